What follows belongs to an exercise in optimizing a design on an open flow for small area and a short achievable clock period; a production flow would make more cautious choices.
The RTL was checked by simulation tests, not by an equivalence proof against the original design.
Order is by start time. A run may have started before the one above it ended, and the first run may already hold edits.
Some runs may be left out. An edit can pass the tests and still lose a function that they never use.
Power is estimated from default activity; no workload was simulated.

==> design/flow/design.v <==
module DffNegRst #(
    parameter DATA_WIDTH = 1,
    parameter RST_VALUE = 1'b0
) (
    input clk,
    input rst_n,
    input  [DATA_WIDTH - 1 : 0] d,
    output [DATA_WIDTH - 1 : 0] q
);
  reg [DATA_WIDTH - 1 : 0] q_reg;
  always @(posedge clk or negedge rst_n) begin
    if (~rst_n) q_reg <= {DATA_WIDTH{RST_VALUE}};
    else q_reg <= d;
  end
  assign q = q_reg;
endmodule
module DffNegRstEn #(
    parameter DATA_WIDTH = 1,
    parameter RST_VALUE = 1'b0
) (
    input clk,
    input rst_n,
    input en,
    input  [DATA_WIDTH - 1 : 0] d,
    output [DATA_WIDTH - 1 : 0] q
);
  reg [DATA_WIDTH - 1 : 0] q_reg;
  always @(posedge clk or negedge rst_n) begin
    if (~rst_n) q_reg <= {DATA_WIDTH{RST_VALUE}};
    else if (en) q_reg <= d;
  end
  assign q = q_reg;
endmodule
module DffNegRstEnClr #(
    parameter DATA_WIDTH = 1,
    parameter RST_VALUE = 1'b0
) ( 
    input clk,
    input rst_n,
    input en,
    input clr,
    input  [DATA_WIDTH - 1 : 0] d,
    output [DATA_WIDTH - 1 : 0] q
);
  reg [DATA_WIDTH - 1 : 0] q_reg;
  always @(posedge clk or negedge rst_n) begin
    if (~rst_n) q_reg <= {DATA_WIDTH{RST_VALUE}};
    else if (clr) q_reg <= {DATA_WIDTH{1'b0}};
    else if (en) q_reg <= d;
  end
  assign q = q_reg;
endmodule
module DffPosRst #(
    parameter DATA_WIDTH = 1,
    parameter RST_VALUE = 1'b0
) (
    input clk,
    input rst,
    input  [DATA_WIDTH - 1 : 0] d,
    output [DATA_WIDTH - 1 : 0] q
);
  reg [DATA_WIDTH - 1 : 0] q_reg;
  always @(posedge clk or posedge rst) begin
    if (rst) q_reg <= {DATA_WIDTH{RST_VALUE}};
    else q_reg <= d;
  end
  assign q = q_reg;
endmodule
module DffnoRst #(
    parameter DATA_WIDTH = 1
) (
    input clk,
    input  [DATA_WIDTH - 1 : 0] d,
    output [DATA_WIDTH - 1 : 0] q
);
  reg [DATA_WIDTH - 1 : 0] q_reg;
  always @(posedge clk) begin
    q_reg <= d;
  end
  assign q = q_reg;
endmodule
module Round#(
    parameter INPUT_DATA_WIDTH = 16,
    parameter OUTPUT_DATA_WIDTH = 8
)(
    input [INPUT_DATA_WIDTH - 1 : 0] data_in,
    output [OUTPUT_DATA_WIDTH - 1 : 0] data_out
);
assign data_out = (|data_in[INPUT_DATA_WIDTH - 1 : OUTPUT_DATA_WIDTH]) ? {OUTPUT_DATA_WIDTH{1'b1}} : data_in;
endmodule
module Mac#(
    parameter INPUT_DATA_WIDTH = 8,
    parameter OUTPUT_DATA_WIDTH = 8
)(
    input [INPUT_DATA_WIDTH-1:0] data_in,
    input [INPUT_DATA_WIDTH-1:0] weight_in,
    input [INPUT_DATA_WIDTH-1:0] bias_in,
    output [OUTPUT_DATA_WIDTH-1:0] res_out
);
    wire [INPUT_DATA_WIDTH * 2 + 1 - 1 : 0] mac_res;  
    assign mac_res = data_in * weight_in + bias_in;
    Round#(
        .INPUT_DATA_WIDTH(INPUT_DATA_WIDTH * 2 + 1),
        .OUTPUT_DATA_WIDTH(OUTPUT_DATA_WIDTH)
    ) RoundUnit(
        .data_in(mac_res),
        .data_out(res_out)
    );
endmodule
module PE#(
    parameter DATA_WIDTH = 8
)(
    input clk,
    input rst_n,
    input [2 : 0] mode_ctrl, 
    input weight_clr,
    input [DATA_WIDTH - 1 : 0] data_in,
    input [DATA_WIDTH - 1 : 0] weight_sum_in,
    output [DATA_WIDTH - 1 : 0] data_out,  
    output [DATA_WIDTH - 1 : 0] weight_sum_out  
);
    localparam integer OS_COMPUTE = 3'b110;
    localparam integer OS_OUTPUT = 3'b111;
    localparam integer WS_COMPUTE = 3'b101;
    localparam integer WS_LOAD = 3'b100;
    localparam integer IDLE = 3'b000;
    wire [DATA_WIDTH - 1 : 0] weight_sum_reg_in;
    wire [DATA_WIDTH - 1 : 0] weight_sum_reg_out;
    wire [DATA_WIDTH - 1 : 0] mac_data_in;
    wire [DATA_WIDTH - 1 : 0] mac_weight_in;
    wire [DATA_WIDTH - 1 : 0] mac_bias_in;
    wire [DATA_WIDTH - 1 : 0] mac_res_out;
    assign weight_sum_reg_in = (mode_ctrl == OS_COMPUTE) ? mac_res_out : weight_sum_in;
   DffNegRstEnClr #(
        .DATA_WIDTH(DATA_WIDTH),
        .RST_VALUE({DATA_WIDTH{1'b0}})
   ) weight_acc_reg (
        .clk(clk),
        .rst_n(rst_n),
        .en(mode_ctrl == WS_LOAD || mode_ctrl == OS_COMPUTE || mode_ctrl == OS_OUTPUT),
        .clr(weight_clr),
        .d(weight_sum_reg_in),
        .q(weight_sum_reg_out)
   );
    assign mac_data_in = data_in;
    assign mac_weight_in = (mode_ctrl == OS_COMPUTE) ? weight_sum_in : weight_sum_reg_out;
    assign mac_bias_in = (mode_ctrl == OS_COMPUTE) ? weight_sum_reg_out : weight_sum_in;
    Mac #(
        .INPUT_DATA_WIDTH(DATA_WIDTH),
        .OUTPUT_DATA_WIDTH(DATA_WIDTH)
    ) mac_unit(
        .data_in(mac_data_in),
        .weight_in(mac_weight_in),
        .bias_in(mac_bias_in),
        .res_out(mac_res_out)
    );
    DffNegRstEn #(
        .DATA_WIDTH(DATA_WIDTH),
        .RST_VALUE({DATA_WIDTH{1'b0}})
    ) horizontal_reg (
        .clk(clk),
        .rst_n(rst_n),
        .en(mode_ctrl == WS_COMPUTE || mode_ctrl == OS_COMPUTE),
        .d(data_in),
        .q(data_out)
    );
    wire [DATA_WIDTH - 1 : 0] vertical_reg_in;
    wire [DATA_WIDTH - 1 : 0] vertical_reg_out;
    assign vertical_reg_in = (mode_ctrl == OS_COMPUTE) ? weight_sum_in : mac_res_out;
    DffNegRstEn #(
        .DATA_WIDTH(DATA_WIDTH),
        .RST_VALUE({DATA_WIDTH{1'b0}})
    ) vertical_reg (
        .clk(clk),
        .rst_n(rst_n),
        .en(mode_ctrl == WS_COMPUTE || mode_ctrl == OS_COMPUTE),
        .d(vertical_reg_in),
        .q(vertical_reg_out)
    );
   assign weight_sum_out = (mode_ctrl == WS_LOAD || mode_ctrl == OS_COMPUTE) ? weight_sum_reg_out : vertical_reg_out;
endmodule
module PEarray#(
    parameter integer DATA_WIDTH = 8,
    parameter integer PE_CHANNEL = 8,
    parameter integer PE_DIM = 8
)(
    input clk,
    input rst_n,
    input [2 : 0] mode_ctrl,
    input weight_clr,
    input [DATA_WIDTH * PE_DIM - 1:0] data_in,
    input [DATA_WIDTH * PE_CHANNEL - 1:0] weight_in,
    output [DATA_WIDTH * PE_CHANNEL - 1:0] res_out
);
wire [DATA_WIDTH - 1 : 0] data_path[0 : PE_DIM - 1][0 : PE_CHANNEL];
wire [DATA_WIDTH - 1 : 0] weight_sum_path[0 : PE_DIM][0 : PE_CHANNEL - 1];
genvar i, j;
generate
    for (i = 0; i < PE_DIM; i = i + 1) begin : gen_PE_INPUT_horizonal
       assign data_path[i][0] = data_in[DATA_WIDTH * (i + 1) - 1 : DATA_WIDTH * i];
    end
    for (i = 0; i < PE_CHANNEL; i = i + 1) begin : gen_PE_INPUT_vertical
       assign weight_sum_path[0][i] = weight_in[DATA_WIDTH * (i + 1) - 1 : DATA_WIDTH * i];
    end
    for (i = 0; i < PE_CHANNEL; i = i + 1) begin : gen_PE_OUTPUT_vertical
       assign res_out[DATA_WIDTH * (i + 1) - 1 : DATA_WIDTH * i] = weight_sum_path[PE_DIM][i];
    end
endgenerate
generate
    for (i = 0; i < PE_DIM; i = i + 1) begin : gen_PE_DIM_horizonal
        for (j = 0; j < PE_CHANNEL; j = j + 1) begin : gen_PE_CHANNEL_vertical
            PE #(
                .DATA_WIDTH(DATA_WIDTH)
            ) pe (
                .clk(clk),
                .rst_n(rst_n),
                .mode_ctrl(mode_ctrl),
                .weight_clr(weight_clr),
                .data_in(data_path[i][j]),
                .weight_sum_in(weight_sum_path[i][j]),
                .data_out(data_path[i][j+1]),
                .weight_sum_out(weight_sum_path[i+1][j])
            );
        end
    end
endgenerate
endmodule
==> design/flow/run.sh <==
#!/bin/bash
# synth_recipe.tcl (not shown) runs the flow's synth.tcl, then flattens the netlist and writes it again
# the make line also repeats each setting of config.mk as NAME=value (left out here)
make -C /OpenROAD-flow-scripts/flow DESIGN_CONFIG=/design/flow/config.mk WORK_HOME=/design/flow/orfs CLKGATE_MAP_FILE= SYNTH_SCRIPT=/design/flow/synth_recipe.tcl finish
==> design/flow/config.mk <==
export PLATFORM = sky130hd
export DESIGN_NAME = PEarray
export DESIGN_NICKNAME = PEarray
export VERILOG_FILES = /design/flow/design.v
export SDC_FILE = /design/flow/constraint.sdc
export NUM_CORES = 4
export LEC_CHECK = 0
export CAP_MARGIN = 20
export CORE_MARGIN = 2
export CORE_UTILIZATION = 40
export SLEW_MARGIN = 20
==> design/flow/constraint.sdc <==
create_clock -name core_clock -period 8.0 [get_ports {clk}]
set_input_delay 1.6000 -clock core_clock [delete_from_list [all_inputs] [get_ports {clk}]]
set_output_delay 1.6000 -clock core_clock [all_outputs]
set_load 0.01 [all_outputs]
==> results of run 1 <==
## area by class of cell
class,instances,area (µm²)
Tap cell,7727,9668
Clock inverter,92,1299
Antenna cell,30,75.07
Clock buffer,243,5276
Timing Repair Buffer,3245,26400
Multi-Input combinational cell,22233,177000
Inverter,3304,12410
Sequential cell,1472,36840
Fill cell,56543,308400
## Yosys cell counts, types with 166 or more instances
library cell | number | share of area, %
clkbuf_1 | 1183 | 1.9
a21oi_1 | 1286 | 2.8
nor3_1 | 683 | 1.5
ha_1 | 2560 | 14
nand2_1 | 6511 | 11
a31oi_1 | 176 | 0.47
o22ai_1 | 314 | 0.85
inv_1 | 3304 | 5.3
dfrtp_1 | 1472 | 16
xnor2_1 | 166 | 0.63
a21o_1 | 298 | 0.96
and2_1 | 1657 | 4.5
o21ai_0 | 1523 | 3.3
a211oi_1 | 209 | 0.68
fa_1 | 2816 | 24
nor2_1 | 1035 | 1.7
a22oi_1 | 169 | 0.55
mux2i_1 | 468 | 2.0
## worst reg2reg max path: cells and delay by family, from the launching register on
family / cells / cell delay [ns]
simple gates: 4 / 1.07
fa+ha+maj: 5 / 2.17
flops: 1 / 0.64
compound gates: 8 / 1.90
buf+inv: 5 / 0.55
## power breakdown
group,leakage [nW],internal (mW),switching (mW)
Sequential,18.6,9.72,5.71
Combinational,117,21.6,26.2
Clock,3.18,5.48,3.92
Total,139,36.8,35.8
## routing by layer
layer  global-route usage [%]  vias to the layer above
met1                    35.02                   104072
met5                        0                        -
met2                    43.29                     7449
li1                         -                    97496
met4                    10.90                       20
met3                    4.428                     1388
## cells by family after synthesis
| kind of cell | Yosys count | share of synthesized area [%] |
|---|---|---|
| AND/OR/NAND/NOR | 10960 | 21.14 |
| adder cells (fa/ha/maj) | 5376 | 38.11 |
| AO/OA/AOI/OAI | 5106 | 13.67 |
| buffers and inverters | 4764 | 7.945 |
| flip-flops | 1472 | 15.88 |
| multiplexers | 486 | 2.107 |
| XOR/XNOR | 305 | 1.152 |
## worst max path at each step
stage                       startpoint   end  slack, ns
after floorplan           mode_ctrl[1]  flop      -0.02
after global placement    mode_ctrl[2]  flop      -0.67
after detailed placement  mode_ctrl[2]  flop      -0.79
after CTS                 mode_ctrl[2]  flop       0.18
after global routing      mode_ctrl[2]  flop      -0.04
final                     mode_ctrl[2]  flop       0.28
## timing repair
action | CTS | global route
setup buffers | 0 | 2
resized for setup | 0 | 56
hold buffers | 0 | 0
endpoints found under the hold margin | 0 | 0
endpoints found under the setup margin | 0 | 155
==> flow_metrics.env, run 1 <==
export IMPL_nNetsFinal=35955
export IMPL_grt_max_degree=174
export IMPL_initial_core_util_pct=40.18
export IMPL_worstSetupEndpointType="flop"
export IMPL_path_buf_inv=9
export IMPL_synth_edf_count=0
export IMPL_p_per_area_nw_per_um2=270.0
export IMPL_drt_iter0_drc=17668
export IMPL_num_vias=210425
export IMPL_setup_viol=0
export IMPL_synth_cells=28469
export IMPL_die_w_um=765.5
export IMPL_power_mw=72.63
export IMPL_drive_gt1_share_pct=11.59
export IMPL_grt_pass1_wl_um=1236000
export IMPL_clock_path_buffers=4
export IMPL_dp_cells=37977
export IMPL_yosys_warnings=3
export IMPL_max_stage_delay_ns=0.63
export IMPL_drt_pass1_iter_count=7
export IMPL_max_cap_violations=0
export IMPL_most_common_layout_cells="nand2_1, inv_1, buf_4"
export IMPL_cp_arrival_ns=8.47
export IMPL_grt_usage_pct=26.54
export IMPL_ff2ff_path_depth=22
export IMPL_wl_um=784900
export IMPL_syn_nets=33979
export IMPL_clock_sinks=1472
export IMPL_fin_skew_ns=0.1015
export IMPL_path_depth=27
export IMPL_report_final_slew_viol_count=0
export IMPL_relSlewSlack_pct=19.06
export IMPL_num_rows=279
export IMPL_antenna_found_initial=41
export IMPL_port_buffers=197
export IMPL_coreArea_um2=577400
export IMPL_worst_slack_ns=0.2778
export IMPL_wl_per_cell_um=20.47
export IMPL_synthFlopType="dfrtp_1"
export IMPL_vias_per_cell=5.488
export IMPL_cts_htree_levels=4
export IMPL_routed_top_layer="met5"
export IMPL_fin_setup_tns_ns=0
export IMPL_p_leak_nw=138.5
export IMPL_clk_pin_slew_ns=0.06
export IMPL_m1WireLength_um=329200
export IMPL_ir_drop_v=0.0002307
export IMPL_critPathSlowestCell="or4b_2"
export IMPL_cpLargestDelayFamily="adder cells"
export IMPL_dpl_instance_area_um2=262100
export IMPL_cts_inserted_buffers=189
export IMPL_period_needed_ns=7.722
export IMPL_worst_ep_required_time_ns=8.75
export IMPL_hp_class="reg2reg"
export IMPL_hold_slack_ns=0.4759
export IMPL_fin_crit_sh_pct=96.53
export IMPL_synth_async_reset_ratio_pct=100.0
export IMPL_cp_start_kind="primary input"
export IMPL_dpl_hpwl_um=626800
export IMPL_grt_ovfl_total=0
export IMPL_syn_avg_cell_area_um2=8.148
export IMPL_yosysUniqueCellTypes=94
export IMPL_status="finished clean"
export IMPL_cts_root_buffer="clkbuf_16"
export IMPL_yosys_register_bits=1472
export IMPL_gp_congestion=0.9374
export IMPL_drc=0
export IMPL_die_height_um=765.5
export IMPL_layout_commonest_cell="nand2_1"
export IMPL_fmax_ghz=0.1295
export IMPL_met2_length_um=357300
export IMPL_syn_to_final_growth_pct=15.95
export IMPL_grt_pass1_vias=214063
export IMPL_criticalPathCategory="in2reg"
export IMPL_final_util_pct=46.59
export IMPL_hold_path_cell_count=1
export IMPL_finalNonFillerCells=38346
export IMPL_r2r_slack_ns=1.56
export IMPL_ys_seq_area_share_pct=15.88
export IMPL_place_ws_ns=-0.7934
export IMPL_cp_max_fo=21
export IMPL_worst_pin_slew_ns=1.214
export IMPL_pin_count=198
export IMPL_ant_nets=0
export IMPL_finalInstanceArea_um2=269000
export IMPL_hold_violations=0
export IMPL_met3_length_um=60850
export IMPL_clock_latency_ns=0.98
export IMPL_mappedNetlistArea_um2=232000
export IMPL_die_area_um2=586100
export IMPL_cts_tree="yes"
==> run 2, diff against run 1 <==
==> design/flow/design.v (replaced) <==
module Mac (
    input  [7:0] a,
    input  [7:0] b,
    input  [7:0] c,
    output [7:0] res
);
  wire pp0_0 = a[0] & b[0];
  wire pp0_1 = a[0] & b[1];
  wire pp0_2 = a[0] & b[2];
  wire pp0_3 = a[0] & b[3];
  wire pp0_4 = a[0] & b[4];
  wire pp0_5 = a[0] & b[5];
  wire pp0_6 = a[0] & b[6];
  wire pp0_7 = a[0] & b[7];
  wire pp1_0 = a[1] & b[0];
  wire pp1_1 = a[1] & b[1];
  wire pp1_2 = a[1] & b[2];
  wire pp1_3 = a[1] & b[3];
  wire pp1_4 = a[1] & b[4];
  wire pp1_5 = a[1] & b[5];
  wire pp1_6 = a[1] & b[6];
  wire pp2_0 = a[2] & b[0];
  wire pp2_1 = a[2] & b[1];
  wire pp2_2 = a[2] & b[2];
  wire pp2_3 = a[2] & b[3];
  wire pp2_4 = a[2] & b[4];
  wire pp2_5 = a[2] & b[5];
  wire pp3_0 = a[3] & b[0];
  wire pp3_1 = a[3] & b[1];
  wire pp3_2 = a[3] & b[2];
  wire pp3_3 = a[3] & b[3];
  wire pp3_4 = a[3] & b[4];
  wire pp4_0 = a[4] & b[0];
  wire pp4_1 = a[4] & b[1];
  wire pp4_2 = a[4] & b[2];
  wire pp4_3 = a[4] & b[3];
  wire pp5_0 = a[5] & b[0];
  wire pp5_1 = a[5] & b[1];
  wire pp5_2 = a[5] & b[2];
  wire pp6_0 = a[6] & b[0];
  wire pp6_1 = a[6] & b[1];
  wire pp7_0 = a[7] & b[0];
  wire fs0, fc0;
  wire fs1, fc1;
  wire fs2, fc2;
  wire fs3, fc3;
  wire fs4, fc4;
  wire fs5, fc5;
  wire fs6, fc6;
  wire fs7, fc7;
  wire fs8, fc8;
  wire fs9, fc9;
  wire fs10, fc10;
  wire fs11, fc11;
  wire fs12, fc12;
  wire fs13, fc13;
  wire fs14, fc14;
  wire fs15, fc15;
  wire fs16, fc16;
  wire fs17, fc17;
  wire fs18, fc18;
  wire fs19, fc19;
  wire fs20, fc20;
  wire fs21, fc21;
  wire fs22, fc22;
  wire fs23, fc23;
  wire fs24, fc24;
  wire fs25, fc25;
  wire fs26, fc26;
  wire fs27, fc27;
  assign fs0 = c[1] ^ pp0_1 ^ pp1_0;
  assign fc0 = (c[1] & pp0_1) | (c[1] & pp1_0) | (pp0_1 & pp1_0);
  assign fs1 = c[2] ^ pp0_2 ^ pp1_1;
  assign fc1 = (c[2] & pp0_2) | (c[2] & pp1_1) | (pp0_2 & pp1_1);
  assign fs2 = pp2_0 ^ fc0 ^ fs1;
  assign fc2 = (pp2_0 & fc0) | (pp2_0 & fs1) | (fc0 & fs1);
  assign fs3 = c[3] ^ pp0_3 ^ pp1_2;
  assign fc3 = (c[3] & pp0_3) | (c[3] & pp1_2) | (pp0_3 & pp1_2);
  assign fs4 = pp2_1 ^ pp3_0 ^ fc1;
  assign fc4 = (pp2_1 & pp3_0) | (pp2_1 & fc1) | (pp3_0 & fc1);
  assign fs5 = fs3 ^ fc2 ^ fs4;
  assign fc5 = (fs3 & fc2) | (fs3 & fs4) | (fc2 & fs4);
  assign fs6 = c[4] ^ pp0_4 ^ pp1_3;
  assign fc6 = (c[4] & pp0_4) | (c[4] & pp1_3) | (pp0_4 & pp1_3);
  assign fs7 = pp2_2 ^ pp3_1 ^ pp4_0;
  assign fc7 = (pp2_2 & pp3_1) | (pp2_2 & pp4_0) | (pp3_1 & pp4_0);
  assign fs8 = fc3 ^ fs6 ^ fs7;
  assign fc8 = (fc3 & fs6) | (fc3 & fs7) | (fs6 & fs7);
  assign fs9 = fc4 ^ fs8 ^ fc5;
  assign fc9 = (fc4 & fs8) | (fc4 & fc5) | (fs8 & fc5);
  assign fs10 = c[5] ^ pp0_5 ^ pp1_4;
  assign fc10 = (c[5] & pp0_5) | (c[5] & pp1_4) | (pp0_5 & pp1_4);
  assign fs11 = pp2_3 ^ pp3_2 ^ pp4_1;
  assign fc11 = (pp2_3 & pp3_2) | (pp2_3 & pp4_1) | (pp3_2 & pp4_1);
  assign fs12 = pp5_0 ^ fc6 ^ fc7;
  assign fc12 = (pp5_0 & fc6) | (pp5_0 & fc7) | (fc6 & fc7);
  assign fs13 = fs10 ^ fs11 ^ fc8;
  assign fc13 = (fs10 & fs11) | (fs10 & fc8) | (fs11 & fc8);
  assign fs14 = fs12 ^ fs13 ^ fc9;
  assign fc14 = (fs12 & fs13) | (fs12 & fc9) | (fs13 & fc9);
  assign fs15 = c[6] ^ pp0_6 ^ pp1_5;
  assign fc15 = (c[6] & pp0_6) | (c[6] & pp1_5) | (pp0_6 & pp1_5);
  assign fs16 = pp2_4 ^ pp3_3 ^ pp4_2;
  assign fc16 = (pp2_4 & pp3_3) | (pp2_4 & pp4_2) | (pp3_3 & pp4_2);
  assign fs17 = pp5_1 ^ pp6_0 ^ fc10;
  assign fc17 = (pp5_1 & pp6_0) | (pp5_1 & fc10) | (pp6_0 & fc10);
  assign fs18 = fc11 ^ fs15 ^ fs16;
  assign fc18 = (fc11 & fs15) | (fc11 & fs16) | (fs15 & fs16);
  assign fs19 = fc12 ^ fs17 ^ fs18;
  assign fc19 = (fc12 & fs17) | (fc12 & fs18) | (fs17 & fs18);
  assign fs20 = fc13 ^ fs19 ^ fc14;
  assign fc20 = (fc13 & fs19) | (fc13 & fc14) | (fs19 & fc14);
  assign fs21 = c[7] ^ pp0_7 ^ pp1_6;
  assign fc21 = (c[7] & pp0_7) | (c[7] & pp1_6) | (pp0_7 & pp1_6);
  assign fs22 = pp2_5 ^ pp3_4 ^ pp4_3;
  assign fc22 = (pp2_5 & pp3_4) | (pp2_5 & pp4_3) | (pp3_4 & pp4_3);
  assign fs23 = pp5_2 ^ pp6_1 ^ pp7_0;
  assign fc23 = (pp5_2 & pp6_1) | (pp5_2 & pp7_0) | (pp6_1 & pp7_0);
  assign fs24 = fc15 ^ fc16 ^ fs21;
  assign fc24 = (fc15 & fc16) | (fc15 & fs21) | (fc16 & fs21);
  assign fs25 = fs22 ^ fs23 ^ fc17;
  assign fc25 = (fs22 & fs23) | (fs22 & fc17) | (fs23 & fc17);
  assign fs26 = fc18 ^ fs24 ^ fs25;
  assign fc26 = (fc18 & fs24) | (fc18 & fs25) | (fs24 & fs25);
  assign fs27 = fc19 ^ fs26 ^ fc20;
  assign fc27 = (fc19 & fs26) | (fc19 & fc20) | (fs26 & fc20);
  wire [7:0] r0 = {fs27, fs20, fs14, fs9, fs5, fs2, fs0, c[0]};
  wire [7:0] r1 = {1'b0, 1'b0, 1'b0, 1'b0, 1'b0, 1'b0, 1'b0, pp0_0};
  wire [8:0] s = r0 + r1;
  wire hi = (a[1] & (|b[7:7])) | (a[2] & (|b[7:6])) | (a[3] & (|b[7:5])) | (a[4] & (|b[7:4])) | (a[5] & (|b[7:3])) | (a[6] & (|b[7:2])) | (a[7] & (|b[7:1]));
  wire ovf = hi | fc21 | fc22 | fc23 | fc24 | fc25 | fc26 | fc27 | s[8];
  assign res = s[7:0] | {8{ovf}};
endmodule
module PE (
    input clk,
    input rst_n,
    input [2:0] mode_ctrl,
    input weight_clr,
    input [7:0] din,    
    input [7:0] wa,     
    input [7:0] va,     
    output reg [7:0] w_q,
    output reg [7:0] v_q,
    output reg [7:0] h_q
);
  wire m2 = mode_ctrl[2];
  wire m1 = mode_ctrl[1];
  wire m0 = mode_ctrl[0];
  wire [7:0] mac_b = m1 ? wa : w_q;
  wire [7:0] mac_c = m1 ? w_q : va;
  wire [7:0] mac;
  Mac mac_unit (
      .a(din),
      .b(mac_b),
      .c(mac_c),
      .res(mac)
  );
  wire hv_en = m1 ^ m0;                
  wire w_en = m2 & (m1 | ~m0);         
  wire [7:0] w_d = ~m1 ? wa : (m0 ? va : mac);
  wire [7:0] v_d = m1 ? wa : mac;
  always @(posedge clk or negedge rst_n) begin
    if (~rst_n) w_q <= 8'd0;
    else if (weight_clr) w_q <= 8'd0;
    else if (w_en) w_q <= w_d;
  end
  always @(posedge clk or negedge rst_n) begin
    if (~rst_n) begin
      v_q <= 8'd0;
      h_q <= 8'd0;
    end else if (hv_en) begin
      v_q <= v_d;
      h_q <= din;
    end
  end
endmodule
module PEarray #(
    parameter integer DATA_WIDTH = 8,
    parameter integer PE_CHANNEL = 8,
    parameter integer PE_DIM = 8
) (
    input clk,
    input rst_n,
    input [2 : 0] mode_ctrl,
    input weight_clr,
    input [DATA_WIDTH * PE_DIM - 1:0] data_in,
    input [DATA_WIDTH * PE_CHANNEL - 1:0] weight_in,
    output [DATA_WIDTH * PE_CHANNEL - 1:0] res_out
);
  wire [7:0] h[0:7][0:7];
  wire [7:0] w[0:7][0:7];
  wire [7:0] v[0:7][0:7];
  wire wso_w = mode_ctrl[2] & ~mode_ctrl[0];
  genvar i, j;
  generate
    for (i = 0; i < 8; i = i + 1) begin : gen_row
      for (j = 0; j < 8; j = j + 1) begin : gen_col
        wire [7:0] din = (j == 0) ? data_in[8*i+7:8*i] : h[i][(j==0)?0:j-1];
        wire [7:0] wa = (i == 0) ? weight_in[8*j+7:8*j] : w[(i==0)?0:i-1][j];
        wire [7:0] va = (i == 0) ? weight_in[8*j+7:8*j] : v[(i==0)?0:i-1][j];
        PE pe (
            .clk(clk),
            .rst_n(rst_n),
            .mode_ctrl(mode_ctrl),
            .weight_clr(weight_clr),
            .din(din),
            .wa(wa),
            .va(va),
            .w_q(w[i][j]),
            .v_q(v[i][j]),
            .h_q(h[i][j])
        );
      end
    end
    for (j = 0; j < 8; j = j + 1) begin : gen_out
      assign res_out[8*j+7:8*j] = wso_w ? w[7][j] : v[7][j];
    end
  endgenerate
endmodule
==> run 2 against run 1 <==
Net effect:
- via count shrank 43%
- critical path type unchanged
- routed wire length shrank 41%
- highest routed layer unchanged
- setup slack gained 0.93 ns
- die area shrank 35%
==> flow_metrics.env, run 2 <==
export IMPL_cts_root_buffer="clkbuf_16"
export IMPL_syn_to_final_growth_pct=9.368
export IMPL_hp_class="reg2reg"
export IMPL_layout_commonest_cell="fa_1"
export IMPL_relSlewSlack_pct=24.94
export IMPL_ant_nets=0
export IMPL_coreArea_um2=372500
export IMPL_fmax_ghz=0.1472
export IMPL_fillers=35895
export IMPL_cp_max_fo=38
export IMPL_post_cts_setup_buffers=0
export IMPL_nNetsFinal=17643
export IMPL_yosysMostFrequentCell="fa_1"
export IMPL_grt_pass1_vias=123005
export IMPL_hold_end="gen_row[7].gen_col[0].pe.v_q[4]$_DFFE_PN0P_"
export IMPL_hold_path_startpoint="gen_row[7].gen_col[0].pe.v_q[4]$_DFFE_PN0P_"
export IMPL_cts_htree_levels=4
export IMPL_grt_ovfl_total=0
export IMPL_grt_usage_pct=24.26
export IMPL_gp_congestion=0.8972
export IMPL_fin_setup_tns_ns=0
export IMPL_worst_ep_required_time_ns=8.71
export IMPL_num_rows=224
export IMPL_ir_drop_v=0.0002057
export IMPL_drc=0
export IMPL_hold_path_cell_count=2
export IMPL_ff2ff_path_depth=15
export IMPL_num_vias=119765
export IMPL_fin_crit_sh_pct=84.94
export IMPL_max_stage_delay_ns=0.57
export IMPL_cts_inserted_buffers=193
export IMPL_initial_core_util_pct=40.21
export IMPL_cts_tree="yes"
export IMPL_drt_pass1_iter_count=8
export IMPL_max_cap_violations=0
export IMPL_port_buffers=197
export IMPL_antenna_found_initial=21
export IMPL_yosysTopAreaCell="dfrtp_1"
export IMPL_ys_seq_area_share_pct=24.59
export IMPL_mappedNetlistArea_um2=149800
export IMPL_wl_um=459700
export IMPL_worstSetupEndpointType="flop"
export IMPL_post_cts_resize_count=0
export IMPL_holdBufCountCts=0
export IMPL_vias_per_cell=5.780
export IMPL_largestRegisters="gen_row.gen_col.pe.v_q x512, gen_row.gen_col.pe.w_q x512, gen_row.gen_col.pe.h_q x448"
export IMPL_status="finished clean"
export IMPL_clock_latency_ns=0.91
export IMPL_place_ws_ns=0.3931
export IMPL_critPathSlowestCell="mux2i_1"
export IMPL_report_final_slew_viol_count=0
export IMPL_dpl_hpwl_um=336900
export IMPL_path_cells="buf_16 > buf_12 > buf_12 > mux2i_1 > nor2b_1 > fa_1 > fa_1 > fa_1 > fa_1 > inv_1 > fa_1 > inv_1 > fa_1 > fa_1 > nor4_1 > nand3_1 > nor4_4 > a31oi_1"
export IMPL_die_w_um=615.9
export IMPL_period_needed_ns=6.795
export IMPL_yosysUniqueCellTypes=107
export IMPL_r2r_end="gen_row[0].gen_col[6].pe.v_q[5]$_DFFE_PN0P_"
export IMPL_path_buf_inv=5
export IMPL_fin_skew_ns=0.05879
export IMPL_cpLargestDelayFamily="adder cells"
export IMPL_worst_pin_slew_ns=1.126
export IMPL_syn_nets=17806
export IMPL_wl_per_cell_um=22.18
export IMPL_p_per_area_nw_per_um2=302.1
export IMPL_cp_start_kind="primary input"
export IMPL_p_leak_nw=66.57
export IMPL_clock_sinks=1472
export IMPL_criticalPathCategory="in2reg"
export IMPL_yosys_register_bits=1472
export IMPL_die_height_um=615.9
export IMPL_drt_iter0_drc=10168
export IMPL_rsz0062_at_grt="no"
export IMPL_setup_viol=0
export IMPL_synthFlopType="dfrtp_1"
export IMPL_syn_avg_cell_area_um2=9.509
export IMPL_clk_pin_slew_ns=0.06
export IMPL_grt_pass1_wl_um=741300
export IMPL_hold_violations=0
export IMPL_yosysTopAreaCellShare_pct=24.59
export IMPL_synth_cells=15751
export IMPL_r2r_start="gen_row[0].gen_col[6].pe.w_q[1]$_DFFE_PN0P_"
export IMPL_synth_async_reset_ratio_pct=100.0
export IMPL_pin_count=198
export IMPL_worst_slack_ns=1.205
export IMPL_cp_arrival_ns=7.51
export IMPL_synth_area_leaders="dfrtp_1, fa_1, mux2_2, and2_1, inv_1"
export IMPL_cpMostUsedCell="fa_1"
export IMPL_yosys_warnings=2
export IMPL_drive_gt1_share_pct=11.78
export IMPL_most_common_layout_cells="fa_1, inv_1, nand2_1"
export IMPL_clock_path_buffers=4
export IMPL_grt_max_degree=181
export IMPL_die_area_um2=379300
export IMPL_r2r_slack_ns=2.04
export IMPL_synthTopCellsByCount="fa_1, inv_1, nand2_1"
export IMPL_synth_edf_count=0
export IMPL_power_mw=49.49
[run 2: changes by cell type after synthesis, moves of 662 or more]
cell | previous run | this run
a21oi_1 | 1286 | 590
ha_1 | 2560 | 129
inv_1 | 3304 | 1504
mux2_2 | 18 | 1041
clkbuf_1 | 1183 | 521
nand2_1 | 6511 | 1486
fa_1 | 2816 | 1792
[run 2: cells by family (layout without fill, tap and decap cells)]
group | count (synthesis) | after routing | share of synthesized area [%]
mux | 1364 | 1364 | 9.996
compound gates | 3222 | 3222 | 13.60
xor+xnor | 367 | 367 | 2.146
other cells | 0 | 13 | 0
flops | 1472 | 1472 | 24.59
fa+ha+maj | 1921 | 1921 | 25.03
buf+inv | 2377 | 2361 | 6.374
simple gates | 5028 | 5028 | 18.26
[run 2: how the worst max path moves through the flow]
stage / from / endpoint / slack, ns / depth (start not counted)
after global placement: mode_ctrl[1] / gen_row[7].gen_col[5].pe.v_q[6]$_DFFE_PN0P_ / 0.47 / 20
final: mode_ctrl[1] / gen_row[6].gen_col[0].pe.v_q[7]$_DFFE_PN0P_ / 1.20 / 18
after floorplan: mode_ctrl[1] / gen_row[0].gen_col[6].pe.v_q[5]$_DFFE_PN0P_ / 0.03 / 23
after detailed placement: mode_ctrl[1] / gen_row[6].gen_col[0].pe.v_q[7]$_DFFE_PN0P_ / 0.39 / 18
after global routing: mode_ctrl[1] / gen_row[1].gen_col[0].pe.v_q[5]$_DFFE_PN0P_ / 0.84 / 19
after CTS: mode_ctrl[1] / gen_row[6].gen_col[0].pe.v_q[6]$_DFFE_PN0P_ / 1.33 / 18
[run 2: power breakdown]
part / internal [mW] / switching [mW] / total, mW
registers: 9.51 / 4.03 / 13.5
logic: 11.6 / 15.2 / 26.8
clock network: 5.51 / 3.67 / 9.17
total: 26.6 / 22.9 / 49.5
[run 2: final cells by class]
class / count / area, µm² / share of cell area, %
Antenna cell: 13 / 32.53 / 0.01986
Clock buffer: 266 / 5589 / 3.412
Sequential cell: 1472 / 36840 / 22.49
Clock inverter: 76 / 960.9 / 0.5866
Tap cell: 4972 / 6221 / 3.798
Inverter: 1506 / 5675 / 3.465
Timing Repair Buffer: 513 / 4982 / 3.042
Multi-Input combinational cell: 11902 / 103500 / 63.19
[run 2: worst min-delay path: cells and delay by family (launching register included)]
| kind | cells | cell delay [ns] |
|---|---|---|
| simple gates | 1 | 0.04 |
| compound gates | 1 | 0.06 |
| flops | 1 | 0.34 |
[run 2: stage by stage]
| stage | cell area, µm² | utilization, % | hold slack (ns) | std cells |
|---|---|---|---|---|
| after floorplan | 149800 | - | 0.4444 | 15751 |
| after global placement | 157200 | 42.21 | 0.4596 | 20364 |
| after detailed placement | 157200 | 42.21 | 0.4623 | 20365 |
| after CTS | 163800 | 43.97 | 0.4785 | 20707 |
| after global routing | 163800 | 43.98 | 0.4934 | 20717 |
| final | 163800 | 43.98 | 0.4772 | 20720 |
[run 2: per-layer routing]
metal / GRT usage (%) / routed length (µm) / vias to the layer above
met3: 3.226 / 29620 / 588
met2: 37.87 / 206000 / 4127
met1: 35.88 / 214600 / 61239
li1: - / - / 53801
met5: 0 / 68 / -
met4: 5.034 / 9325 / 10
==> run 3, diff against run 2 <==
--- a/design/flow/config.mk
+++ b/design/flow/config.mk
@@ -8,4 +8,5 @@
 export CAP_MARGIN = 20
 export CORE_MARGIN = 2
 export CORE_UTILIZATION = 40
+export SETUP_SLACK_MARGIN = 2
 export SLEW_MARGIN = 20
==> run 3 against run 2 <==
Net effect:
- fmax rose by 14%
- register-to-register slack improved by 0.55 ns
- critical path depth grew 1
- cell area is 4.3% higher
- hold slack improved by 0.0024 ns
- setup slack improved by 0.82 ns
- via count rose by 1.6%
- sequential cell count unchanged
- critical path type unchanged
- largest power group unchanged
- highest routed layer unchanged
==> flow_metrics.env, run 3 <==
export IMPL_clk_pin_slew_ns=0.06
export IMPL_nNetsFinal=17895
export IMPL_muxShareOfSynthArea_pct=9.996
export IMPL_synthTopCellsByCount="fa_1, inv_1, nand2_1"
export IMPL_vias_per_cell=5.804
export IMPL_cp_arrival_ns=6.68
export IMPL_cts_root_buffer="clkbuf_16"
export IMPL_routed_top_layer="met5"
export IMPL_yosys_area_share_simple_pct=18.26
export IMPL_synth_async_reset_ratio_pct=100.0
export IMPL_ys_seq_area_share_pct=24.59
export IMPL_syn_avg_cell_area_um2=9.509
export IMPL_dpl_instance_area_um2=157600
export IMPL_fmax_ghz=0.1674
export IMPL_yosys_warnings=2
export IMPL_port_buffers=197
export IMPL_cts_htree_levels=4
export IMPL_critPathSlowestCell="or4b_4"
export IMPL_syn_nets=17806
export IMPL_holdBufCountCts=0
export IMPL_most_common_layout_cells="fa_1, inv_1, dfrtp_1"
export IMPL_grt_max_degree=192
export IMPL_die_area_um2=379300
export IMPL_antenna_found_initial=26
export IMPL_mappedNetlistArea_um2=149800
export IMPL_wl_per_cell_um=22.93
export IMPL_hold_path_cell_count=2
export IMPL_cts_tree="yes"
export IMPL_initial_core_util_pct=40.21
export IMPL_final_util_pct=45.87
export IMPL_synth_adder_area_share_pct=25.03
export IMPL_yosysTopAreaCell="dfrtp_1"
export IMPL_ir_drop_v=0.0001945
export IMPL_fin_setup_tns_ns=0
export IMPL_p_leak_nw=69.34
export IMPL_synthFlopType="dfrtp_1"
export IMPL_seqCellArea_um2=36840
export IMPL_die_w_um=615.9
export IMPL_place_ws_ns=0.4490
export IMPL_rsz0062_at_grt="yes"
export IMPL_clock_sinks=1472
export IMPL_synth_top_family_by_area="adder cells"
export IMPL_gp_congestion=0.8918
export IMPL_criticalPathCategory="in2reg"
export IMPL_ff2ff_path_depth=16
export IMPL_worst_pin_slew_ns=1.220
export IMPL_synth_cells=15751
export IMPL_relSlewSlack_pct=18.69
export IMPL_cp_start_kind="primary input"
export IMPL_cts_inserted_buffers=190
export IMPL_num_vias=121668
export IMPL_finalInstanceArea_um2=170800
export IMPL_layout_commonest_cell="fa_1"
export IMPL_hp_class="reg2reg"
export IMPL_worst_slack_ns=2.025
export IMPL_drt_pass1_iter_count=9
export IMPL_max_stage_delay_ns=0.55
export IMPL_synth_edf_count=0
export IMPL_met3_length_um=32000
export IMPL_drc=0
export IMPL_grt_pass1_wl_um=752100
export IMPL_drive_gt1_share_pct=16.26
export IMPL_drt_iter0_drc=10423
export IMPL_fin_crit_sh_pct=74.68
export IMPL_hold_violations=0
export IMPL_cpMostUsedCell="fa_2"
export IMPL_fillers=35204
export IMPL_max_cap_violations=0
export IMPL_clock_path_buffers=4
export IMPL_met2_length_um=219400
export IMPL_coreArea_um2=372500
export IMPL_grt_usage_pct=24.75
export IMPL_report_final_slew_viol_count=0
export IMPL_m1WireLength_um=219200
export IMPL_synth_compound_area_share_pct=13.60
export IMPL_setup_viol=0
export IMPL_die_height_um=615.9
export IMPL_synth_area_leaders="dfrtp_1, fa_1, mux2_2, and2_1, inv_1"
export IMPL_grt_pass1_vias=122469
export IMPL_path_cells="buf_16 > buf_12 > mux2_4 > and2_4 > fa_1 > fa_2 > fa_2 > fa_2 > inv_2 > fa_2 > inv_2 > fa_2 > fa_2 > nand4b_1 > a2111o_1 > buf_4 > or4b_4 > nor4_1 > o31ai_1"
export IMPL_syn_to_final_growth_pct=14.07
export IMPL_clock_latency_ns=0.88
export IMPL_status="finished clean"
export IMPL_worst_ep_required_time_ns=8.71
export IMPL_yosys_register_bits=1472
export IMPL_dpl_hpwl_um=334000
export IMPL_wl_um=480700
export IMPL_pin_count=198
export IMPL_num_rows=224
export IMPL_grt_ovfl_total=0
export IMPL_yosysUniqueCellTypes=107
export IMPL_multi_input_area_um2=106500
export IMPL_p_per_area_nw_per_um2=304.1
export IMPL_largestRegisters="gen_row.gen_col.pe.v_q x512, gen_row.gen_col.pe.w_q x512, gen_row.gen_col.pe.h_q x448"
export IMPL_synthXorXnorAreaFrac_pct=2.146
export IMPL_ant_nets=0
export IMPL_worstSetupEndpointType="flop"
export IMPL_cp_max_fo=9
export IMPL_yosysTopAreaCellShare_pct=24.59
export IMPL_fin_skew_ns=0.03329
export IMPL_yosysMostFrequentCell="fa_1"
export IMPL_period_needed_ns=5.975
-- run 3: cell types whose count changed in the layout (fill, tap and decap cells not counted), sizes merged, moves of 8 or more --
cell	before	now
bufinv	20	28
clkbuf	266	282
bufbuf	0	16
clkdlybuf4s50	194	173
dlymetal6s2s	0	16
buf	319	527
-- run 3: cell families after synthesis --
logic type      count (synthesis)
compound gates               3222
xor+xnor                      367
fa+ha+maj                    1921
buf+inv                      2377
flops                        1472
mux                          1364
simple gates                 5028
-- run 3: worst paths after layout --
check	startpoint	endpoint	slack [ns]
worst min register to register	gen_row[7].gen_col[0].pe.v_q[0]$_DFFE_PN0P_	gen_row[7].gen_col[0].pe.v_q[0]$_DFFE_PN0P_	0.48
worst max-delay path	mode_ctrl[1]	gen_row[0].gen_col[7].pe.v_q[2]$_DFFE_PN0P_	2.03
worst max register to register	gen_row[4].gen_col[7].pe.w_q[1]$_DFFE_PN0P_	gen_row[4].gen_col[7].pe.v_q[6]$_DFFE_PN0P_	2.59
min in group asynchronous	rst_n	gen_row[7].gen_col[6].pe.h_q[2]$_DFFE_PN0P_	0.58
max in group asynchronous	rst_n	gen_row[7].gen_col[2].pe.h_q[0]$_DFFE_PN0P_	5.62
worst min-delay path	gen_row[7].gen_col[0].pe.v_q[0]$_DFFE_PN0P_	gen_row[7].gen_col[0].pe.v_q[0]$_DFFE_PN0P_	0.48
-- run 3: where the power goes --
| group | switching, mW | total, mW | internal (mW) |
|---|---|---|---|
| Clock | 3.67 | 9.29 | 5.62 |
| Sequential | 4.06 | 13.6 | 9.51 |
| Combinational | 16.2 | 29.1 | 12.9 |
-- run 3: timing repair --
item,CTS,global route
gates resized for setup,170,541
endpoints found under the setup margin,1019,998
gates cloned,33,38
setup buffers,98,163
pin swaps,63,214
-- run 3: layout make-up --
class                           instances  area share (%)
Clock inverter                         81          0.6745
Sequential cell                      1472           21.56
Clock buffer                          253           3.165
Inverter                             1506           3.325
Antenna cell                            7         0.01025
Multi-Input combinational cell      11905           62.34
Tap cell                             4972           3.641
Timing Repair Buffer                  765           5.285
-- run 3: through the flow --
step / power, mW / hold WS, ns / instances
floorplan: 32.73 / 0.4444 / 15751
global placement: 40.17 / 0.4583 / 20286
detailed placement: 40.57 / 0.4653 / 20287
CTS: 50.71 / 0.4800 / 20752
global route: 56.14 / 0.5022 / 20959
finish: 51.96 / 0.4796 / 20961
-- run 3: worst max-delay path: cells and delay by family --
kind	cells	cell delay (ns)
simple gates	4	1.16
fa+ha+maj	7	2.42
mux	1	0.35
buf+inv	5	0.60
compound gates	2	0.50
-- run 3: per-layer routing --
| layer | GRT usage [%] | vias to the layer above |
|---|---|---|
| li1 | - | 54301 |
| met1 | 36.29 | 62491 |
| met2 | 38.89 | 4265 |
| met3 | 3.226 | 591 |
| met4 | 5.572 | 20 |
| met5 | 0 | - |
==> run 4, diff against run 3 <==
--- a/design/flow/design.v
+++ b/design/flow/design.v
@@ -2,7 +2,11 @@
     input  [7:0] a,
     input  [7:0] b,
     input  [7:0] c,
-    output [7:0] res
+    input  fb,
+    input  fc,
+    output [7:0] s,
+    output fe,
+    output fl
 );
   wire pp0_0 = a[0] & b[0];
   wire pp0_1 = a[0] & b[1];
@@ -40,6 +44,7 @@
   wire pp6_0 = a[6] & b[0];
   wire pp6_1 = a[6] & b[1];
   wire pp7_0 = a[7] & b[0];
+  wire [7:0] cc = c;
   wire fs0, fc0;
   wire fs1, fc1;
   wire fs2, fc2;
@@ -68,28 +73,28 @@
   wire fs25, fc25;
   wire fs26, fc26;
   wire fs27, fc27;
-  assign fs0 = c[1] ^ pp0_1 ^ pp1_0;
-  assign fc0 = (c[1] & pp0_1) | (c[1] & pp1_0) | (pp0_1 & pp1_0);
-  assign fs1 = c[2] ^ pp0_2 ^ pp1_1;
-  assign fc1 = (c[2] & pp0_2) | (c[2] & pp1_1) | (pp0_2 & pp1_1);
+  assign fs0 = cc[1] ^ pp0_1 ^ pp1_0;
+  assign fc0 = (cc[1] & pp0_1) | (cc[1] & pp1_0) | (pp0_1 & pp1_0);
+  assign fs1 = cc[2] ^ pp0_2 ^ pp1_1;
+  assign fc1 = (cc[2] & pp0_2) | (cc[2] & pp1_1) | (pp0_2 & pp1_1);
   assign fs2 = pp2_0 ^ fc0 ^ fs1;
   assign fc2 = (pp2_0 & fc0) | (pp2_0 & fs1) | (fc0 & fs1);
-  assign fs3 = c[3] ^ pp0_3 ^ pp1_2;
-  assign fc3 = (c[3] & pp0_3) | (c[3] & pp1_2) | (pp0_3 & pp1_2);
+  assign fs3 = cc[3] ^ pp0_3 ^ pp1_2;
+  assign fc3 = (cc[3] & pp0_3) | (cc[3] & pp1_2) | (pp0_3 & pp1_2);
   assign fs4 = pp2_1 ^ pp3_0 ^ fc1;
   assign fc4 = (pp2_1 & pp3_0) | (pp2_1 & fc1) | (pp3_0 & fc1);
   assign fs5 = fs3 ^ fc2 ^ fs4;
   assign fc5 = (fs3 & fc2) | (fs3 & fs4) | (fc2 & fs4);
-  assign fs6 = c[4] ^ pp0_4 ^ pp1_3;
-  assign fc6 = (c[4] & pp0_4) | (c[4] & pp1_3) | (pp0_4 & pp1_3);
+  assign fs6 = cc[4] ^ pp0_4 ^ pp1_3;
+  assign fc6 = (cc[4] & pp0_4) | (cc[4] & pp1_3) | (pp0_4 & pp1_3);
   assign fs7 = pp2_2 ^ pp3_1 ^ pp4_0;
   assign fc7 = (pp2_2 & pp3_1) | (pp2_2 & pp4_0) | (pp3_1 & pp4_0);
   assign fs8 = fc3 ^ fs6 ^ fs7;
   assign fc8 = (fc3 & fs6) | (fc3 & fs7) | (fs6 & fs7);
   assign fs9 = fc4 ^ fs8 ^ fc5;
   assign fc9 = (fc4 & fs8) | (fc4 & fc5) | (fs8 & fc5);
-  assign fs10 = c[5] ^ pp0_5 ^ pp1_4;
-  assign fc10 = (c[5] & pp0_5) | (c[5] & pp1_4) | (pp0_5 & pp1_4);
+  assign fs10 = cc[5] ^ pp0_5 ^ pp1_4;
+  assign fc10 = (cc[5] & pp0_5) | (cc[5] & pp1_4) | (pp0_5 & pp1_4);
   assign fs11 = pp2_3 ^ pp3_2 ^ pp4_1;
   assign fc11 = (pp2_3 & pp3_2) | (pp2_3 & pp4_1) | (pp3_2 & pp4_1);
   assign fs12 = pp5_0 ^ fc6 ^ fc7;
@@ -98,8 +103,8 @@
   assign fc13 = (fs10 & fs11) | (fs10 & fc8) | (fs11 & fc8);
   assign fs14 = fs12 ^ fs13 ^ fc9;
   assign fc14 = (fs12 & fs13) | (fs12 & fc9) | (fs13 & fc9);
-  assign fs15 = c[6] ^ pp0_6 ^ pp1_5;
-  assign fc15 = (c[6] & pp0_6) | (c[6] & pp1_5) | (pp0_6 & pp1_5);
+  assign fs15 = cc[6] ^ pp0_6 ^ pp1_5;
+  assign fc15 = (cc[6] & pp0_6) | (cc[6] & pp1_5) | (pp0_6 & pp1_5);
   assign fs16 = pp2_4 ^ pp3_3 ^ pp4_2;
   assign fc16 = (pp2_4 & pp3_3) | (pp2_4 & pp4_2) | (pp3_3 & pp4_2);
   assign fs17 = pp5_1 ^ pp6_0 ^ fc10;
@@ -110,8 +115,8 @@
   assign fc19 = (fc12 & fs17) | (fc12 & fs18) | (fs17 & fs18);
   assign fs20 = fc13 ^ fs19 ^ fc14;
   assign fc20 = (fc13 & fs19) | (fc13 & fc14) | (fs19 & fc14);
-  assign fs21 = c[7] ^ pp0_7 ^ pp1_6;
-  assign fc21 = (c[7] & pp0_7) | (c[7] & pp1_6) | (pp0_7 & pp1_6);
+  assign fs21 = cc[7] ^ pp0_7 ^ pp1_6;
+  assign fc21 = (cc[7] & pp0_7) | (cc[7] & pp1_6) | (pp0_7 & pp1_6);
   assign fs22 = pp2_5 ^ pp3_4 ^ pp4_3;
   assign fc22 = (pp2_5 & pp3_4) | (pp2_5 & pp4_3) | (pp3_4 & pp4_3);
   assign fs23 = pp5_2 ^ pp6_1 ^ pp7_0;
@@ -124,12 +129,13 @@
   assign fc26 = (fc18 & fs24) | (fc18 & fs25) | (fs24 & fs25);
   assign fs27 = fc19 ^ fs26 ^ fc20;
   assign fc27 = (fc19 & fs26) | (fc19 & fc20) | (fs26 & fc20);
-  wire [7:0] r0 = {fs27, fs20, fs14, fs9, fs5, fs2, fs0, c[0]};
+  wire [7:0] r0 = {fs27, fs20, fs14, fs9, fs5, fs2, fs0, cc[0]};
   wire [7:0] r1 = {1'b0, 1'b0, 1'b0, 1'b0, 1'b0, 1'b0, 1'b0, pp0_0};
-  wire [8:0] s = r0 + r1;
+  wire [8:0] sum = r0 + r1;
+  assign s = sum[7:0];
   wire hi = (a[1] & (|b[7:7])) | (a[2] & (|b[7:6])) | (a[3] & (|b[7:5])) | (a[4] & (|b[7:4])) | (a[5] & (|b[7:3])) | (a[6] & (|b[7:2])) | (a[7] & (|b[7:1]));
-  wire ovf = hi | fc21 | fc22 | fc23 | fc24 | fc25 | fc26 | fc27 | s[8];
-  assign res = s[7:0] | {8{ovf}};
+  assign fe = hi | (fb & (|a)) | fc | fc21 | fc22 | fc23 | fc24 | fc25 | fc26;
+  assign fl = fc27 | sum[8];
 endmodule
 module PE (
     input clk,
@@ -138,38 +144,60 @@
     input weight_clr,
     input [7:0] din,    
     input [7:0] wa,     
+    input [1:0] wa_f,   
     input [7:0] va,     
+    input [1:0] va_f,
     output reg [7:0] w_q,
+    output reg [1:0] w_f,
     output reg [7:0] v_q,
+    output reg [1:0] v_f,
     output reg [7:0] h_q
 );
   wire m2 = mode_ctrl[2];
   wire m1 = mode_ctrl[1];
   wire m0 = mode_ctrl[0];
   wire [7:0] mac_b = m1 ? wa : w_q;
+  wire mac_bf = m1 ? |wa_f : |w_f;
   wire [7:0] mac_c = m1 ? w_q : va;
-  wire [7:0] mac;
+  wire mac_cf = m1 ? |w_f : |va_f;
+  wire [7:0] mac_s;
+  wire [1:0] mac_f;
   Mac mac_unit (
       .a(din),
       .b(mac_b),
       .c(mac_c),
-      .res(mac)
+      .fb(mac_bf),
+      .fc(mac_cf),
+      .s(mac_s),
+      .fe(mac_f[0]),
+      .fl(mac_f[1])
   );
   wire hv_en = m1 ^ m0;                
   wire w_en = m2 & (m1 | ~m0);         
-  wire [7:0] w_d = ~m1 ? wa : (m0 ? va : mac);
-  wire [7:0] v_d = m1 ? wa : mac;
+  wire [7:0] w_d = ~m1 ? wa : (m0 ? va : mac_s);
+  wire [1:0] w_df = ~m1 ? wa_f : (m0 ? va_f : mac_f);
+  wire [7:0] v_d = m1 ? wa : mac_s;
+  wire [1:0] v_df = m1 ? wa_f : mac_f;
   always @(posedge clk or negedge rst_n) begin
-    if (~rst_n) w_q <= 8'd0;
-    else if (weight_clr) w_q <= 8'd0;
-    else if (w_en) w_q <= w_d;
+    if (~rst_n) begin
+      w_q <= 8'd0;
+      w_f <= 2'd0;
+    end else if (weight_clr) begin
+      w_q <= 8'd0;
+      w_f <= 2'd0;
+    end else if (w_en) begin
+      w_q <= w_d;
+      w_f <= w_df;
+    end
   end
   always @(posedge clk or negedge rst_n) begin
     if (~rst_n) begin
       v_q <= 8'd0;
+      v_f <= 2'd0;
       h_q <= 8'd0;
     end else if (hv_en) begin
       v_q <= v_d;
+      v_f <= v_df;
       h_q <= din;
     end
   end
@@ -190,6 +218,8 @@
   wire [7:0] h[0:7][0:7];
   wire [7:0] w[0:7][0:7];
   wire [7:0] v[0:7][0:7];
+  wire [1:0] wf[0:7][0:7];
+  wire [1:0] vf[0:7][0:7];
   wire wso_w = mode_ctrl[2] & ~mode_ctrl[0];
   genvar i, j;
   generate
@@ -198,6 +228,8 @@
         wire [7:0] din = (j == 0) ? data_in[8*i+7:8*i] : h[i][(j==0)?0:j-1];
         wire [7:0] wa = (i == 0) ? weight_in[8*j+7:8*j] : w[(i==0)?0:i-1][j];
         wire [7:0] va = (i == 0) ? weight_in[8*j+7:8*j] : v[(i==0)?0:i-1][j];
+        wire [1:0] wa_f = (i == 0) ? 2'b0 : wf[(i==0)?0:i-1][j];
+        wire [1:0] va_f = (i == 0) ? 2'b0 : vf[(i==0)?0:i-1][j];
         PE pe (
             .clk(clk),
             .rst_n(rst_n),
@@ -205,15 +237,19 @@
             .weight_clr(weight_clr),
             .din(din),
             .wa(wa),
+            .wa_f(wa_f),
             .va(va),
+            .va_f(va_f),
             .w_q(w[i][j]),
+            .w_f(wf[i][j]),
             .v_q(v[i][j]),
+            .v_f(vf[i][j]),
             .h_q(h[i][j])
         );
       end
     end
     for (j = 0; j < 8; j = j + 1) begin : gen_out
-      assign res_out[8*j+7:8*j] = wso_w ? w[7][j] : v[7][j];
+      assign res_out[8*j+7:8*j] = wso_w ? (w[7][j] | {8{|wf[7][j]}}) : (v[7][j] | {8{|vf[7][j]}});
     end
   endgenerate
 endmodule
==> design/flow/flow/run.sh (new file) <==
#!/bin/bash
# Layout flow: the standard flow (standard.sh, unchanged synthesis and steps), except that
# the port buffers that global placement inserts on every input and output are
# sky130_fd_sc_hd__buf_4 cells instead of the default cell chosen by buffer_ports, so that the
# timing repair can resize them (sky130hd only resizes a cell within its own footprint).
set -euo pipefail
export BUFFER_PORTS_ARGS="-buffer_cell sky130_fd_sc_hd__buf_4"
bash standard.sh finish > standard.log 2>&1
==> design/flow/standard.sh (new file) <==
#!/bin/bash
# synth_recipe.tcl (not shown) runs the flow's synth.tcl, then flattens the netlist and writes it again
# the make line also repeats each setting of config.mk as NAME=value (left out here)
make -C /OpenROAD-flow-scripts/flow DESIGN_CONFIG=/design/flow/config.mk WORK_HOME=/design/flow/orfs CLKGATE_MAP_FILE= SYNTH_SCRIPT=/design/flow/synth_recipe.tcl "${@:-finish}"
--- a/design/flow/config.mk
+++ b/design/flow/config.mk
@@ -8,5 +8,5 @@
 export CAP_MARGIN = 20
 export CORE_MARGIN = 2
 export CORE_UTILIZATION = 40
-export SETUP_SLACK_MARGIN = 2
+export SETUP_SLACK_MARGIN = 3.0
 export SLEW_MARGIN = 20
removed: design/flow/run.sh
==> run 4 against run 3 <==
Net effect:
- sequential power rose by 7%
- setup slack improved by 0.78 ns
- fmax rose by 15%
- clock power rose by 15%
- hold slack got worse by 0.0075 ns
- cell area rose by 11%
- register-to-register slack improved by 0.79 ns
- highest routed layer unchanged
==> flow_metrics.env, run 4 <==
export IMPL_p_per_area_nw_per_um2=221.3
export IMPL_worst_ep_required_time_ns=8.83
export IMPL_setup_viol=0
export IMPL_port_buffers=197
export IMPL_clock_sinks=1728
export IMPL_synthTopCellsByCount="nand2_1, fa_1, dfrtp_1"
export IMPL_grt_usage_pct=29.03
export IMPL_fin_setup_tns_ns=0
export IMPL_nNetsFinal=19470
export IMPL_wl_um=611700
export IMPL_use_met1_pct=41.25
export IMPL_synth_area_leaders="dfrtp_1, fa_1, mux2_2, nand2_1, mux2i_1"
export IMPL_report_final_slew_viol_count=0
export IMPL_ir_drop_v=0.0002108
export IMPL_yosys_warnings=2
export IMPL_gp_congestion=0.9416
export IMPL_clock_latency_ns=0.97
export IMPL_layout_commonest_cell="nand2_1"
export IMPL_yosysTopAreaCell="dfrtp_1"
export IMPL_relSlewSlack_pct=13.38
export IMPL_initial_core_util_pct=40.16
export IMPL_power_mw=42.05
export IMPL_grt_pass1_wl_um=899100
export IMPL_clock_path_buffers=4
export IMPL_cp_max_fo=8
export IMPL_clk_pin_slew_ns=0.06
export IMPL_worstSetupEndpointType="flop"
export IMPL_period_needed_ns=5.199
export IMPL_p_leak_nw=80.55
export IMPL_status="finished clean"
export IMPL_hp_class="in2async"
export IMPL_die_height_um=639.7
export IMPL_yosysTopAreaCellShare_pct=26.75
export IMPL_largestRegisters="gen_row.gen_col.pe.v_q x512, gen_row.gen_col.pe.w_q x512, gen_row.gen_col.pe.h_q x448"
export IMPL_fin_crit_sh_pct=64.99
export IMPL_vias_per_cell=5.810
export IMPL_die_area_um2=409300
export IMPL_synth_async_reset_ratio_pct=100.0
export IMPL_hold_slack_ns=0.4721
export IMPL_num_rows=233
export IMPL_grt_ovfl_total=0
export IMPL_grt_pass1_vias=131833
export IMPL_worst_pin_slew_ns=1.299
export IMPL_use_met2_pct=43.47
export IMPL_max_cap_violations=0
export IMPL_die_w_um=639.7
export IMPL_cts_root_buffer="clkbuf_16"
export IMPL_wl_per_cell_um=26.54
export IMPL_pin_count=198
export IMPL_fin_skew_ns=0.07022
export IMPL_criticalPathCategory="in2reg"
export IMPL_synth_edf_count=0
export IMPL_grt_max_degree=152
export IMPL_coreArea_um2=402600
export IMPL_synthFlopType="dfrtp_1"
export IMPL_fmax_ghz=0.1923
export IMPL_final_util_pct=47.20
export IMPL_drive_gt1_share_pct=20.97
export IMPL_syn_avg_cell_area_um2=9.323
export IMPL_synth_cells=17341
export IMPL_rsz0062_at_grt="yes"
export IMPL_yosysMostFrequentCell="nand2_1"
export IMPL_drt_pass1_iter_count=9
export IMPL_cp_start_kind="primary input"
export IMPL_yosys_register_bits=1728
export IMPL_cts_htree_levels=4
export IMPL_mappedNetlistArea_um2=161700
export IMPL_hold_violations=0
export IMPL_cts_tree="yes"
export IMPL_ant_nets=0
export IMPL_drt_iter0_drc=12822
export IMPL_cts_inserted_buffers=216
export IMPL_most_common_layout_cells="nand2_1, dfrtp_1, inv_1"
export IMPL_busiest_layer="met2"
export IMPL_antenna_found_initial=89
export IMPL_cp_arrival_ns=6.02
export IMPL_dpl_hpwl_um=430000
export IMPL_yosysUniqueCellTypes=89
export IMPL_ys_seq_area_share_pct=26.75
export IMPL_syn_to_final_growth_pct=17.55
export IMPL_met3_usage_pct=5.521
export IMPL_drc=0
export IMPL_num_vias=133889
export IMPL_syn_nets=19396
run 4: worst paths after layout:
kind	startpoint	to	slack [ns]	cells after the start
worst max-delay path	mode_ctrl[1]	gen_row[3].gen_col[3].pe.w_q[7]$_DFFE_PN0P_	2.80	18
worst max register to register	gen_row[5].gen_col[0].pe.w_q[1]$_DFFE_PN0P_	gen_row[6].gen_col[0].pe.w_q[7]$_DFFE_PN0P_	3.38	17
worst min-delay path	rst_n	gen_row[1].gen_col[3].pe.w_q[0]$_DFFE_PN0P_	0.47	1
min in group core_clock	gen_row[7].gen_col[5].pe.v_q[2]$_DFFE_PN0P_	gen_row[7].gen_col[5].pe.v_q[2]$_DFFE_PN0P_	0.48	1
worst min register to register	gen_row[7].gen_col[5].pe.v_q[2]$_DFFE_PN0P_	gen_row[7].gen_col[5].pe.v_q[2]$_DFFE_PN0P_	0.48	1
max in group asynchronous	rst_n	gen_row[7].gen_col[5].pe.v_q[1]$_DFFE_PN0P_	5.55	3
run 4: power breakdown:
part           switching [mW]  total, mW  internal (mW)
Combinational            9.11       16.9           7.75
Sequential               4.02       14.5           10.5
Clock                    4.41       10.7           6.27
Total                    17.5       42.0           24.5
run 4: critical path, cell delays in order:
cell and delay, ns:
buf_16 0.23, buf_16 0.18, buf_16 0.16, buf_4 0.12, mux2_4 0.32, and2_4 0.17, fa_2 0.47, fa_2 0.36
fa_2 0.35, fa_2 0.34, inv_2 0.07, fa_2 0.18, inv_1 0.05, fa_2 0.35, fa_1 0.48, xnor2_1 0.16
a221oi_1 0.26, o21ai_1 0.11
run 4: through the flow:
stage | setup slack [ns] | cell area (µm²) | instances
finish | 2.801 | 190000 | 23045
global route | 2.749 | 190000 | 23030
CTS | 2.881 | 183800 | 22677
detailed placement | 1.264 | 171500 | 22119
global placement | 1.208 | 171500 | 22119
floorplan | 1.964 | 166100 | 17341
run 4: logic make-up after synthesis:
| group | after synthesis | synth area share [%] |
|---|---|---|
| buffers and inverters | 2693 | 6.576 |
| AO/OA/AOI/OAI | 3604 | 14.13 |
| flip-flops | 1728 | 26.75 |
| multiplexers | 1635 | 10.77 |
| adder cells (fa/ha/maj) | 1921 | 23.19 |
| XOR/XNOR | 384 | 2.080 |
| AND/OR/NAND/NOR | 5376 | 16.50 |
run 4: per-layer routing:
layer / wire length (µm) / vias to the layer above
met5: 262 / -
met4: 28650 / 20
met3: 49730 / 1081
met2: 267000 / 5535
met1: 266100 / 68540
li1: - / 58713
run 4: layout make-up:
type | instances | area (µm²)
Inverter | 1650 | 6205
Antenna cell | 44 | 110.1
Timing Repair Buffer | 899 | 11640
Multi-Input combinational cell | 12920 | 114500
Clock buffer | 296 | 6188
Clock inverter | 103 | 1411
Fill cell | 38019 | 212600
Tap cell | 5405 | 6763
Sequential cell | 1728 | 43240
run 4: repair_timing:
| item | CTS | global route |
|---|---|---|
| pin swaps | 42 | 266 |
| hold buffers | 0 | 0 |
| gates resized for setup | 454 | 674 |
| gates cloned | 68 | 41 |
| buffers inserted | 91 | 283 |
| setup endpoints to repair | 533 | 303 |
==> run 5, diff against run 4 <==
==> design/flow/run.sh (new file) <==
#!/bin/bash
# synth_recipe.tcl (not shown) runs the flow's synth.tcl, then flattens the netlist and writes it again
# the make line also repeats each setting of config.mk as NAME=value (left out here)
make -C /OpenROAD-flow-scripts/flow DESIGN_CONFIG=/design/flow/config.mk WORK_HOME=/design/flow/orfs CLKGATE_MAP_FILE= SYNTH_SCRIPT=/design/flow/synth_recipe.tcl finish
removed: design/flow/flow/run.sh
removed: design/flow/standard.sh
==> run 5 against run 4 <==
Net effect:
- setup slack got worse by 0.099 ns
- clock skew grew 0.012 ns
- non-clock buffer count is 115 higher
- fmax decreased by 1.9%
- cell count grew 0.74%
- largest power group unchanged
==> flow_metrics.env, run 5 <==
export IMPL_hold_slack_ns=0.4815
export IMPL_most_common_layout_cells="nand2_1, dfrtp_1, inv_1"
export IMPL_finalNonFillerCells=23216
export IMPL_finalInstanceArea_um2=192500
export IMPL_yosysMostFrequentCell="nand2_1"
export IMPL_synth_async_reset_ratio_pct=100.0
export IMPL_fmax_ghz=0.1887
export IMPL_drt_pass1_iter_count=7
export IMPL_yosys_warnings=2
export IMPL_fin_skew_ns=0.08234
export IMPL_fin_setup_tns_ns=0
export IMPL_worst_slack_ns=2.702
export IMPL_drive_gt1_share_pct=21.13
export IMPL_yosys_register_bits=1728
export IMPL_place_ws_ns=1.067
export IMPL_cp_arrival_ns=6.07
export IMPL_num_vias=135089
export IMPL_wl_um=615200
export IMPL_drt_iter0_drc=13572
export IMPL_ir_drop_v=0.0002078
export IMPL_grt_ovfl_total=0
export IMPL_synth_area_leaders="dfrtp_1, fa_1, mux2_2, nand2_1, mux2i_1"
export IMPL_grt_max_degree=182
export IMPL_num_rows=233
export IMPL_antenna_found_initial=113
export IMPL_vias_per_cell=5.819
export IMPL_die_w_um=639.7
export IMPL_ys_seq_area_share_pct=26.75
export IMPL_cts_inserted_buffers=215
export IMPL_fillers=37507
export IMPL_cts_tree="yes"
export IMPL_pin_count=198
export IMPL_period_needed_ns=5.298
export IMPL_hold_violations=0
export IMPL_power_mw=42.40
export IMPL_drc=0
export IMPL_syn_nets=19396
export IMPL_rsz0062_at_grt="yes"
export IMPL_worst_pin_slew_ns=1.193
export IMPL_layout_commonest_cell="nand2_1"
export IMPL_worst_ep_required_time_ns=8.77
export IMPL_worstSetupEndpointType="flop"
export IMPL_final_util_pct=47.80
export IMPL_mappedNetlistArea_um2=161700
export IMPL_synth_edf_count=0
export IMPL_synth_cells=17341
export IMPL_clock_path_buffers=4
export IMPL_die_area_um2=409300
export IMPL_dpl_hpwl_um=428100
export IMPL_yosysTopAreaCell="dfrtp_1"
export IMPL_port_buffers=197
export IMPL_initial_core_util_pct=40.16
export IMPL_clock_sinks=1728
export IMPL_die_height_um=639.7
export IMPL_nNetsFinal=19584
export IMPL_synthFlopType="dfrtp_1"
export IMPL_syn_avg_cell_area_um2=9.323
export IMPL_grt_pass1_vias=131741
export IMPL_p_leak_nw=81.46
export IMPL_clock_latency_ns=0.97
export IMPL_cts_root_buffer="clkbuf_16"
export IMPL_clk_pin_slew_ns=0.07
export IMPL_grt_usage_pct=29.06
export IMPL_status="finished clean"
export IMPL_yosysUniqueCellTypes=89
export IMPL_yosysTopAreaCellShare_pct=26.75
export IMPL_wl_per_cell_um=26.50
export IMPL_synthTopCellsByCount="nand2_1, fa_1, dfrtp_1"
export IMPL_report_final_slew_viol_count=0
export IMPL_largestRegisters="gen_row.gen_col.pe.v_q x512, gen_row.gen_col.pe.w_q x512, gen_row.gen_col.pe.h_q x448"
export IMPL_p_per_area_nw_per_um2=220.3
export IMPL_fin_crit_sh_pct=66.23
export IMPL_ant_nets=0
export IMPL_coreArea_um2=402600
export IMPL_dp_cells=22115
export IMPL_dpl_instance_area_um2=171800
export IMPL_grt_pass1_wl_um=899800
export IMPL_hp_class="reg2reg"
export IMPL_criticalPathCategory="in2reg"
export IMPL_setup_viol=0
export IMPL_syn_to_final_growth_pct=19.05
export IMPL_gp_congestion=0.9372
export IMPL_cts_htree_levels=4
export IMPL_cp_start_kind="primary input"
export IMPL_max_cap_violations=0
export IMPL_cp_max_fo=8
export IMPL_relSlewSlack_pct=20.46
==> run 5: final timing paths <==
path                                                        startpoint                                           to  slack (ns)  cells past startpoint
max in group asynchronous                                        rst_n  gen_row[4].gen_col[7].pe.v_q[0]$_DFFE_PN0P_        5.57                      3
min in group asynchronous                                        rst_n  gen_row[0].gen_col[1].pe.h_q[6]$_DFFE_PN0P_        0.52                      1
min reg2reg                gen_row[7].gen_col[5].pe.v_q[4]$_DFFE_PN0P_  gen_row[7].gen_col[5].pe.v_q[4]$_DFFE_PN0P_        0.48                      1
max reg2reg                gen_row[4].gen_col[3].pe.w_q[2]$_DFFE_PN0P_  gen_row[4].gen_col[3].pe.w_f[1]$_DFFE_PN0P_        3.35                     17
max                                                       mode_ctrl[1]  gen_row[1].gen_col[1].pe.w_f[1]$_DFFE_PN0P_        2.70                     18
min                        gen_row[7].gen_col[5].pe.v_q[4]$_DFFE_PN0P_  gen_row[7].gen_col[5].pe.v_q[4]$_DFFE_PN0P_        0.48                      1
==> run 5: logic make-up (layout without fill, tap and decap cells) <==
family / count (synthesis) / count (layout) / synth area share [%]
mux: 1635 / 1635 / 10.77
flops: 1728 / 1728 / 26.75
simple gates: 5376 / 5376 / 16.50
fa+ha+maj: 1921 / 1921 / 23.19
buf+inv: 2693 / 3061 / 6.576
xor+xnor: 384 / 384 / 2.080
other cells: 0 / 102 / 0
compound gates: 3604 / 3604 / 14.13
==> run 5: critical path: stages <==
cell and delay, ns:
buf_16 0.19, buf_16 0.21, buf_16 0.15, mux2_4 0.36
and2_4 0.18, fa_1 0.46, fa_2 0.39, fa_2 0.35
fa_2 0.34, inv_2 0.07, fa_2 0.19, inv_2 0.04
fa_2 0.35, fa_1 0.56, buf_4 0.17, a31o_2 0.20
mux2i_1 0.13, o21ai_1 0.07
==> run 5: area by class of cell <==
type / count / area, µm² / share of cell area (%)
Timing Repair Buffer: 1014 / 13160 / 6.840
Clock inverter: 110 / 1550 / 0.8055
Antenna cell: 102 / 255.2 / 0.1326
Multi-Input combinational cell: 12920 / 115200 / 59.87
Inverter: 1650 / 6205 / 3.224
Sequential cell: 1728 / 43240 / 22.47
Tap cell: 5405 / 6763 / 3.514
Clock buffer: 287 / 6062 / 3.150
==> run 5: report_power, final <==
group,switching [mW],internal (mW)
sequential,4.04,10.5
combinational,9.21,7.90
clock,4.40,6.37
total,17.6,24.8
==> run 5: routing by layer <==
| metal | part of all wire [%] | wire (µm) | track usage, % | up-vias |
|---|---|---|---|---|
| li1 | - | - | - | 59012 |
| met1 | 43 | 264800 | 41.07 | 68942 |
| met2 | 44 | 270900 | 43.84 | 5975 |
| met3 | 8.2 | 50730 | 5.744 | 1130 |
| met4 | 4.6 | 28460 | 11.19 | 30 |
| met5 | 0.049 | 304 | 0.3545 | - |
==> run 5: repair_timing <==
item	in CTS	in global routing
pin swaps	85	256
setup endpoints to repair	608	368
gates cloned	77	45
hold buffers	0	0
resized for setup	582	828
setup buffers	141	339
==> run 6, diff against run 5 <==
==> design/flow/flow/run.sh (new file) <==
#!/bin/bash
# Layout flow: the standard flow (standard.sh, unchanged synthesis and steps), except that
# the port buffers that global placement inserts on every input and output are
# sky130_fd_sc_hd__buf_4 cells instead of the default cell chosen by buffer_ports, so that the
# timing repair can resize them (sky130hd only resizes a cell within its own footprint).
set -euo pipefail
export BUFFER_PORTS_ARGS="-buffer_cell sky130_fd_sc_hd__buf_4"
bash standard.sh finish > standard.log 2>&1
==> design/flow/standard.sh (new file) <==
#!/bin/bash
# synth_recipe.tcl (not shown) runs the flow's synth.tcl, then flattens the netlist and writes it again
# the make line also repeats each setting of config.mk as NAME=value (left out here)
make -C /OpenROAD-flow-scripts/flow DESIGN_CONFIG=/design/flow/config.mk WORK_HOME=/design/flow/orfs CLKGATE_MAP_FILE= SYNTH_SCRIPT=/design/flow/synth_recipe.tcl "${@:-finish}"
--- a/design/flow/config.mk
+++ b/design/flow/config.mk
@@ -7,6 +7,6 @@
 export LEC_CHECK = 0
 export CAP_MARGIN = 20
 export CORE_MARGIN = 2
-export CORE_UTILIZATION = 40
+export CORE_UTILIZATION = 55
 export SETUP_SLACK_MARGIN = 3.0
 export SLEW_MARGIN = 20
removed: design/flow/run.sh
==> run 6 against run 5 <==
Net effect:
- routed wire length decreased by 1.9%
- synthesized cell count unchanged
- clock power is essentially flat
- largest power group unchanged
- critical endpoint is now gen_row[6].gen_col[3].pe.w_f[1]$_DFFE_PN0P_
- fmax is 2.1% higher
- highest routed layer unchanged
- still clean
- setup slack better by 0.11 ns
==> flow_metrics.env, run 6 <==
export IMPL_clock_path_buffers=4
export IMPL_coreArea_um2=293100
export IMPL_clock_sinks=1728
export IMPL_vias_per_cell=6.245
export IMPL_cts_root_buffer="clkbuf_16"
export IMPL_hold_violations=0
export IMPL_nNetsFinal=19403
export IMPL_largestRegisters="gen_row.gen_col.pe.v_q x512, gen_row.gen_col.pe.w_q x512, gen_row.gen_col.pe.h_q x448"
export IMPL_clk_pin_slew_ns=0.06
export IMPL_ant_nets=0
export IMPL_worst_slack_ns=2.811
export IMPL_fillers=24897
export IMPL_p_leak_nw=80.03
export IMPL_yosysMostFrequentCell="nand2_1"
export IMPL_mappedNetlistArea_um2=161700
export IMPL_max_cap_violations=0
export IMPL_grt_pass1_wl_um=894200
export IMPL_ir_drop_v=0.0002714
export IMPL_clock_latency_ns=0.95
export IMPL_yosysTopAreaCell="dfrtp_1"
export IMPL_most_common_layout_cells="nand2_1, dfrtp_1, inv_1"
export IMPL_power_mw=41.67
export IMPL_drc=0
export IMPL_synth_edf_count=0
export IMPL_fin_setup_tns_ns=0
export IMPL_multi_input_area_um2=114000
export IMPL_layout_commonest_cell="nand2_1"
export IMPL_status="finished clean"
export IMPL_drive_gt1_share_pct=20.28
export IMPL_p_per_area_nw_per_um2=223.0
export IMPL_syn_avg_cell_area_um2=9.323
export IMPL_place_ws_ns=0.9942
export IMPL_finalNonFillerCells=21513
export IMPL_hp_class="reg2reg"
export IMPL_synth_area_leaders="dfrtp_1, fa_1, mux2_2, nand2_1, mux2i_1"
export IMPL_worst_pin_slew_ns=1.181
export IMPL_grt_max_degree=153
export IMPL_die_area_um2=298300
export IMPL_grt_usage_pct=39.77
export IMPL_gp_congestion=0.9594
export IMPL_dp_cells=20649
export IMPL_cp_max_fo=8
export IMPL_ys_seq_area_share_pct=26.75
export IMPL_fmax_ghz=0.1927
export IMPL_yosysTopAreaCellShare_pct=26.75
export IMPL_drt_pass1_iter_count=8
export IMPL_die_w_um=546.2
export IMPL_worstSetupEndpointType="flop"
export IMPL_cts_inserted_buffers=213
export IMPL_synth_cells=17341
export IMPL_syn_nets=19396
export IMPL_cp_start_kind="primary input"
export IMPL_wl_per_cell_um=28.05
export IMPL_seqCellArea_um2=43240
export IMPL_cts_tree="yes"
export IMPL_grt_pass1_vias=130832
export IMPL_yosys_warnings=2
export IMPL_syn_to_final_growth_pct=15.61
export IMPL_port_buffers=197
export IMPL_dpl_hpwl_um=429200
export IMPL_holdBufCountCts=0
export IMPL_fin_crit_sh_pct=64.86
export IMPL_die_height_um=546.2
export IMPL_drt_iter0_drc=14226
export IMPL_yosysUniqueCellTypes=89
export IMPL_num_rows=199
export IMPL_initial_core_util_pct=55.16
export IMPL_cts_htree_levels=4
export IMPL_report_final_slew_viol_count=0
export IMPL_yosys_register_bits=1728
export IMPL_worst_ep_required_time_ns=8.76
export IMPL_synthFlopType="dfrtp_1"
export IMPL_pin_count=198
export IMPL_synthTopCellsByCount="nand2_1, fa_1, dfrtp_1"
export IMPL_criticalPathCategory="in2reg"
export IMPL_grt_ovfl_total=0
export IMPL_num_vias=134339
export IMPL_cp_arrival_ns=5.95
export IMPL_fin_skew_ns=0.05053
export IMPL_period_needed_ns=5.189
export IMPL_rsz0062_at_grt="yes"
export IMPL_setup_viol=0
export IMPL_relSlewSlack_pct=21.27
export IMPL_antenna_found_initial=87
export IMPL_synth_async_reset_ratio_pct=100.0
export IMPL_wl_um=603500
run 6: per-layer routing:
| layer | part of all wire [%] | track usage (%) | up-vias | wire (µm) |
|---|---|---|---|---|
| met3 | 9.3 | 8.474 | 1126 | 56370 |
| met4 | 5.6 | 19.16 | 22 | 33720 |
| met1 | 43 | 57.34 | 68096 | 256900 |
| met5 | 0.023 | 0 | - | 140 |
| met2 | 42 | 56.98 | 6431 | 256400 |
| li1 | - | - | 58664 | - |
run 6: worst paths after layout:
path	depth (start not counted)	to	slack, ns	start
worst min-delay path	2	gen_row[7].gen_col[3].pe.v_f[0]$_DFFE_PN0P_	0.48	gen_row[7].gen_col[3].pe.v_f[0]$_DFFE_PN0P_
worst max register to register	16	gen_row[6].gen_col[3].pe.w_f[1]$_DFFE_PN0P_	3.41	gen_row[5].gen_col[3].pe.w_q[1]$_DFFE_PN0P_
worst max-delay path	21	gen_row[6].gen_col[3].pe.w_f[1]$_DFFE_PN0P_	2.81	mode_ctrl[1]
worst min register to register	2	gen_row[7].gen_col[3].pe.v_f[0]$_DFFE_PN0P_	0.48	gen_row[7].gen_col[3].pe.v_f[0]$_DFFE_PN0P_
max in group asynchronous	3	gen_row[1].gen_col[2].pe.v_q[3]$_DFFE_PN0P_	5.56	rst_n
min in group asynchronous	1	gen_row[7].gen_col[6].pe.w_q[2]$_DFFE_PN0P_	0.51	rst_n
run 6: cell families after synthesis:
kind of cell	after synthesis	synth area share, %
AO/OA/AOI/OAI	3604	14.13
XOR/XNOR	384	2.080
adder cells (fa/ha/maj)	1921	23.19
buffers and inverters	2693	6.576
flip-flops	1728	26.75
multiplexers	1635	10.77
AND/OR/NAND/NOR	5376	16.50
run 6: layout make-up:
| cell class | count | share of cell area [%] |
|---|---|---|
| antenna | 70 | 0.09372 |
| tap | 3919 | 2.623 |
| clock buffer | 275 | 3.214 |
| multi-input combinational | 12920 | 60.99 |
| inverter | 1650 | 3.320 |
| clock inverter | 116 | 0.7471 |
| sequential | 1728 | 23.14 |
| timing repair buffer | 835 | 5.875 |
run 6: timing repair:
item / CTS / global route
endpoints found under the setup margin: 640 / 303
setup buffers: 64 / 228
pin swaps: 26 / 164
gates cloned: 71 / 40
gates resized for setup: 377 / 589
run 6: where the power goes:
part           switching (mW)  leakage (nW)  internal [mW]
clock network            4.34          3.61           6.11
registers                3.92          22.6           10.5
logic                    9.13          53.8           7.68
total                    17.4          80.0           24.3
run 6: critical path: stages:
cell,delay [ns]
buf_16,0.13
clkinvlp_4,0.11
buf_12,0.14
buf_16,0.17
buf_6,0.15
buf_12,0.13
a21boi_4,0.16
nor2_2,0.06
fa_2,0.42
fa_2,0.35
fa_2,0.37
fa_2,0.35
inv_2,0.07
fa_2,0.20
inv_2,0.04
fa_2,0.34
fa_1,0.52
buf_4,0.16
a31o_2,0.20
mux2i_1,0.13
o21ai_1,0.09
run 6: stage by stage:
stage / instance area [µm²] / hold slack, ns / utilization [%]
after detailed placement: 169700 / 0.4665 / 57.92
after floorplan: 166100 / 0.4438 / -
final: 186900 / 0.4765 / 63.78
after global routing: 186900 / 0.4975 / 63.76
after global placement: 169700 / 0.4584 / 57.92
after CTS: 181500 / 0.4804 / 61.94
==> run 7, diff against run 6 <==
--- a/design/flow/config.mk
+++ b/design/flow/config.mk
@@ -7,6 +7,6 @@
 export LEC_CHECK = 0
 export CAP_MARGIN = 20
 export CORE_MARGIN = 2
-export CORE_UTILIZATION = 55
+export CORE_UTILIZATION = 65
 export SETUP_SLACK_MARGIN = 3.0
 export SLEW_MARGIN = 20
==> run 7 against run 6 <==
Net effect:
- still clean on timing, DRC and antenna
- routed wire length down 1.4%
- sequential share of layout area up 0.22 points
- core utilization up 11 points
- register-to-register slack worse by 0.04 ns
- combinational power hardly changed
- critical path type unchanged
==> flow_metrics.env, run 7 <==
export IMPL_status="finished clean"
export IMPL_drt_iter0_drc=17721
export IMPL_hp_class="reg2reg"
export IMPL_die_area_um2=252700
export IMPL_dpl_instance_area_um2=168700
export IMPL_fin_setup_tns_ns=0
export IMPL_relSlewSlack_pct=23.11
export IMPL_synth_async_reset_ratio_pct=100.0
export IMPL_max_cap_violations=0
export IMPL_num_vias=137873
export IMPL_cts_tree="yes"
export IMPL_finalInstanceArea_um2=185200
export IMPL_dpl_hpwl_um=412500
export IMPL_cts_inserted_buffers=210
export IMPL_holdBufCountCts=0
export IMPL_criticalPathCategory="in2reg"
export IMPL_mappedNetlistArea_um2=161700
export IMPL_die_w_um=502.7
export IMPL_drt_pass1_iter_count=7
export IMPL_yosysMostFrequentCell="nand2_1"
export IMPL_setup_viol=0
export IMPL_hold_violations=0
export IMPL_synthXorXnorAreaFrac_pct=2.080
export IMPL_fin_crit_sh_pct=65.21
export IMPL_ys_seq_area_share_pct=26.75
export IMPL_yosysTopAreaCell="dfrtp_1"
export IMPL_coreArea_um2=248000
export IMPL_synth_top_family_by_area="adder cells"
export IMPL_drc=0
export IMPL_p_per_area_nw_per_um2=224.0
export IMPL_cts_root_buffer="clkbuf_16"
export IMPL_cpMostUsedCell="fa_2"
export IMPL_initial_core_util_pct=65.19
export IMPL_rsz0062_at_grt="yes"
export IMPL_fillers=18157
export IMPL_vias_per_cell=6.615
export IMPL_path_cells="buf_16 > buf_16 > bufbuf_16 > buf_4 > a21oi_4 > nor2b_2 > fa_2 > fa_2 > fa_2 > fa_2 > inv_2 > fa_1 > inv_1 > fa_2 > fa_2 > xnor2_2 > a222oi_1 > o21ai_1"
export IMPL_worst_pin_slew_ns=1.153
export IMPL_yosys_warnings=2
export IMPL_muxShareOfSynthArea_pct=10.77
export IMPL_grt_pass1_vias=133769
export IMPL_fin_skew_ns=0.03967
export IMPL_grt_max_degree=167
export IMPL_p_seq_share_pct=35.0
export IMPL_synth_adder_area_share_pct=23.19
export IMPL_yosys_register_bits=1728
export IMPL_synth_area_leaders="dfrtp_1, fa_1, mux2_2, nand2_1, mux2i_1"
export IMPL_grt_usage_pct=46.35
export IMPL_die_height_um=502.7
export IMPL_cp_start_kind="primary input"
export IMPL_most_common_layout_cells="nand2_1, dfrtp_1, inv_1"
export IMPL_ir_drop_v=0.0002730
export IMPL_synth_edf_count=0
export IMPL_num_rows=183
export IMPL_cp_max_fo=10
export IMPL_report_final_slew_viol_count=0
export IMPL_ant_nets=0
export IMPL_switching_share_pct=41.97
export IMPL_clock_sinks=1728
export IMPL_cp_arrival_ns=5.94
export IMPL_critPathSlowestCell="fa_2"
export IMPL_grt_pass1_wl_um=877700
export IMPL_yosysTopAreaCellShare_pct=26.75
export IMPL_switching_power_mw=17.40
export IMPL_yosys_area_share_simple_pct=16.50
export IMPL_syn_avg_cell_area_um2=9.323
export IMPL_synth_compound_area_share_pct=14.13
export IMPL_syn_nets=19396
export IMPL_clock_latency_ns=0.91
export IMPL_synthTopCellsByCount="nand2_1, fa_1, dfrtp_1"
export IMPL_port_buffers=197
export IMPL_synth_cells=17341
export IMPL_largestRegisters="gen_row.gen_col.pe.v_q x512, gen_row.gen_col.pe.w_q x512, gen_row.gen_col.pe.h_q x448"
export IMPL_cts_htree_levels=4
export IMPL_pin_count=198
export IMPL_yosysUniqueCellTypes=89
export IMPL_combPwrFrac_pct=40.4
export IMPL_p_int_mw=24.07
export IMPL_p_leak_nw=79.42
export IMPL_gp_congestion=1.018
export IMPL_wl_um=594900
export IMPL_antenna_found_initial=98
export IMPL_layout_commonest_cell="nand2_1"
export IMPL_clk_pin_slew_ns=0.06
export IMPL_wl_per_cell_um=28.54
export IMPL_clockPowerShare_pct=24.6
export IMPL_grt_ovfl_total=0
export IMPL_clock_path_buffers=4
export IMPL_period_needed_ns=5.217
export IMPL_nNetsFinal=19317
export IMPL_synthFlopType="dfrtp_1"
export IMPL_worstSetupEndpointType="flop"
export IMPL_fmax_ghz=0.1917
export IMPL_worst_ep_required_time_ns=8.72
export IMPL_drive_gt1_share_pct=19.72
export IMPL_max_stage_delay_ns=0.57
export IMPL_syn_to_final_growth_pct=14.53
-- run 7: cell type report --
cell class              instances  area [µm²]  share of cell area (%)
well taps                    3330        4167                   2.250
clock buffers                 275        5923                   3.199
diodes                         84       210.2                  0.1135
repair buffers                752       10150                   5.482
inverters                    1650        6205                   3.351
multi-input cells           12920      114000                   61.57
flip-flops and latches       1728       43240                   23.35
clock inverters               102        1259                  0.6798
-- run 7: cells by family after synthesis --
family | after synthesis
AOI/OAI and AO/OA | 3604
adders and majority gates | 1921
xor gates and xnor gates | 384
buffers and inverters | 2693
DFF | 1728
and+or+nand+nor | 5376
muxes | 1635
-- run 7: timing repair --
item / CTS / global route
cloned: 80 / 29
gates resized for setup: 444 / 482
setup endpoints to repair: 631 / 316
setup buffers: 95 / 142
pin swaps: 52 / 166
-- run 7: worst max-delay path: cells and delay by family --
kind                       cells  cell delay, ns
adders and majority gates      7            2.59
buffers and inverters          6            0.90
AOI/OAI and AO/OA              3            0.59
xor gates and xnor gates       1            0.11
and+or+nand+nor                1            0.09
-- run 7: per-stage QoR --
step	worst slack (ns)	hold slack (ns)	power, mW	std cells	utilization, %
global placement	1.289	0.4605	29.35	20034	68.03
detailed placement	1.192	0.4664	29.73	20034	68.03
CTS	2.850	0.4808	40.36	20586	73.05
global route	2.723	0.4974	43.51	20817	74.64
floorplan	1.964	0.4438	24.33	17341	-
finish	2.783	0.4788	41.47	20841	74.67
-- run 7: worst paths after layout --
path,end,depth (start not counted),start,slack (ns)
setup / recovery,gen_row[2].gen_col[2].pe.w_q[7]$_DFFE_PN0P_,18,mode_ctrl[1],2.78
hold / removal,gen_row[7].gen_col[4].pe.v_f[0]$_DFFE_PN0P_,2,gen_row[7].gen_col[4].pe.v_f[0]$_DFFE_PN0P_,0.48
setup reg to reg,gen_row[4].gen_col[4].pe.w_q[7]$_DFFE_PN0P_,14,gen_row[3].gen_col[4].pe.w_q[1]$_DFFE_PN0P_,3.37
hold reg to reg,gen_row[7].gen_col[4].pe.v_f[0]$_DFFE_PN0P_,2,gen_row[7].gen_col[4].pe.v_f[0]$_DFFE_PN0P_,0.48
max in group asynchronous,gen_row[7].gen_col[2].pe.v_q[0]$_DFFE_PN0P_,3,rst_n,5.33
min in group asynchronous,gen_row[7].gen_col[6].pe.v_q[0]$_DFFE_PN0P_,1,rst_n,0.62
-- run 7: layer usage --
layer	GRT usage [%]	up-vias	routed length, µm
met3	13.48	1808	72710
met1	63.15	69104	227600
li1	-	58427	-
met5	0	-	229
met2	64.00	8500	245600
met4	31.61	34	48690
-- run 7: power groups by stage --
stage / Clock [mW] / Combinational (mW) / Sequential, mW
after floorplan: 0 / 12.4 / 12.0
after global placement: 0 / 15.0 / 14.4
after detailed placement: 0 / 15.3 / 14.4
after CTS: 10.2 / 15.9 / 14.3
after global routing: 10.5 / 18.3 / 14.6
final: 10.2 / 16.8 / 14.5
==> run 8, diff against run 7 <==
--- a/design/flow/config.mk
+++ b/design/flow/config.mk
@@ -7,6 +7,7 @@
 export LEC_CHECK = 0
 export CAP_MARGIN = 20
 export CORE_MARGIN = 2
-export CORE_UTILIZATION = 65
+export CORE_UTILIZATION = 55
+export CTS_BUF_LIST = sky130_fd_sc_hd__clkbuf_8
 export SETUP_SLACK_MARGIN = 3.0
 export SLEW_MARGIN = 20
==> run 8 against run 7 <==
Net effect:
- largest power group unchanged
- critical endpoint is now gen_row[7].gen_col[7].pe.w_q[7]$_DFFE_PN0P_
- routed wire length shrank 0.68%
- global-route usage shrank 7.4 points
- power shrank 3.5%
- via count shrank 3.7%
- cell count grew 3.0%
- synthesized cell count is the same
- cell area shrank 2.1%
- sequential cell count is the same
- first-iteration DRC count shrank 24%
- register-to-register slack lost 0.02 ns
- fmax grew 3.0%
- core utilization shrank 13 points
==> flow_metrics.env, run 8 <==
export IMPL_syn_nets=19396
export IMPL_fin_skew_ns=0.05006
export IMPL_drt_iter0_drc=13427
export IMPL_antenna_found_initial=95
export IMPL_vias_per_cell=6.185
export IMPL_synth_cells=17341
export IMPL_hold_violations=0
export IMPL_cpLargestDelayFamily="adder cells"
export IMPL_report_final_slew_viol_count=0
export IMPL_cts_tree="yes"
export IMPL_coreArea_um2=293100
export IMPL_port_buffers=197
export IMPL_ys_seq_area_share_pct=26.75
export IMPL_cpMostUsedCell="fa_2"
export IMPL_drc=0
export IMPL_setup_viol=0
export IMPL_cts_root_buffer="clkbuf_8"
export IMPL_path_buf_inv=7
export IMPL_nNetsFinal=19287
export IMPL_cts_inserted_buffers=331
export IMPL_die_area_um2=298300
export IMPL_grt_max_degree=153
export IMPL_syn_avg_cell_area_um2=9.323
export IMPL_power_mw=40.01
export IMPL_fin_setup_tns_ns=0
export IMPL_dpl_hpwl_um=429200
export IMPL_mappedNetlistArea_um2=161700
export IMPL_layout_commonest_cell="nand2_1"
export IMPL_pin_count=198
export IMPL_cts_htree_levels=5
export IMPL_period_needed_ns=5.066
export IMPL_worst_ep_required_time_ns=8.94
export IMPL_drt_pass1_iter_count=8
export IMPL_dpl_instance_area_um2=169700
export IMPL_synthTopCellsByCount="nand2_1, fa_1, dfrtp_1"
export IMPL_num_vias=132769
export IMPL_clock_sinks=1728
export IMPL_rsz0062_at_grt="yes"
export IMPL_yosys_warnings=2
export IMPL_num_rows=199
export IMPL_cp_max_fo=8
export IMPL_wl_per_cell_um=27.52
export IMPL_hp_class="in2async"
export IMPL_worst_slack_ns=2.934
export IMPL_critPathSlowestCell="fa_2"
export IMPL_clock_latency_ns=1.10
export IMPL_grt_usage_pct=38.91
export IMPL_die_w_um=546.2
export IMPL_grt_ovfl_total=0
export IMPL_synth_area_leaders="dfrtp_1, fa_1, mux2_2, nand2_1, mux2i_1"
export IMPL_yosysUniqueCellTypes=89
export IMPL_holdBufCountCts=0
export IMPL_grt_pass1_vias=130264
export IMPL_yosysTopAreaCell="dfrtp_1"
export IMPL_wl_um=590800
export IMPL_place_ws_ns=0.9942
export IMPL_clk_pin_slew_ns=0.06
export IMPL_worst_pin_slew_ns=1.171
export IMPL_criticalPathCategory="in2reg"
export IMPL_gp_congestion=0.9594
export IMPL_clock_path_buffers=4
export IMPL_max_stage_delay_ns=0.55
export IMPL_max_cap_violations=0
export IMPL_yosys_register_bits=1728
export IMPL_worstSetupEndpointType="flop"
export IMPL_finalInstanceArea_um2=181300
export IMPL_yosysTopAreaCellShare_pct=26.75
export IMPL_status="finished clean"
export IMPL_drive_gt1_share_pct=18.34
export IMPL_fin_crit_sh_pct=63.33
export IMPL_syn_to_final_growth_pct=12.15
export IMPL_path_cells="buf_16 > buf_16 > buf_16 > buf_12 > buf_12 > o21ai_4 > and2_4 > fa_1 > fa_2 > fa_2 > inv_2 > fa_2 > inv_2 > fa_2 > nor2b_4 > nand4_1 > xnor2_2 > a222oi_1 > o21ai_1"
export IMPL_largestRegisters="gen_row.gen_col.pe.v_q x512, gen_row.gen_col.pe.w_q x512, gen_row.gen_col.pe.h_q x448"
export IMPL_most_common_layout_cells="nand2_1, dfrtp_1, inv_1"
export IMPL_p_per_area_nw_per_um2=220.7
export IMPL_die_height_um=546.2
export IMPL_synth_edf_count=0
export IMPL_dp_cells=20649
export IMPL_cp_start_kind="primary input"
export IMPL_ir_drop_v=0.0002256
export IMPL_grt_pass1_wl_um=878300
export IMPL_synthFlopType="dfrtp_1"
export IMPL_initial_core_util_pct=55.16
export IMPL_synth_async_reset_ratio_pct=100.0
export IMPL_relSlewSlack_pct=21.73
export IMPL_yosysMostFrequentCell="nand2_1"
export IMPL_cp_arrival_ns=6.00
export IMPL_p_leak_nw=77.79
export IMPL_ant_nets=0
export IMPL_fmax_ghz=0.1974
export IMPL_finalNonFillerCells=21468
-- run 8: cell counts after synthesis --
No cell type changed its count.
-- run 8: area by class of cell --
| class | instances | area, µm² |
|---|---|---|
| multi-input cells | 12920 | 112400 |
| repair buffers | 601 | 7415 |
| inverters | 1650 | 6205 |
| diodes | 64 | 160.2 |
| fillers | 25669 | 111700 |
| flip-flops and latches | 1728 | 43240 |
| clock inverters | 167 | 1215 |
| clock buffers | 419 | 5767 |
| well taps | 3919 | 4903 |
-- run 8: through the flow --
step | util [%] | hold slack (ns)
after floorplan | - | 0.4438
after global placement | 57.92 | 0.4584
after detailed placement | 57.92 | 0.4665
after CTS | 60.81 | 0.3256
after global routing | 61.86 | 0.3911
final | 61.87 | 0.3614
-- run 8: what timing repair did --
action,in CTS,in global routing
pin swaps,1,70
resized for setup,131,314
endpoints found under the setup margin,532,292
hold endpoints to repair,0,0
buffers inserted,10,101
cloned,26,32
-- run 8: power breakdown --
group	switching, mW	internal [mW]	total (mW)
Combinational	8.85	7.21	16.1
Clock	4.36	5.20	9.56
Sequential	3.89	10.5	14.4
-- run 8: worst register-to-register path, stage by stage (launching register included) --
cell and delay, ns:
dfrtp_1 0.70, nor2b_2 0.37, a21oi_2 0.11, nor2b_2 0.17, fa_2 0.46, fa_2 0.36, fa_2 0.35, fa_2 0.34
inv_2 0.07, fa_1 0.16, inv_1 0.05, fa_2 0.33, fa_1 0.50, xnor2_2 0.17, a221oi_1 0.27, o21ai_1 0.11
-- run 8: cell families after synthesis --
kind of cell / Yosys count / synth area share, %
AO/OA/AOI/OAI: 3604 / 14.13
XOR/XNOR: 384 / 2.080
adder cells (fa/ha/maj): 1921 / 23.19
buffers and inverters: 2693 / 6.576
flip-flops: 1728 / 26.75
multiplexers: 1635 / 10.77
AND/OR/NAND/NOR: 5376 / 16.50
-- run 8: metal layers --
layer	global-route usage, %	up-vias	wire length, µm
met5	0	-	208
met4	18.46	32	30640
met3	8.172	1093	55260
met2	55.52	6138	251100
met1	56.49	67142	253600
li1	-	58364	-
-- run 8: worst paths after layout --
check	start	cells past startpoint	slack [ns]	to
hold / removal	rst_n	1	0.36	gen_row[7].gen_col[6].pe.w_q[2]$_DFFE_PN0P_
hold reg to reg	gen_row[7].gen_col[3].pe.v_f[0]$_DFFE_PN0P_	2	0.48	gen_row[7].gen_col[3].pe.v_f[0]$_DFFE_PN0P_
setup / recovery	mode_ctrl[1]	19	2.93	gen_row[7].gen_col[7].pe.w_q[7]$_DFFE_PN0P_
min in group core_clock	gen_row[7].gen_col[3].pe.v_f[0]$_DFFE_PN0P_	2	0.48	gen_row[7].gen_col[3].pe.v_f[0]$_DFFE_PN0P_
setup reg to reg	gen_row[5].gen_col[3].pe.w_q[2]$_DFFE_PN0P_	15	3.35	gen_row[5].gen_col[3].pe.w_q[7]$_DFFE_PN0P_
max in group asynchronous	rst_n	3	5.74	gen_row[0].gen_col[2].pe.v_q[6]$_DFFE_PN0P_

==> static timing again, ports no longer ideal <==
How much do the figures lean on ideal ports? The routed layouts below were timed once more, with nothing changed but the port constraints. Step 1 (the two cells are an assumption about what drives the block):
set clk [get_ports {clk}]
set_driving_cell -lib_cell sky130_fd_sc_hd__clkbuf_16 $clk
set_driving_cell -lib_cell sky130_fd_sc_hd__buf_2 [delete_from_list [all_inputs] $clk]
Step 2 also shifts input and output timing later by t, the mid clock arrival at the registers, as if the neighbouring blocks saw the same clock. Three values: ideal ports, drivers, drivers and shift; two values: the first two.
run	t, ns	setup WS [ns]	hold slack, ns	worst setup path at the end	worst data-port slew with drivers (ns)
run 1	1.065	0.278 / 0.333 / -0.732	0.476 / 0.476 / 0.476	input to register	0.51
run 2	0.980	1.205 / 1.218 / 0.238	0.477 / 0.477 / 0.477	input to register	0.16
run 3	0.980	2.025 / 1.380 / 0.400	0.480 / 0.480 / 0.480	input to register	0.95
run 4	1.051	2.801 / 2.235 / 1.184	0.472 / 0.441 / 0.475	input to register	0.90
run 5	1.055	2.702 / 2.325 / 1.270	0.481 / 0.481 / 0.481	input to register	0.60
run 6	1.043	2.811 / 2.200 / 1.157	0.477 / 0.475 / 0.477	input to register	0.89
run 7	1.008	2.783 / 2.148 / 1.140	0.479 / 0.479 / 0.479	input to register	0.96
run 8	1.193	2.934 / 2.224 / 1.031	0.361 / 0.330 / 0.476	input to register	0.98
Met with ideal ports but missed after step 2: setup timing in run 1. The setup slack of run 8, which loses most, moves by -0.710 ns with the drivers and by -1.903 ns with both steps.
